This design comes from an exercise in tuning for small area on the open sky130 flow, not from production work.
Function was checked by simulation only, so behaviour that the tests miss may differ from the original.
Runs are listed by start time; runs that overlapped did not see each other's results, and the first one shown may already differ from the original design.
Some runs may be left out. An edit can pass the tests and still lose a function that they never use.
Power and IR drop assume default switching activity.

### flow/constraint.sdc
create_clock -name core_clock -period 8.0 [get_ports {clk}]
set_input_delay 1.6000 -clock core_clock [delete_from_list [all_inputs] [get_ports {clk}]]
set_output_delay 1.6000 -clock core_clock [all_outputs]
set_load 0.01 [all_outputs]
### flow/run.sh
#!/bin/bash
# synth_recipe.tcl (not shown) runs the flow's synth.tcl, then flattens the netlist and writes it again
# the make line also repeats each setting of config.mk as NAME=value (left out here)
make -C /OpenROAD-flow-scripts/flow DESIGN_CONFIG=/design/flow/config.mk WORK_HOME=/design/flow/orfs CLKGATE_MAP_FILE= SYNTH_SCRIPT=/design/flow/synth_recipe.tcl finish
### flow/config.mk
export PLATFORM = sky130hd
export DESIGN_NAME = DevelopmentBoard
export DESIGN_NICKNAME = DevelopmentBoard
export VERILOG_FILES = /design/flow/design.v
export SDC_FILE = /design/flow/constraint.sdc
export NUM_CORES = 4
export LEC_CHECK = 0
export CAP_MARGIN = 20
export CORE_MARGIN = 2
export CORE_UTILIZATION = 40
export SLEW_MARGIN = 20
### flow/design.v
module btn_ctrl(	input clk,
				input reset_n,
				input a,
				input b,
				input c,
				output start,
				output reg [WIDTH-1:0] ctrl);
	parameter WIDTH = 6;
	parameter LIMIT = 19;
	parameter DEBOUNCE = 15000;
reg [2:0] btn;
reg [2:0] btn_d1;
reg [2:0] btn_d2;
always@(posedge clk or negedge reset_n) begin
    if(~reset_n) begin
        btn <= 3'b111;
        btn_d1 <= 3'b111;
        btn_d2 <= 3'b111;
    end else begin
        btn <= {c,b,a};
        btn_d1 <= btn;
        btn_d2 <= btn_d1;
    end
end
wire b2_fall = ~btn_d1[0] & btn_d2[0];
wire b3_fall = ~btn_d1[1] & btn_d2[1];
assign start = ~btn_d1[2] & btn_d2[2];
	always @ (posedge clk or negedge reset_n)
	begin : encoder_logic
		if (!reset_n)
		begin
			ctrl <= 9;
		end
		else if (b3_fall) 
		begin
			if (ctrl < LIMIT) 
				ctrl <= ctrl + 1'b1; 
			else
				ctrl <= ctrl; 
		end
		else if (b2_fall) 
		begin
			if (ctrl > 1) 
				ctrl <= ctrl - 1'b1; 
			else
				ctrl <= ctrl;
		end
	end
endmodule
module vga( input pxl_clk,
            input reset_n,
            output reg [9:0] hcount,
            output reg [9:0] vcount,
            output reg vsync,
            output reg hsync );
    always @ (posedge pxl_clk or negedge reset_n)
    begin : hcounter
        if (!reset_n) hcount <= 0;
        else if (hcount <= 799) hcount <= hcount + 1'b1;
        else hcount <= 0;
    end
    always @ (posedge pxl_clk or negedge reset_n)
    begin : vcounter
        if (!reset_n) vcount <= 0;
        else if (hcount == 799 && vcount <= 524) vcount <= vcount + 1'b1;
        else if(vcount <= 524) vcount <= vcount;
        else vcount <= 0;
    end
    always @ (posedge pxl_clk)
    begin : hsync_decoder
        if (hcount >= 656 && hcount <= 752) hsync <= 1;
        else hsync <= 0;
    end
    always @ (posedge pxl_clk)
    begin : vsync_decoder
        if (vcount >= 490 && vcount <= 492) vsync <= 1;
        else vsync <= 0;
    end
endmodule
module ball_logic(  input pxl_clk,
                    input reset_n,
                    input vsync,
                    input h_collision,
                    input v_collision,
                    input start,
                    output reg [9:0] ball_x,
                    output reg [9:0] ball_y   );
    parameter down_right = 3'b000;
    parameter down_left = 3'b001;
    parameter up_right = 3'b010;
    parameter up_left = 3'b011;
    parameter stop = 3'b100;
    parameter speed = 10;
    reg drawn;
    reg [2:0] ball_state;
    reg [2:0] next_ball_state;
    always @ (posedge pxl_clk or negedge reset_n)
    begin : ball_logic
        if (!reset_n)  
        begin
            drawn <= 1;
            ball_y <= 400;
            ball_x <= 320;
        end
        else if (vsync && !drawn) 
        begin
            drawn <= 1;
            case(ball_state)
                stop:
                begin
                    ball_x <= ball_x;
                    ball_y <= ball_y;
                end
                down_right:
                begin
                    ball_x <= ball_x + 'd1 * speed;
                    ball_y <= ball_y + 'd2 * speed;
                end
                down_left:
                begin
                    ball_x <= ball_x - 'd1 * speed;
                    ball_y <= ball_y + 'd2 * speed;
                end
                up_right:
                begin
                    ball_x <= ball_x + 'd1 * speed;
                    ball_y <= ball_y - 'd2 * speed;
                end
                up_left:
                begin
                    ball_x <= ball_x - 'd1 * speed;
                    ball_y <= ball_y - 'd2 * speed;
                end
                default:
                begin
                    ball_x <= ball_x + 'd1 * speed;
                    ball_y <= ball_y + 'd2 * speed;
                end
            endcase
        end
        else if (~vsync && drawn)
        begin
            drawn <= 0;
        end
    end
    always @ (posedge pxl_clk or negedge reset_n)
    begin : register_generation
        if (!reset_n) ball_state <= stop;
        else ball_state <= next_ball_state;
    end
    always @ (ball_state or ball_x or ball_y or h_collision or v_collision or start)
    begin
        case (ball_state)
            stop:
            begin
                if (start == 1) next_ball_state = up_left;
                else next_ball_state = stop;
            end
            down_right:
            begin
                if (ball_y+8 >= 472) next_ball_state = up_right;
                else if (ball_x+8 >= 632) next_ball_state = down_left;
                else if (v_collision) next_ball_state = up_right;
                else if (h_collision) next_ball_state = down_left;
                else next_ball_state = down_right;
            end
            down_left:
            begin
                if (ball_y+8 >= 472) next_ball_state = up_left;
                else if (ball_x-8 <= 8) next_ball_state = down_right;
                else if (v_collision) next_ball_state = up_left;
                else if (h_collision) next_ball_state = down_right;
                else next_ball_state = down_left;
            end
            up_right:
            begin
                if (ball_y-2*speed <= 8) next_ball_state = down_right;
                else if (ball_x+8 >= 632) next_ball_state = up_left;
                else if (v_collision) next_ball_state = down_right;
                else if (h_collision) next_ball_state = up_left;
                else next_ball_state = up_right;
            end
            up_left:
            begin
                if (ball_y-2*speed <= 8) next_ball_state = down_left;
                else if (ball_x-8 <= 8) next_ball_state = up_right;
                else if (v_collision) next_ball_state = down_left;
                else if (h_collision) next_ball_state = up_right;
                else next_ball_state = up_left;
            end 
            default: next_ball_state = stop;
        endcase
    end
endmodule
module collision_logic( input pxl_clk,
                        input reset_n,
                        input [9:0] vcount,
                        input [9:0] hcount,
                        input [9:0] ball_x,
                        input [9:0] ball_y,
                        input vsync,
                        input start,
                        input [1:0] mode,
                        input drawing_player,
                        input [2:0] drawing_block,
                        output reg win,
                        output reg lose,
                        output wire [3:0] block_num,
                        output reg [7:0] block_status1,
                        output reg [7:0] block_status2,
                        output reg [7:0] block_status3,
                        output reg h_collision,
                        output reg v_collision );
    reg block_clr;
    wire [9:0] block_addr_r;
    reg [9:0] block_addr_wr;
    reg [3:0] block_to_delete;
    reg [4:0] num_blocks;
    reg [9:0] block_addr;
    reg checked;
    reg [1:0] hold;
    wire [9:0] block_hcount = hcount - 64;
    assign block_num = 4'd0;
    always @ (posedge pxl_clk or negedge reset_n)
    begin : delete_objects
        if (!reset_n)
        begin
            block_addr_wr <= 0;
            checked <= 1;
            block_clr <= 0;
            block_to_delete <= 0;
            v_collision <= 0;
            h_collision <= 0;
            hold <= 0;
            win <= 0;
            lose <= 0;
            num_blocks <= 0;
            block_status1 <= 0;
            block_status2 <= 0;
            block_status3 <= 0;
        end
        else if(start)
        begin
            if(mode[0]) begin
                num_blocks <= 16;
                block_status1 <= 8'hFF;
                block_status2 <= 0;
                block_status3 <= 8'hFF;
            end else if(mode[1])begin
                num_blocks <= 1;
                block_status1 <= 8'h01;
                block_status2 <= 8'h00;
                block_status3 <= 8'h00;
            end else begin
                num_blocks <= 24;
                block_status1 <= 8'hff;
                block_status2 <= 8'hff;
                block_status3 <= 8'hff;
            end
        end
        else if (~vsync)
        begin
            block_clr <= 0;
            if (drawing_player) 
            begin
                if (ball_x == hcount && ball_y-3 <= vcount && ball_y + 3 >= vcount) v_collision <= 1;
                else v_collision <= 0;
            end 
            else if (drawing_block[0])
            begin
                if (ball_x == hcount && ball_y - 10 <= vcount && ball_y + 10 >= vcount & block_status1[block_hcount[8:6]])
                begin
                    v_collision <= 1;
                    block_status1[block_hcount[8:6]] <= 0;
                    num_blocks <= num_blocks - 1;
                    if (num_blocks == 1) win <= 1;
                end
                else if (ball_y == vcount && ball_x - 5 <= hcount && ball_x + 5 >= hcount & block_status1[block_hcount[8:6]]) 
                begin
                    h_collision <= 1;
                    block_status1[block_hcount[8:6]] <= 0;
                    num_blocks <= num_blocks - 1;
                    if (num_blocks == 1) win <= 1;
                end
                else
                begin
                    v_collision <= 0;
                    h_collision <= 0;
                end
            end
            else if (drawing_block[1])
            begin
                if (ball_x == hcount && ball_y - 1 <= vcount && ball_y + 10 >= vcount & block_status2[block_hcount[8:6]])
                begin
                    v_collision <= 1;
                    block_status2[block_hcount[8:6]]  <= 0;
                    num_blocks <= num_blocks - 1;
                    if (num_blocks == 1) win <= 1;
                end
                else if (ball_y == vcount && ball_x - 5 <= hcount && ball_x + 5 >= hcount & block_status2[block_hcount[8:6]]) 
                begin
                    h_collision <= 1;
                    block_status2[block_hcount[8:6]]  <= 0;
                    num_blocks <= num_blocks - 1;
                    if (num_blocks == 1) win <= 1;
                end
                else
                begin
                    v_collision <= 0;
                    h_collision <= 0;
                end
            end
            else if (drawing_block[2])
            begin
                if (ball_x == hcount && ball_y - 1 <= vcount && ball_y + 10 >= vcount & block_status3[block_hcount[8:6]])
                begin
                    v_collision <= 1;
                    block_status3[block_hcount[8:6]]  <= 0;
                    num_blocks <= num_blocks - 1;
                    if (num_blocks == 1) win <= 1;
                end
                else if (ball_y == vcount && ball_x - 5 <= hcount && ball_x + 5 >= hcount & block_status3[block_hcount[8:6]]) 
                begin
                    h_collision <= 1;
                    block_status3[block_hcount[8:6]]  <= 0;
                    num_blocks <= num_blocks - 1;
                    if (num_blocks == 1) win <= 1;
                end
                else
                begin
                    v_collision <= 0;
                    h_collision <= 0;
                end
            end
            else if (ball_y >= 472) lose <= 1;
        end
        else if (vsync && checked)  
        begin
            block_addr_wr <= 0;
            checked <= 0;
            block_clr <= 0;
            hold <= 0;
        end
        else if (vsync && !checked)
        begin
            if (block_num != 0 && block_num == block_to_delete) 
            begin
                block_clr <= 1;
            end
            else 
            begin
                block_clr <= 0;
            end
            if (hold != 2 ) block_addr_wr <= block_addr_wr;
            else block_addr_wr <= block_addr_wr + 1;
            hold <= hold + 1;
            if (block_addr_wr >= 256) 
            begin
                block_addr_wr <= 0;
                checked <= 1;
            end
        end
    end
endmodule
module display_logic(   input pxl_clk,
                        input reset_n,
                        input [9:0] hcount,
                        input [9:0] vcount,
                        input [9:0] ball_y,
                        input [9:0] ball_x,
                        input [5:0] paddle_position,
                        input [3:0] block_num,
                        input vsync,
                        input lose,
                        input win,
                        input [7:0] block_status1,
                        input [7:0] block_status2,
                        input [7:0] block_status3,
                        output reg drawing_player,
                        output reg [2:0] drawing_block,
                        output reg [2:0] rgb    );
    reg [2:0] flash;
    reg [3:0] flash_time;
    reg flash_hold;
    reg [9:0] block_vcount;
    reg [9:0] block_hcount;
    reg [2:0] rgb_block;
    always@(*) begin
        block_vcount[9:0] = vcount - 64;
        block_hcount[9:0] = hcount - 64;
        rgb_block = 0;
        if (vcount > 64 && vcount <= 96 && hcount > 64 && hcount <= 576)
        begin
            rgb_block = block_status1[block_hcount[8:6]] ? block_hcount[8:6] : 0;
        end                    
        else if (vcount > 128 && vcount <= 160 && hcount > 64 && hcount <= 576)
        begin
            rgb_block = block_status2[block_hcount[8:6]] ? block_hcount[8:6] : 0;
        end                    
        else if (vcount > 192 && vcount <= 224 && hcount > 64 && hcount <= 576)
        begin
            rgb_block = block_status3[block_hcount[8:6]] ? block_hcount[8:6] : 0;
        end
    end
    always@(posedge pxl_clk or negedge reset_n) begin
        if(~reset_n)
            drawing_player <= 0;
        else if(   vcount > 460 && vcount < (460 + 8 ) && 
                    hcount > (paddle_position << 5) - 32 + 8 && 
                    hcount < ((paddle_position << 5) + 32 + 8) )
            drawing_player <= 1;
        else
            drawing_player <= 0;
    end
    always@(posedge pxl_clk or negedge reset_n) begin
        if(~reset_n)
            drawing_block <= 0;
        else if(vcount > 64 && vcount <= 96 && hcount > 64 && hcount <= 576)
            drawing_block <= 3'd1;
        else if(vcount > 128 && vcount <= 160 && hcount > 64 && hcount <= 576)
            drawing_block <= 3'd2;
        else if(vcount > 192 && vcount <= 224 && hcount > 64 && hcount <= 576)
            drawing_block <= 3'd4;
        else
            drawing_block <= 0;
    end
    always@(posedge pxl_clk or negedge reset_n)
    begin
        if(~reset_n)
            rgb <= 3'd0;
        else if (hcount > 639 || vcount > 479) rgb <= 3'b000;
        else if (win) rgb <= flash;
        else if (lose) rgb <= 3'b100;
        else if (vcount < 472 && hcount < 8) rgb <= 3'b010;
        else if (vcount < 472 && hcount > 632) rgb <= 3'b010;
        else if (vcount < 8 ) rgb <= 3'b010;
        else if (vcount > 472) rgb <= 3'b100;
        else if (vcount < ball_y + 3 && vcount > ball_y - 3 && 
                    hcount < ball_x + 3 && hcount > ball_x - 3) rgb <= 3'b111;
        else if (   vcount > 460 && vcount < (460 + 8 ) && 
                    hcount > (paddle_position << 5) - 32 + 8 && 
                    hcount < ((paddle_position << 5) + 32 + 8) ) 
        begin
            rgb <= 3'b111;
        end 
        else if (vcount > 64 && vcount <= 96 && hcount > 64 && hcount <= 576)
        begin
            rgb <= block_status1[block_hcount[8:6]] ? (|rgb_block ? rgb_block : rgb_block + 3) : 0;
        end                    
        else if (vcount > 128 && vcount <= 160 && hcount > 64 && hcount <= 576)
        begin
            rgb <= block_status2[block_hcount[8:6]] ? (|rgb_block ? rgb_block : rgb_block + 3) : 0;
        end
        else if (vcount > 192 && vcount <= 224 && hcount > 64 && hcount <= 576)
        begin
            rgb <= block_status3[block_hcount[8:6]] ? (|rgb_block ? rgb_block : rgb_block + 3) : 0;
        end
        else rgb <= 3'b000;
    end
    always @ (posedge pxl_clk or negedge reset_n)
    begin
        if (!reset_n)
        begin
            flash <= 3'b000;
            flash_time <= 0;
            flash_hold <= 0;
        end
        else begin
        if (vsync)
        begin
            if (!flash_hold) flash_time <= flash_time + 1;
            flash_hold <= 1;
        end
        else
        begin
            flash_hold <= 0;
        end
        if (flash_time == 0)
        begin
            flash <= 3'b000;
        end
        else if (flash_time == 3)
        begin
            if (win) flash <=  3'b111;
            else if (lose) flash <= 3'b100;
        end
        else if (flash_time >= 6)
        begin
            flash_time <= 0;
        end
        end
    end
endmodule
module start_end(
    input   clk,
    input   rst,
    input  video_hs	,     
    input  video_vs	, 
    input  [1:0] mode,    
    input  	[9:0]  pixel_xpos	,
    input  	[9:0]  pixel_ypos  ,
    output reg [15:0] rgb565
);
reg [127:0] char_0 [0:31];
reg [127:0] char_1 [0:10];
integer i;
always@(posedge clk) begin
    if(rst) begin
        for(i=0; i<=31;i=i+1)
            char_0[i] <= 0;
    end else begin
        char_0[ 0] <= 128'h00000000000000000000000000000000;
        char_0[ 1] <= 128'h00000000000000000000000000000000;
        char_0[ 2] <= 128'h00000000000000000000000000000000;
        char_0[ 3] <= 128'h00000000000000000000000000000000;
        char_0[ 4] <= 128'h00000000000000000000000000000000;
        char_0[ 5] <= 128'h00000000000000000000000000000000;
        char_0[ 6] <= 128'h7FE07FE07FFC03807E7C03C0FC3E3FFC;
        char_0[ 7] <= 128'h18381838180C038018300C3030083184;
        char_0[ 8] <= 128'h18181818180403801820181830082186;
        char_0[ 9] <= 128'h180C180C180203801860100830084182;
        char_0[10] <= 128'h180C180C180204C01840300C30084182;
        char_0[11] <= 128'h180C180C180004C01880300C30080180;
        char_0[12] <= 128'h180C180C180004C01880600430080180;
        char_0[13] <= 128'h180C180C181004C01900600630080180;
        char_0[14] <= 128'h1818181818100C401900600630080180;
        char_0[15] <= 128'h18301830183008601B00600630080180;
        char_0[16] <= 128'h1FE01FE01FF008601D80600630080180;
        char_0[17] <= 128'h181818C0183008601D80600630080180;
        char_0[18] <= 128'h180C18C01810182018C0600630080180;
        char_0[19] <= 128'h1804186018101FF018C0600630080180;
        char_0[20] <= 128'h18061860180010301860600630080180;
        char_0[21] <= 128'h18061860180010301860200630080180;
        char_0[22] <= 128'h18061830180010301830300C30080180;
        char_0[23] <= 128'h18061830180220181830300C30080180;
        char_0[24] <= 128'h18061830180220181830100830080180;
        char_0[25] <= 128'h180C1818180420181818181818100180;
        char_0[26] <= 128'h18181818180C601C18180C301C200180;
        char_0[27] <= 128'h7FF07E1E7FFCF83E7E3E03C007C007E0;
        char_0[28] <= 128'h00000000000000000000000000000000;
        char_0[29] <= 128'h00000000000000000000000000000000;
        char_0[30] <= 128'h00000000000000000000000000000000;
        char_0[31] <= 128'h00000000000000000000000000000000;
    end
end
always@(posedge clk) begin
    if(rst) begin
        for(i=0; i<=10;i=i+1)
            char_1[i] <= 0;
    end else begin
        char_1[ 0] <= 128'h07F80380F00F7FFC00007FFCF01F7FC0;
        char_1[ 1] <= 128'h1C3C0380381C18040000180438041818;
        char_1[ 2] <= 128'h381C04C0381C1802000018022C04180C;
        char_1[ 3] <= 128'h700004C02C2C18000000180026041806;
        char_1[ 4] <= 128'hF0000C402C2C18100000181023041806;
        char_1[ 5] <= 128'hF00008602C4C1FF000001FF021841806;
        char_1[ 6] <= 128'hF0FF1820264C18100000181020C41806;
        char_1[ 7] <= 128'hF01C1030268C18000000180020641806;
        char_1[ 8] <= 128'h781C1030238C1800000018002034180C;
        char_1[ 9] <= 128'h381C2018230C180200001802201C1818;
        char_1[10] <= 128'h1E7C601C210C180C0000180C200C1860;
    end
end
reg video_vs_d;
reg content_sel;
wire vs_fall = ~video_vs & video_vs_d;
always@(posedge clk) begin
    if(rst) video_vs_d <= 0;
    else    video_vs_d <= video_vs;
end
always@(posedge clk) begin
    if(rst) content_sel <= 0;
    else if(vs_fall) begin
        content_sel <= ~content_sel;
    end
end
always@(posedge clk) begin
    if(rst) begin
        rgb565 <= 'h0;
    end else if(mode == 3)begin
        case(content_sel)
            1'b1: begin
                if(pixel_xpos >= 'd256 & pixel_xpos < 'd384 & pixel_ypos >=210 & pixel_ypos < 221) begin
                    rgb565 <= {16{(pixel_xpos != 'd256) & char_1[pixel_ypos-210][384-pixel_xpos]}};
                end else begin
                    rgb565 <= 0;
                end
            end
            default: begin
                if(pixel_xpos >= 'd256 & pixel_xpos < 'd384 & pixel_ypos >=200 & pixel_ypos < 211) begin
                    rgb565 <= {16{(pixel_xpos != 'd256) & char_1[pixel_ypos-200][384-pixel_xpos]}};
                end else begin
                    rgb565 <= 0;
                end
            end
        endcase
    end else begin
        case(content_sel)
            1'b1: begin
                if(pixel_xpos >= 'd256 & pixel_xpos < 'd384 & pixel_ypos >=210 & pixel_ypos < 242) begin
                    rgb565 <= {16{(pixel_xpos != 'd256) & char_0[pixel_ypos-210][384-pixel_xpos]}};
                end else begin
                    rgb565 <= 0;
                end
            end
            default: begin
                if(pixel_xpos >= 'd256 & pixel_xpos < 'd384 & pixel_ypos >=200 & pixel_ypos < 232) begin
                    rgb565 <= {16{(pixel_xpos != 'd256) & char_0[pixel_ypos-200][384-pixel_xpos]}};
                end else begin
                    rgb565 <= 0;
                end
            end
        endcase
    end
end
endmodule
module breakout_top(  input wire clk,
                    input wire reset_n,
                    input wire btn_start,
                    input wire btn_l,
                    input wire btn_r,
                    input wire [1:0] mode,
                    output wire [9:0] hcount,
                    output wire [9:0] vcount,
                    output wire [2:0] rgb,
                    output wire lose,
                    output wire hsync,
                    output wire vsync
                    );
    wire [5:0] paddle_position;
    wire pxl_clk;        
    wire win;
    wire [9:0] ball_x;
    wire [9:0] ball_y;
    wire [3:0] block_num;
    wire v_collision;
    wire h_collision;
    wire drawing_player;
    wire [2:0] drawing_block;  
    wire [7:0] block_status1;
    wire [7:0] block_status2;
    wire [7:0] block_status3;
    wire start;
    assign pxl_clk = clk;
    btn_ctrl btn_ctrl (.clk(pxl_clk),
                            .reset_n(reset_n),
                            .a(btn_l),
                            .b(btn_r),
                            .c(btn_start),
                            .start(start),
                            .ctrl(paddle_position) );
    vga vga_inst(   .pxl_clk(pxl_clk),
                    .reset_n(reset_n),
                    .hcount(hcount),
                    .vcount(vcount),
                    .vsync(vsync),
                    .hsync(hsync)   );
    ball_logic ball_inst(   .pxl_clk(pxl_clk),
                            .reset_n(reset_n),
                            .vsync(vsync),
                            .h_collision(h_collision),
                            .v_collision(v_collision),
                            .start(start),
                            .ball_x(ball_x),
                            .ball_y(ball_y) );
    display_logic display_logic_inst(   .pxl_clk(pxl_clk),
                                        .reset_n(reset_n),
                                        .hcount(hcount),
                                        .vcount(vcount),
                                        .ball_y(ball_y),
                                        .ball_x(ball_x),
                                        .paddle_position(paddle_position),
                                        .block_num(block_num),
                                        .lose(lose),
                                        .win(win),
                                        .vsync(vsync),
                                        .block_status1(block_status1),
                                        .block_status2(block_status2),
                                        .block_status3(block_status3),
                                        .drawing_player(drawing_player),
                                        .drawing_block(drawing_block),
                                        .rgb(rgb)    );
    collision_logic collision_inst( .pxl_clk(pxl_clk),
                                    .reset_n(reset_n),
                                    .start(start),
                                    .mode(mode),
                                    .vcount(vcount),
                                    .hcount(hcount),
                                    .ball_x(ball_x),
                                    .ball_y(ball_y),
                                    .vsync(vsync),
                                    .drawing_player(drawing_player),
                                    .drawing_block(drawing_block),
                                    .win(win),
                                    .lose(lose),
                                    .block_num(block_num),
                                    .block_status1(block_status1),
                                    .block_status2(block_status2),
                                    .block_status3(block_status3),
                                    .h_collision(h_collision),
                                    .v_collision(v_collision)    );
endmodule
module DevelopmentBoard(
    input wire clk,  
    input wire reset, B2, B3, B4, B5,
    output wire h_sync, v_sync,
    output wire [15:0] rgb
);
reg [3:0] btn;
reg [3:0] btn_d1;
reg [3:0] btn_d2;
always@(posedge clk or negedge reset) begin
    if(~reset) begin
        btn <= 4'b1111;
        btn_d1 <= 4'b1111;
        btn_d2 <= 4'b1111;
    end else begin
        btn <= {B5,B4,B3,B2};
        btn_d1 <= btn;
        btn_d2 <= btn_d1;
    end
end
wire b2_fall = ~btn_d1[0] & btn_d2[0];
wire b3_fall = ~btn_d1[1] & btn_d2[1];
wire b4_fall = ~btn_d1[2] & btn_d2[2];
wire b5_fall = ~btn_d1[3] & btn_d2[3];
wire [2:0] vgaRgb;
wire [9:0] pix_x;
wire [9:0] pix_y;
wire [15:0] start_rgb;
wire lose;
reg [2:0] mode;
assign rgb = (mode == 0 || mode == 3) ? start_rgb : {{5{vgaRgb[2]}},{6{vgaRgb[1]}},{5{vgaRgb[0]}}};
always@(posedge clk or negedge reset) begin
    if(~reset) begin
        mode <= 0;
    end else if(b2_fall & (mode==0)) begin
        mode <= 2'd1;
    end else if(b5_fall & (mode==0)) begin
        mode <= 2'd2;
    end else if(b3_fall & (mode==0)) begin
        mode <= 3'd4;
	end else if(lose & (mode==1 | mode==2)) begin
        mode <= 2'd3;
	end else if(b2_fall & (mode==3)) begin
        mode <= 2'd0;		
    end
end
start_end start_end(
    .clk(clk),
    .rst(~reset),
    .video_hs	(h_sync),     
    .video_vs	(v_sync),    
	.mode(mode) ,
    .pixel_xpos	(pix_x),
    .pixel_ypos (pix_y) ,
    .rgb565(start_rgb)
);
breakout_top breakout_top(  
	.clk(clk),
    .reset_n(reset),
	.btn_start(B2|B5),
    .btn_l(B3),
    .btn_r(B4),
    .mode(mode[2:1]),
	.hcount(pix_x),
    .vcount(pix_y),
    .rgb(vgaRgb),
	.lose(lose),
    .hsync(h_sync),
    .vsync(v_sync)
);
endmodule
==> impl_metrics.csv, run 1 <==
group,metric,value,unit
status,status,"complete, no violations",
synthesis,synthArstFlopShare,94.9,%
timing,tns,0,ps
floorplanning,initial_core_util,40.8,%
timing,clock_skew,16.8,ps
power,leakagePower,6.81,nW
worst_setup_path,crit_path_end_kind,"flop",
timing,hold_viol,0,
synthesis,synth_area_leaders,"dfrtp_1, ha_1, nand2_1",
timing,finalSetupViolCount,0,
drt,detail_route.wl_per_cell,27.3,um
clock_network,cts_resized,0,
layout,area_growth_syn_to_layout,7.48,%
layout,mostFrequentLayoutCell,"nand2_1",
floorplanning,ioPinCount,24,
synthesis,synth.yosys.seq_area_share,18.1,%
synthesis,synth_fp_nets,2339,
placed_design,io_buffers,23,
timing,fin_crit_sh,65.0,%
clock_network,path_clk_slew,70,ps
synthesis,yosys.cell_types.count,113,
global_route,grt_pass1_wl,109000,um
min_path,min-delay-start,"breakout_top.btn_ctrl.btn[0]$_DFF_PN1_",
clock_network,clock-sinks,118,
global_route,grt-ovfl-total,0,
global_route,antenna_found_initial,3,
synthesis,yosys_most_used_dff,"dfrtp_1",
clock_network,post_cts_buffers,0,
layout,final_cell_mix,"nand2_1, nor2_1, a21oi_1",
floorplanning,die_width,206,um
synthesis,synth_top_area_share,13.5,%
synthesis,ys_seq_elements,118,
min_path,min_path_type,"reg -> reg",
synthesis,synth_edf_count,0,
clock_network,cts-root-buf,"clkbuf_16",
synthesis,avgSynthCellArea,7.43,sq um
global_route,grtUsageTotal,33.8,%
placed_design,hpwl,52800,um
global_route,grt_pass1_vias,17200,
timing,rsz0062_at_grt,"no",
power,cellPowerDensity,111,mW/mm^2
drt,first_iter_violations,2575,
placed_design,dp_slack,2990,ps
timing,slew_viol_final,0,
clock_network,htreeDepth,4,
clock_network,cts_max_path_buffers,2,
min_path,whs_path_depth,0,
drt,drtAntennaViolNets,0,
clock_network,cts_tree,"built",
drt,num_vias,18400,
layout,nets,2265,
drt,postRouteWirelength,72400,um
synthesis,syn_area,0.0163,sq mm
timing,slew_headroom,21.0,%
floorplanning,dieHeight,206,um
clock_network,postCtsHoldBufs,0,
drt,drc,0,
power,ir_worst_vdd,0.000135,V
timing,fin_crit,5200,ps
run,max_cap_viol_count,0,
drt,drt_first_pass_iters,9,
layout,drive_gt1_share,9.77,%
worst_setup_path,r2r_cells,13,
worst_setup_path,rr_startpoint,"breakout_top.vga_inst.vcount[1]$_DFFE_PN0P_",
worst_setup_path,critPathMaxFanout,23,
floorplanning,dieArea,0.0423,sq mm
floorplanning,core_area,0.0399,sq mm
min_path,min_to,"breakout_top.btn_ctrl.btn_d1[0]$_DFF_PN1_",
worst_setup_path,crit_type,"reg -> reg",
worst_setup_path,startpoint_type,"flop",
worst_setup_path,worstPathArrival,5570,ps
synthesis,yosys.area.top_type,"dfrtp_1",
synthesis,syn_inst,2189,
timing,fmax,192,MHz
synthesis,yosysWarnings,10,
timing,worstMarginPinSlew,1170,ps
worst_setup_path,worst-r2r-setup-slack,2800,ps
floorplanning,row_count,73,
worst_setup_path,worst_ep_required_time,8370,ps
clock_network,numCtsBuffers,17,
timing,worst_slack,2800,ps
clock_network,clock_latency,450,ps
drt,vias_per_cell,6.92,
global_route,grt_max_degree,69,
worst_setup_path,reg2reg_to,"start_end.rgb565[14]$_SDFF_PN0_",
placed_design,place_congestion,1.01,
[critical path, stage by stage, from the launching register on]
cell	delay (ps)
dfrtp_1	810
inv_1	250
ha_1	410
xnor2_2	470
buf_4	380
a21oi_1	160
a211oi_2	810
nand2_1	350
o31ai_1	320
a211oi_1	110
o31ai_1	360
a21oi_1	130
o311a_1	390
a32oi_1	160
[cell usage after synthesis (all sizes together) (10+ instances only)]
cell       n
mux2i     15
or3       20
o21ai    148
a2111oi   19
nor3      68
o2111ai   10
nand2b    25
a21oi    150
a311oi    19
clkbuf   103
and2      13
and3      14
xor2      31
a31oi     57
buf       73
a21o      18
o31ai     29
nand3     80
ha       143
a221oi    14
xnor2     81
o211ai    59
o311ai    14
o21a      24
nand4     35
dfrtp     88
or2       16
nor2b     31
a211oi    36
dfstp     24
inv       63
nor2     200
nor4      34
o32ai     13
o22ai     25
nand2    204
[flip-flops by register name, summed over array words and instances (netlist names), 2 cells and up]
signal and cells:
breakout_top.vga_inst.hcount 10, breakout_top.vga_inst.vcount 10, breakout_top.ball_inst.ball_x 9, breakout_top.ball_inst.ball_y 8, breakout_top.collision_inst.block_status1 8, breakout_top.collision_inst.block_status2 8
breakout_top.collision_inst.block_status3 8, breakout_top.btn_ctrl.ctrl 6, breakout_top.collision_inst.num_blocks 5, breakout_top.display_logic_inst.flash_time 4, breakout_top.ball_inst.ball_state 3, breakout_top.btn_ctrl.btn 3
breakout_top.btn_ctrl.btn_d1 3, breakout_top.btn_ctrl.btn_d2 3, breakout_top.display_logic_inst.drawing_block 3, breakout_top.display_logic_inst.rgb 3, mode 3, breakout_top.display_logic_inst.flash 2
btn 2, btn_d1 2, btn_d2 2
[logic make-up after synthesis]
logic type      Yosys count  synth area share, %
fa+ha+maj               145                 11.2
other cells               1               0.0230
compound gates          746                 31.5
flops                   118                 18.1
mux                      28                 2.24
xor+xnor                112                 6.07
simple gates            793                 24.3
buf+inv                 246                 6.45
[report_power, final]
group | total (mW) | internal (mW) | leakage (nW) | switching, mW
clock network | 0.787 | 0.469 | 0.287 | 0.318
registers | 0.763 | 0.680 | 1.44 | 0.0828
logic | 0.394 | 0.175 | 5.08 | 0.218
total | 1.94 | 1.32 | 6.81 | 0.619
[area by class of cell]
cell class / count / area, sq um
fill: 4015 / 22400
multi-input combinational: 1825 / 12300
sequential: 118 / 2960
timing repair buffer: 83 / 678
tap: 525 / 657
clock buffer: 18 / 439
inverter: 70 / 263
clock inverter: 14 / 151
antenna: 1 / 2.50
[per-stage QoR]
stage	hold slack [ps]	power (mW)	area, sq um	util (%)	instances
floorplan	345	1.04	16300	-	2189
global placement	346	1.15	16900	42.3	2621
detailed placement	348	1.16	16900	42.3	2621
CTS	356	1.95	17500	43.8	2653
global route	358	2.03	17500	43.8	2653
finish	354	1.94	17500	43.8	2654
[per-layer routing]
| layer | track usage (%) | share of wire, % |
|---|---|---|
| met5 | 0 | 0.064 |
| met4 | 19.4 | 6.6 |
| met3 | 6.60 | 9.9 |
| met2 | 51.0 | 43 |
| met1 | 45.0 | 41 |
[worst max-delay path by stage]
stage / slack [ps] / end / start
5_1_grt: 2540 / start_end.rgb565[14]$_SDFF_PN0_ / breakout_top.vga_inst.vcount[1]$_DFFE_PN0P_
3_3_place_gp: 2840 / start_end.rgb565[14]$_SDFF_PN0_ / breakout_top.vga_inst.vcount[1]$_DFFE_PN0P_
4_1_cts: 2980 / start_end.rgb565[14]$_SDFF_PN0_ / breakout_top.vga_inst.vcount[1]$_DFFE_PN0P_
2_1_floorplan: 3930 / start_end.rgb565[14]$_SDFF_PN0_ / breakout_top.vga_inst.hcount[0]$_DFF_PN0_
6_report: 2800 / start_end.rgb565[14]$_SDFF_PN0_ / breakout_top.vga_inst.vcount[1]$_DFFE_PN0P_
3_5_place_dp: 2990 / start_end.rgb565[14]$_SDFF_PN0_ / breakout_top.vga_inst.vcount[1]$_DFFE_PN0P_
==> inputs of run 2 (changes only) <==
==> flow/design.v (replaced) <==
module start_end(input g, input [4:0] r, input [6:0] c, output reg bit_o);
always @(*) begin
    case ({g, r, c})
        13'h0302, 13'h0303, 13'h0304, 13'h0305, 13'h0306, 13'h0307, 13'h0308, 13'h0309,
        13'h030a, 13'h030b, 13'h0312, 13'h0313, 13'h0314, 13'h0315, 13'h0316, 13'h0317,
        13'h0318, 13'h0319, 13'h031a, 13'h031b, 13'h0322, 13'h0323, 13'h0324, 13'h0325,
        13'h0326, 13'h0327, 13'h0328, 13'h0329, 13'h032a, 13'h032b, 13'h032c, 13'h032d,
        13'h032e, 13'h0337, 13'h0338, 13'h0339, 13'h0342, 13'h0343, 13'h0344, 13'h0345,
        13'h0346, 13'h0347, 13'h034a, 13'h034b, 13'h034c, 13'h034d, 13'h034e, 13'h0357,
        13'h0358, 13'h0359, 13'h035a, 13'h0361, 13'h0362, 13'h0363, 13'h0364, 13'h0365,
        13'h0366, 13'h036b, 13'h036c, 13'h036d, 13'h036e, 13'h036f, 13'h0373, 13'h0374,
        13'h0375, 13'h0376, 13'h0377, 13'h0378, 13'h0379, 13'h037a, 13'h037b, 13'h037c,
        13'h037d, 13'h037e, 13'h0384, 13'h0385, 13'h038b, 13'h038c, 13'h038d, 13'h0394,
        13'h0395, 13'h039b, 13'h039c, 13'h039d, 13'h03a4, 13'h03a5, 13'h03ad, 13'h03ae,
        13'h03b7, 13'h03b8, 13'h03b9, 13'h03c4, 13'h03c5, 13'h03cb, 13'h03cc, 13'h03d5,
        13'h03d6, 13'h03db, 13'h03dc, 13'h03e3, 13'h03e4, 13'h03ed, 13'h03f3, 13'h03f4,
        13'h03f8, 13'h03f9, 13'h03fe, 13'h0404, 13'h0405, 13'h040c, 13'h040d, 13'h0414,
        13'h0415, 13'h041c, 13'h041d, 13'h0424, 13'h0425, 13'h042e, 13'h0437, 13'h0438,
        13'h0439, 13'h0444, 13'h0445, 13'h044b, 13'h0454, 13'h0455, 13'h045c, 13'h045d,
        13'h0463, 13'h0464, 13'h046d, 13'h0473, 13'h0478, 13'h0479, 13'h047e, 13'h047f,
        13'h0484, 13'h0485, 13'h048d, 13'h048e, 13'h0494, 13'h0495, 13'h049d, 13'h049e,
        13'h04a4, 13'h04a5, 13'h04af, 13'h04b7, 13'h04b8, 13'h04b9, 13'h04c4, 13'h04c5,
        13'h04ca, 13'h04cb, 13'h04d4, 13'h04dd, 13'h04e3, 13'h04e4, 13'h04ed, 13'h04f2,
        13'h04f8, 13'h04f9, 13'h04ff, 13'h0504, 13'h0505, 13'h050d, 13'h050e, 13'h0514,
        13'h0515, 13'h051d, 13'h051e, 13'h0524, 13'h0525, 13'h052f, 13'h0536, 13'h0539,
        13'h053a, 13'h0544, 13'h0545, 13'h054a, 13'h0553, 13'h0554, 13'h055d, 13'h055e,
        13'h0563, 13'h0564, 13'h056d, 13'h0572, 13'h0578, 13'h0579, 13'h057f, 13'h0584,
        13'h0585, 13'h058d, 13'h058e, 13'h0594, 13'h0595, 13'h059d, 13'h059e, 13'h05a4,
        13'h05a5, 13'h05b6, 13'h05b9, 13'h05ba, 13'h05c4, 13'h05c5, 13'h05c9, 13'h05d3,
        13'h05d4, 13'h05dd, 13'h05de, 13'h05e3, 13'h05e4, 13'h05ed, 13'h05f8, 13'h05f9,
        13'h0604, 13'h0605, 13'h060d, 13'h060e, 13'h0614, 13'h0615, 13'h061d, 13'h061e,
        13'h0624, 13'h0625, 13'h0636, 13'h0639, 13'h063a, 13'h0644, 13'h0645, 13'h0649,
        13'h0652, 13'h0653, 13'h065e, 13'h0663, 13'h0664, 13'h066d, 13'h0678, 13'h0679,
        13'h0684, 13'h0685, 13'h068d, 13'h068e, 13'h0694, 13'h0695, 13'h069d, 13'h069e,
        13'h06a4, 13'h06a5, 13'h06ac, 13'h06b6, 13'h06b9, 13'h06ba, 13'h06c4, 13'h06c5,
        13'h06c8, 13'h06d2, 13'h06d3, 13'h06de, 13'h06df, 13'h06e3, 13'h06e4, 13'h06ed,
        13'h06f8, 13'h06f9, 13'h0704, 13'h0705, 13'h070c, 13'h070d, 13'h0714, 13'h0715,
        13'h071c, 13'h071d, 13'h0724, 13'h0725, 13'h072c, 13'h0735, 13'h0736, 13'h073a,
        13'h0744, 13'h0745, 13'h0748, 13'h0752, 13'h0753, 13'h075e, 13'h075f, 13'h0763,
        13'h0764, 13'h076d, 13'h0778, 13'h0779, 13'h0784, 13'h0785, 13'h078b, 13'h078c,
        13'h0794, 13'h0795, 13'h079b, 13'h079c, 13'h07a4, 13'h07a5, 13'h07ab, 13'h07ac,
        13'h07b5, 13'h07ba, 13'h07bb, 13'h07c4, 13'h07c5, 13'h07c7, 13'h07c8, 13'h07d2,
        13'h07d3, 13'h07de, 13'h07df, 13'h07e3, 13'h07e4, 13'h07ed, 13'h07f8, 13'h07f9,
        13'h0804, 13'h0805, 13'h0806, 13'h0807, 13'h0808, 13'h0809, 13'h080a, 13'h080b,
        13'h0814, 13'h0815, 13'h0816, 13'h0817, 13'h0818, 13'h0819, 13'h081a, 13'h081b,
        13'h0824, 13'h0825, 13'h0826, 13'h0827, 13'h0828, 13'h0829, 13'h082a, 13'h082b,
        13'h082c, 13'h0835, 13'h083a, 13'h083b, 13'h0844, 13'h0845, 13'h0846, 13'h0848,
        13'h0849, 13'h0852, 13'h0853, 13'h085e, 13'h085f, 13'h0863, 13'h0864, 13'h086d,
        13'h0878, 13'h0879, 13'h0884, 13'h0885, 13'h088c, 13'h088d, 13'h0894, 13'h0895,
        13'h0899, 13'h089a, 13'h08a4, 13'h08a5, 13'h08ab, 13'h08ac, 13'h08b5, 13'h08ba,
        13'h08bb, 13'h08c4, 13'h08c5, 13'h08c6, 13'h08c8, 13'h08c9, 13'h08d2, 13'h08d3,
        13'h08de, 13'h08df, 13'h08e3, 13'h08e4, 13'h08ed, 13'h08f8, 13'h08f9, 13'h0904,
        13'h0905, 13'h090d, 13'h090e, 13'h0914, 13'h0915, 13'h0919, 13'h091a, 13'h0924,
        13'h0925, 13'h092c, 13'h0934, 13'h0935, 13'h093b, 13'h0944, 13'h0945, 13'h0949,
        13'h094a, 13'h0952, 13'h0953, 13'h095e, 13'h095f, 13'h0963, 13'h0964, 13'h096d,
        13'h0978, 13'h0979, 13'h0984, 13'h0985, 13'h098e, 13'h0994, 13'h0995, 13'h099a,
        13'h099b, 13'h09a4, 13'h09a5, 13'h09ac, 13'h09b4, 13'h09b5, 13'h09b6, 13'h09b7,
        13'h09b8, 13'h09b9, 13'h09ba, 13'h09bb, 13'h09bc, 13'h09c4, 13'h09c5, 13'h09c9,
        13'h09ca, 13'h09d2, 13'h09d3, 13'h09de, 13'h09df, 13'h09e3, 13'h09e4, 13'h09ed,
        13'h09f8, 13'h09f9, 13'h0a04, 13'h0a05, 13'h0a0e, 13'h0a0f, 13'h0a14, 13'h0a15,
        13'h0a1a, 13'h0a1b, 13'h0a24, 13'h0a25, 13'h0a34, 13'h0a3b, 13'h0a3c, 13'h0a44,
        13'h0a45, 13'h0a4a, 13'h0a4b, 13'h0a52, 13'h0a53, 13'h0a5e, 13'h0a5f, 13'h0a63,
        13'h0a64, 13'h0a6d, 13'h0a78, 13'h0a79, 13'h0a84, 13'h0a85, 13'h0a8e, 13'h0a8f,
        13'h0a94, 13'h0a95, 13'h0a9a, 13'h0a9b, 13'h0aa4, 13'h0aa5, 13'h0ab4, 13'h0abb,
        13'h0abc, 13'h0ac4, 13'h0ac5, 13'h0aca, 13'h0acb, 13'h0ad3, 13'h0ade, 13'h0adf,
        13'h0ae3, 13'h0ae4, 13'h0aed, 13'h0af8, 13'h0af9, 13'h0b04, 13'h0b05, 13'h0b0e,
        13'h0b0f, 13'h0b14, 13'h0b15, 13'h0b1b, 13'h0b1c, 13'h0b24, 13'h0b25, 13'h0b34,
        13'h0b3b, 13'h0b3c, 13'h0b44, 13'h0b45, 13'h0b4b, 13'h0b4c, 13'h0b53, 13'h0b54,
        13'h0b5d, 13'h0b5e, 13'h0b63, 13'h0b64, 13'h0b6d, 13'h0b78, 13'h0b79, 13'h0b84,
        13'h0b85, 13'h0b8e, 13'h0b8f, 13'h0b94, 13'h0b95, 13'h0b9b, 13'h0b9c, 13'h0ba4,
        13'h0ba5, 13'h0baf, 13'h0bb3, 13'h0bbc, 13'h0bbd, 13'h0bc4, 13'h0bc5, 13'h0bcb,
        13'h0bcc, 13'h0bd3, 13'h0bd4, 13'h0bdd, 13'h0bde, 13'h0be3, 13'h0be4, 13'h0bed,
        13'h0bf8, 13'h0bf9, 13'h0c04, 13'h0c05, 13'h0c0e, 13'h0c0f, 13'h0c14, 13'h0c15,
        13'h0c1b, 13'h0c1c, 13'h0c24, 13'h0c25, 13'h0c2f, 13'h0c33, 13'h0c3c, 13'h0c3d,
        13'h0c44, 13'h0c45, 13'h0c4b, 13'h0c4c, 13'h0c54, 13'h0c5d, 13'h0c63, 13'h0c64,
        13'h0c6d, 13'h0c78, 13'h0c79, 13'h0c84, 13'h0c85, 13'h0c8d, 13'h0c8e, 13'h0c94,
        13'h0c95, 13'h0c9c, 13'h0c9d, 13'h0ca4, 13'h0ca5, 13'h0cae, 13'h0cb3, 13'h0cbc,
        13'h0cbd, 13'h0cc4, 13'h0cc5, 13'h0ccc, 13'h0ccd, 13'h0cd4, 13'h0cd5, 13'h0cdc,
        13'h0cdd, 13'h0ce4, 13'h0ce5, 13'h0cec, 13'h0cf8, 13'h0cf9, 13'h0d04, 13'h0d05,
        13'h0d0c, 13'h0d0d, 13'h0d14, 13'h0d15, 13'h0d1c, 13'h0d1d, 13'h0d24, 13'h0d25,
        13'h0d2d, 13'h0d2e, 13'h0d32, 13'h0d33, 13'h0d3c, 13'h0d3d, 13'h0d3e, 13'h0d44,
        13'h0d45, 13'h0d4c, 13'h0d4d, 13'h0d55, 13'h0d56, 13'h0d5b, 13'h0d5c, 13'h0d64,
        13'h0d65, 13'h0d66, 13'h0d6b, 13'h0d78, 13'h0d79, 13'h0d82, 13'h0d83, 13'h0d84,
        13'h0d85, 13'h0d86, 13'h0d87, 13'h0d88, 13'h0d89, 13'h0d8a, 13'h0d8b, 13'h0d8c,
        13'h0d92, 13'h0d93, 13'h0d94, 13'h0d95, 13'h0d96, 13'h0d97, 13'h0d9c, 13'h0d9d,
        13'h0d9e, 13'h0d9f, 13'h0da2, 13'h0da3, 13'h0da4, 13'h0da5, 13'h0da6, 13'h0da7,
        13'h0da8, 13'h0da9, 13'h0daa, 13'h0dab, 13'h0dac, 13'h0dad, 13'h0dae, 13'h0db1,
        13'h0db2, 13'h0db3, 13'h0db4, 13'h0db5, 13'h0dbb, 13'h0dbc, 13'h0dbd, 13'h0dbe,
        13'h0dbf, 13'h0dc2, 13'h0dc3, 13'h0dc4, 13'h0dc5, 13'h0dc6, 13'h0dc7, 13'h0dcb,
        13'h0dcc, 13'h0dcd, 13'h0dce, 13'h0dcf, 13'h0dd7, 13'h0dd8, 13'h0dd9, 13'h0dda,
        13'h0de6, 13'h0de7, 13'h0de8, 13'h0de9, 13'h0dea, 13'h0df6, 13'h0df7, 13'h0df8,
        13'h0df9, 13'h0dfa, 13'h0dfb, 13'h1006, 13'h1007, 13'h1008, 13'h1009, 13'h100a,
        13'h100b, 13'h100c, 13'h100d, 13'h1017, 13'h1018, 13'h1019, 13'h1021, 13'h1022,
        13'h1023, 13'h1024, 13'h102d, 13'h102e, 13'h102f, 13'h1030, 13'h1032, 13'h1033,
        13'h1034, 13'h1035, 13'h1036, 13'h1037, 13'h1038, 13'h1039, 13'h103a, 13'h103b,
        13'h103c, 13'h103d, 13'h103e, 13'h1052, 13'h1053, 13'h1054, 13'h1055, 13'h1056,
        13'h1057, 13'h1058, 13'h1059, 13'h105a, 13'h105b, 13'h105c, 13'h105d, 13'h105e,
        13'h1061, 13'h1062, 13'h1063, 13'h1064, 13'h106c, 13'h106d, 13'h106e, 13'h106f,
        13'h1070, 13'h1072, 13'h1073, 13'h1074, 13'h1075, 13'h1076, 13'h1077, 13'h1078,
        13'h1079, 13'h107a, 13'h1084, 13'h1085, 13'h1086, 13'h108b, 13'h108c, 13'h108d,
        13'h108e, 13'h1097, 13'h1098, 13'h1099, 13'h10a3, 13'h10a4, 13'h10a5, 13'h10ac,
        13'h10ad, 13'h10ae, 13'h10b4, 13'h10b5, 13'h10be, 13'h10d4, 13'h10d5, 13'h10de,
        13'h10e3, 13'h10e4, 13'h10e5, 13'h10ee, 13'h10f4, 13'h10f5, 13'h10fc, 13'h10fd,
        13'h1103, 13'h1104, 13'h1105, 13'h110c, 13'h110d, 13'h110e, 13'h1116, 13'h1119,
        13'h111a, 13'h1123, 13'h1124, 13'h1125, 13'h112c, 13'h112d, 13'h112e, 13'h1134,
        13'h1135, 13'h113f, 13'h1154, 13'h1155, 13'h115f, 13'h1163, 13'h1165, 13'h1166,
        13'h116e, 13'h1174, 13'h1175, 13'h117d, 13'h117e, 13'h1182, 13'h1183, 13'h1184,
        13'h1196, 13'h1199, 13'h119a, 13'h11a3, 13'h11a5, 13'h11a6, 13'h11ab, 13'h11ad,
        13'h11ae, 13'h11b4, 13'h11b5, 13'h11d4, 13'h11d5, 13'h11e3, 13'h11e6, 13'h11e7,
        13'h11ee, 13'h11f4, 13'h11f5, 13'h11fe, 13'h11ff, 13'h1201, 13'h1202, 13'h1203,
        13'h1204, 13'h1215, 13'h1216, 13'h121a, 13'h1223, 13'h1225, 13'h1226, 13'h122b,
        13'h122d, 13'h122e, 13'h1234, 13'h1235, 13'h123c, 13'h1254, 13'h1255, 13'h125c,
        13'h1263, 13'h1267, 13'h1268, 13'h126e, 13'h1274, 13'h1275, 13'h127e, 13'h127f,
        13'h1281, 13'h1282, 13'h1283, 13'h1284, 13'h1295, 13'h129a, 13'h129b, 13'h12a3,
        13'h12a5, 13'h12a6, 13'h12aa, 13'h12ad, 13'h12ae, 13'h12b4, 13'h12b5, 13'h12b6,
        13'h12b7, 13'h12b8, 13'h12b9, 13'h12ba, 13'h12bb, 13'h12bc, 13'h12d4, 13'h12d5,
        13'h12d6, 13'h12d7, 13'h12d8, 13'h12d9, 13'h12da, 13'h12db, 13'h12dc, 13'h12e3,
        13'h12e8, 13'h12e9, 13'h12ee, 13'h12f4, 13'h12f5, 13'h12fe, 13'h12ff, 13'h1301,
        13'h1302, 13'h1303, 13'h1304, 13'h1309, 13'h130a, 13'h130b, 13'h130c, 13'h130d,
        13'h130e, 13'h130f, 13'h1310, 13'h1314, 13'h1315, 13'h131b, 13'h1323, 13'h1326,
        13'h1327, 13'h132a, 13'h132d, 13'h132e, 13'h1334, 13'h1335, 13'h133c, 13'h1354,
        13'h1355, 13'h135c, 13'h1363, 13'h1369, 13'h136a, 13'h136e, 13'h1374, 13'h1375,
        13'h137e, 13'h137f, 13'h1381, 13'h1382, 13'h1383, 13'h1384, 13'h138c, 13'h138d,
        13'h138e, 13'h1394, 13'h139b, 13'h139c, 13'h13a3, 13'h13a6, 13'h13a7, 13'h13a9,
        13'h13ad, 13'h13ae, 13'h13b4, 13'h13b5, 13'h13d4, 13'h13d5, 13'h13e3, 13'h13ea,
        13'h13eb, 13'h13ee, 13'h13f4, 13'h13f5, 13'h13fe, 13'h13ff, 13'h1402, 13'h1403,
        13'h1404, 13'h1405, 13'h140c, 13'h140d, 13'h140e, 13'h1414, 13'h141b, 13'h141c,
        13'h1423, 13'h1427, 13'h1428, 13'h1429, 13'h142d, 13'h142e, 13'h1434, 13'h1435,
        13'h1454, 13'h1455, 13'h1463, 13'h146b, 13'h146c, 13'h146e, 13'h1474, 13'h1475,
        13'h147d, 13'h147e, 13'h1483, 13'h1484, 13'h1485, 13'h148c, 13'h148d, 13'h148e,
        13'h1493, 13'h149c, 13'h149d, 13'h14a3, 13'h14a7, 13'h14a8, 13'h14ad, 13'h14ae,
        13'h14b4, 13'h14b5, 13'h14bf, 13'h14d4, 13'h14d5, 13'h14df, 13'h14e3, 13'h14ec,
        13'h14ed, 13'h14ee, 13'h14f4, 13'h14f5, 13'h14fc, 13'h14fd, 13'h1504, 13'h1505,
        13'h1506, 13'h1507, 13'h150a, 13'h150b, 13'h150c, 13'h150d, 13'h150e, 13'h1512,
        13'h1513, 13'h151c, 13'h151d, 13'h151e, 13'h1523, 13'h1528, 13'h152d, 13'h152e,
        13'h1534, 13'h1535, 13'h153d, 13'h153e, 13'h1554, 13'h1555, 13'h155d, 13'h155e,
        13'h1563, 13'h156d, 13'h156e, 13'h1574, 13'h1575, 13'h157a, 13'h157b:
            bit_o = 1'b1;
        default: bit_o = 1'b0;
    endcase
end
endmodule
module DevelopmentBoard(
    input wire clk,
    input wire reset, B2, B3, B4, B5,
    output wire h_sync, v_sync,
    output wire [15:0] rgb
);
reg [3:0] q0, q1, q2;    
always @(posedge clk or negedge reset) begin
    if (!reset) begin
        q0 <= 4'b1111;
        q1 <= 4'b1111;
        q2 <= 4'b1111;
    end else begin
        q0 <= {B5, B4, B3, B2};
        q1 <= q0;
        q2 <= q1;
    end
end
wire f2 = ~q1[0] & q2[0];
wire f3 = ~q1[1] & q2[1];
wire f4 = ~q1[2] & q2[2];
wire f5 = ~q1[3] & q2[3];
wire start = ~(q1[0] | q1[3]) & (q2[0] | q2[3]);
reg [9:0] h, v;
wire h800 = h[9] & h[8] & h[5];                  
wire h799 = h[9] & h[8] & (&h[4:0]);             
wire v525 = v[9] & v[3] & v[2] & v[0];           
always @(posedge clk or negedge reset) begin
    if (!reset) begin
        h <= 10'd0;
        v <= 10'd0;
    end else begin
        h <= h800 ? 10'd0 : h + 10'd1;
        if (h799) v <= v + 10'd1;
        else if (v525) v <= 10'd0;
    end
end
wire vs = h800 ? ((v == 10'd491) | (v == 10'd492) | (v == 10'd493))
                : ((v == 10'd490) | (v == 10'd491) | (v == 10'd492));
assign v_sync = vs;
assign h_sync = (h >= 10'd657) & (h <= 10'd753);
wire vrise = (h == 10'd0) & (v == 10'd490);      
wire vfall = (h == 10'd0) & (v == 10'd493);      
reg mt, mg, mo;
wire lose;
reg mt_n, mg_n, mo_n;
always @(*) begin
    mt_n = mt; mg_n = mg; mo_n = mo;
    if (mt & ~mg) begin
        if (f2)      begin mt_n = 1'b0; mg_n = 1'b0; mo_n = 1'b0; end
        else if (f5) begin mt_n = 1'b0; mg_n = 1'b1; mo_n = 1'b0; end
        else if (f3) begin mt_n = 1'b0; mg_n = 1'b0; mo_n = 1'b1; end
    end else if (~mt & ~mo) begin
        if (lose)    begin mt_n = 1'b1; mg_n = 1'b1; end
    end else if (mt & mg) begin
        if (f2)      begin mg_n = 1'b0; end
    end
end
always @(posedge clk or negedge reset) begin
    if (!reset) begin
        mt <= 1'b1; mg <= 1'b0; mo <= 1'b0;
    end else begin
        mt <= mt_n; mg <= mg_n; mo <= mo_n;
    end
end
reg [4:0] p;     
always @(posedge clk or negedge reset) begin
    if (!reset) p <= 5'd9;
    else if (f4) begin
        if (p != 5'd19) p <= p + 5'd1;
    end else if (f3) begin
        if (p != 5'd1) p <= p - 5'd1;
    end
end
reg [8:0] bx;
reg [7:0] by;
reg [2:0] bs;    
reg hc, vc;      
wire ybot = (by == 8'd120);      
wire ytop = (by == 8'd5);        
wire xr   = (bx == 9'd315);      
wire xl   = (bx == 9'd5);        
reg [2:0] bs_n;
always @(*) begin
    case (bs)
        3'd4: bs_n = start ? 3'd3 : 3'd4;
        3'd0: bs_n = ybot ? 3'd2 : xr ? 3'd1 : vc ? 3'd2 : hc ? 3'd1 : 3'd0;
        3'd1: bs_n = ybot ? 3'd3 : xl ? 3'd0 : vc ? 3'd3 : hc ? 3'd0 : 3'd1;
        3'd2: bs_n = ytop ? 3'd0 : xr ? 3'd3 : vc ? 3'd0 : hc ? 3'd3 : 3'd2;
        3'd3: bs_n = ytop ? 3'd1 : xl ? 3'd2 : vc ? 3'd1 : hc ? 3'd2 : 3'd3;
        default: bs_n = 3'd4;
    endcase
end
always @(posedge clk or negedge reset) begin
    if (!reset) begin
        bs <= 3'd4;
        bx <= 9'd160;
        by <= 8'd100;
    end else begin
        bs <= bs_n;
        if (vrise & ~bs[2]) begin
            bx <= bs[0] ? bx - 9'd5 : bx + 9'd5;
            by <= bs[1] ? by - 8'd5 : by + 8'd5;
        end
    end
end
wire [8:0] dx = h[9:1] - bx;                     
wire [7:0] dy = v[9:2] - by;                     
wire dx_m3 = (dx == 9'h1fd), dx_m2 = (dx == 9'h1fe), dx_m1 = (dx == 9'h1ff);
wire dx_0 = (dx == 9'd0), dx_1 = (dx == 9'd1), dx_2 = (dx == 9'd2);
wire dy_m3 = (dy == 8'hfd), dy_m2 = (dy == 8'hfe), dy_m1 = (dy == 8'hff);
wire dy_0 = (dy == 8'd0), dy_1 = (dy == 8'd1), dy_2 = (dy == 8'd2);
wire [1:0] vl = v[1:0];
wire x_eq   = dx_0 & ~h[0];                                      
wire x_box  = dx_m1 | dx_0 | dx_1 & ~h[0];                       
wire x_near = dx_m2 | dx_m1 | dx_0 | dx_1 | dx_2 | dx_m3 & h[0];  
wire y_eq   = dy_0 & (vl == 2'd0);                               
wire y_box  = dy_0 & (vl != 2'd3) | dy_m1 & vl[1];               
wire y_pad  = dy_0 | dy_m1 & (vl != 2'd0);                       
wire y_row1 = dy_m2 | dy_m1 | dy_0 | dy_1 | dy_m3 & vl[1] | dy_2 & (vl != 2'd3);  
wire y_row23 = dy_0 | dy_1 | dy_m1 & (vl == 2'd3) | dy_2 & (vl != 2'd3);          
wire row1 = (v > 10'd64) & (v <= 10'd96);
wire row2 = (v > 10'd128) & (v <= 10'd160);
wire row3 = (v > 10'd192) & (v <= 10'd224);
wire hblk = (h > 10'd64) & (h <= 10'd576);       
wire hdb  = (h > 10'd65) & (h <= 10'd577);       
wire [2:0] k = h[8:6] - 3'd1;                    
reg [7:0] s1, s2, s3;
wire [7:0] srow = (row1 ? s1 : 8'd0) | (row2 ? s2 : 8'd0) | (row3 ? s3 : 8'd0);
wire sbit = srow[k];
wire db = hdb & (row1 | row2 | row3);
reg win, lose_r;
assign lose = lose_r;
reg dp;          
wire vhit = x_eq & (row1 ? y_row1 : y_row23) & sbit;
wire hhit = y_eq & x_near & sbit;
wire del = ~start & db & (vhit | hhit);
wire [7:0] kmask = 8'd1 << k;
reg [7:0] s1_n, s2_n, s3_n;
always @(*) begin
    s1_n = s1; s2_n = s2; s3_n = s3;
    if (start) begin
        if (mg) begin
            s1_n = 8'hff; s2_n = 8'h00; s3_n = 8'hff;
        end else if (mo) begin
            s1_n = 8'h01; s2_n = 8'h00; s3_n = 8'h00;
        end else begin
            s1_n = 8'hff; s2_n = 8'hff; s3_n = 8'hff;
        end
    end else if (del) begin
        if (row1) s1_n = s1 & ~kmask;
        if (row2) s2_n = s2 & ~kmask;
        if (row3) s3_n = s3 & ~kmask;
    end
end
always @(posedge clk or negedge reset) begin
    if (!reset) begin
        s1 <= 8'd0; s2 <= 8'd0; s3 <= 8'd0;
        win <= 1'b0; lose_r <= 1'b0;
        hc <= 1'b0; vc <= 1'b0;
    end else begin
        s1 <= s1_n; s2 <= s2_n; s3 <= s3_n;
        if (del & ~|{s1_n, s2_n, s3_n}) win <= 1'b1;
        if (~start) begin
            if (dp) vc <= x_eq & y_pad;
            else if (db) begin
                if (vhit) vc <= 1'b1;
                else if (hhit) hc <= 1'b1;
                else begin vc <= 1'b0; hc <= 1'b0; end
            end else if (ybot & ~vs) lose_r <= 1'b1;
        end
    end
end
wire [4:0] dpx = h[9:5] - p;
wire pbox = (v >= 10'd461) & (v <= 10'd467) &
            ((dpx == 5'd0) | (dpx == 5'h1f) & (h[4:0] >= 5'd9) | (dpx == 5'd1) & (h[4:0] <= 5'd7));
always @(posedge clk or negedge reset) begin
    if (!reset) dp <= 1'b0;
    else dp <= pbox;
end
reg [2:0] ft;        
reg fw, fr;          
always @(posedge clk or negedge reset) begin
    if (!reset) begin
        ft <= 3'd0; fw <= 1'b0; fr <= 1'b0;
    end else begin
        if (ft == 3'd6) ft <= 3'd0;
        else if (vrise) ft <= ft + 3'd1;
        if (ft == 3'd0) begin
            fw <= 1'b0; fr <= 1'b0;
        end else if (ft == 3'd3) begin
            if (win) begin fw <= 1'b1; fr <= 1'b0; end
            else if (lose_r) begin fw <= 1'b0; fr <= 1'b1; end
        end
    end
end
reg [2:0] g_n;
always @(*) begin
    if (h >= 10'd640 || v >= 10'd480) g_n = 3'b000;
    else if (win) g_n = {fw | fr, fw, fw};
    else if (lose_r) g_n = 3'b100;
    else if (v < 10'd472 && (h < 10'd8 || h > 10'd632) || v < 10'd8) g_n = 3'b010;
    else if (v > 10'd472) g_n = 3'b100;
    else if (x_box & y_box) g_n = 3'b111;
    else if (pbox) g_n = 3'b111;
    else if (hblk & (row1 | row2 | row3)) g_n = sbit ? ((k == 3'd0) ? 3'd3 : k) : 3'd0;
    else g_n = 3'b000;
end
reg cs;      
always @(posedge clk or negedge reset) begin
    if (!reset) cs <= 1'b0;
    else if (vfall) cs <= ~cs;
end
wire [9:0] ty = v - (cs ? 10'd210 : 10'd200);
wire tgo = mt & mg;                              
wire twin = (h[9:7] == 3'b010) & (h[6:0] != 7'd0) & (ty[9:5] == 5'd0) &
            (~tgo | (ty[4:0] <= 5'd10));
wire tbit;
start_end rom (.g(tgo), .r(ty[4:0]), .c(h[6:0]), .bit_o(tbit));
wire t_n = twin & tbit;
reg [2:0] o;
always @(posedge clk or negedge reset) begin
    if (!reset) o <= 3'b000;
    else o <= mt_n ? {3{t_n}} : g_n;
end
assign rgb = {{5{o[2]}}, {6{o[1]}}, {5{o[0]}}};
endmodule
==> run 2 against run 1 <==
Effect of this change: routed wire length shrank 39%; still clean; non-clock buffer count shrank 39; sequential share of layout area grew 6.2 points; global-route usage shrank 0.13 points; first-iteration DRC count shrank 30%; critical path type unchanged; fmax grew 0.46%; largest power group is now sequential cells; critical path depth grew 1; design area shrank 39%; count of clock-buffer cells in the layout shrank 7.
==> impl_metrics.csv, run 2 <==
group,metric,value,unit
worst_setup_path,worstPathArrival,5430,ps
clock_network,clock-sinks,98,
placed_design,hpwl,32100,um
clock_network,cts_tree,"built",
drt,postRouteWirelength,44500,um
timing,slew_headroom,26.7,%
worst_setup_path,startpoint_type,"flop",
power,ir_worst_vdd,0.000134,V
synthesis,synth-compound-area-share,30.0,%
power,leakagePower,3.94,nW
drt,drtAntennaViolNets,0,
timing,rsz0062_at_grt,"no",
global_route,grt_pass1_vias,10800,
power,power,1.20,mW
status,status,"complete, no violations",
timing,clock_skew,13.0,ps
timing,finalSetupViolCount,0,
layout,n_antenna_cell,0,
timing,fin_crit_sh,64.7,%
min_path,min-delay-start,"q0[2]$_DFF_PN1_",
drt,num_vias,11500,
synthesis,synthTopCellsByCount,"nand2_1, nor2_1, o21ai_0",
global_route,grt_max_degree,71,
global_route,grt_pass1_wl,67700,um
layout,fin_util,43.9,%
timing,slew_viol_final,0,
synthesis,synth.yosys.seq_area_share,24.7,%
timing,fin_crit,5180,ps
timing,worstMarginPinSlew,1090,ps
placed_design,place_inst,1636,
floorplanning,initial_core_util,41.0,%
min_path,min_to,"q1[2]$_DFF_PN1_",
timing,whs,357,ps
worst_setup_path,worst_ep_required_time,8250,ps
synthesis,synthMuxAreaShare,1.05,%
clock_network,cts-root-buf,"clkbuf_16",
run,max_cap_viol_count,0,
layout,drive_gt1_share,5.87,%
min_path,min_path_type,"reg -> reg",
worst_setup_path,crit_chain,"buf_4, inv_1, ha_1, nor4b_1, a2bb2oi_1, nor3_1, a311oi_1, o41ai_1, nor3_1, a211o_1, or2_1, o31ai_1, a41o_1, a31o_1",
synthesis,synth_xor_area_share,4.28,%
synthesis,synthAdderAreaFrac,6.96,%
floorplanning,dieHeight,162,um
worst_setup_path,critPathMaxFanout,29,
worst_setup_path,r2r_cells,14,
drt,drt_first_pass_iters,6,
placed_design,io_buffers,23,
placed_design,place_congestion,1.08,
worst_setup_path,rr_startpoint,"v[0]$_DFFE_PN0P_",
worst_setup_path,reg2reg_to,"win$_DFFE_PN0P_",
floorplanning,ioPinCount,24,
synthesis,yosysWarnings,2,
layout,instances_no_fill,1652,
clock_network,cts_resized,0,
min_path,whs_path_depth,0,
floorplanning,row_count,57,
clock_network,clock_latency,360,ps
synthesis,ys_seq_elements,98,
synthesis,synthArstFlopShare,100,%
floorplanning,dieArea,0.0263,sq mm
worst_setup_path,cp-startpoint,"v[0]$_DFFE_PN0P_",
synthesis,yosysMostFrequentCell,"nand2_1",
layout,reg.largest.list,"h x10, v x10, bx x9",
placed_design,placed_cell_area,0.0104,sq mm
global_route,grt-ovfl-total,0,
synthesis,syn_area,0.0100,sq mm
synthesis,yosys.cell_types.count,77,
synthesis,syn_inst,1367,
synthesis,synth_edf_count,0,
layout,final_cell_mix,"nand2_1, nor2_1, o21ai_0",
layout,nets,1383,
synthesis,yosys_most_used_dff,"dfrtp_1",
layout,area_growth_syn_to_layout,7.03,%
clock_network,htreeDepth,3,
layout,fill_cells,2539,
synthesis,synth_area_leaders,"dfrtp_1, nand2_1, ha_1",
worst_setup_path,crit_type,"reg -> reg",
floorplanning,die_width,162,um
timing,fmax,193,MHz
timing,hold_viol,0,
clock_network,path_clk_slew,70,ps
worst_setup_path,worst-r2r-setup-slack,2820,ps
synthesis,avgSynthCellArea,7.33,sq um
synthesis,synthSimpleGateAreaFrac,26.6,%
drt,vias_per_cell,6.94,
worst_setup_path,cpPeakStageDelay,780,ps
drt,detail_route.wl_per_cell,26.9,um
timing,worst_slack,2820,ps
worst_setup_path,cpMostUsedCell,"nor3_1",
global_route,antenna_found_initial,0,
worst_setup_path,crit_path_end_kind,"flop",
floorplanning,core_area,0.0245,sq mm
worst_setup_path,crit_slowest_cell,"nor3_1",
global_route,grtUsageTotal,33.7,%
drt,drc,0,
clock_network,numCtsBuffers,9,
timing,tns,0,ps
power,cellPowerDensity,112,mW/mm^2
clock_network,cts_max_path_buffers,2,
synthesis,synth_fp_nets,1427,
synthesis,synth_top_area_share,19.2,%
clock_network,post_cts_buffers,0,
synthesis,synth_top_family_by_area,"compound AO/OA/AOI/OAI gates",
layout,mostFrequentLayoutCell,"nand2_1",
layout,fin_area,0.0107,sq mm
clock_network,postCtsHoldBufs,0,
placed_design,dp_slack,3020,ps
drt,first_iter_violations,1796,
synthesis,yosys.area.top_type,"dfrtp_1",
-- run 2: cell types whose count changed in the layout (fill, tap and decap cells not counted), moves of 36 or more --
cell | previous run | this run
ha_1 | 142 | 51
nor2_1 | 196 | 114
nand3_1 | 80 | 34
a21oi_1 | 145 | 105
o211ai_1 | 59 | 19
buf_4 | 61 | 22
xnor2_1 | 77 | 40
a31oi_1 | 57 | 21
-- run 2: how the worst max path moves through the flow --
stage	end	slack, ps	depth (start not counted)
floorplan	win$_DFFE_PN0P_	3560	16
global placement	win$_DFFE_PN0P_	3040	14
detailed placement	win$_DFFE_PN0P_	3020	14
CTS	v_sync	2880	4
global route	v_sync	2550	4
finish	win$_DFFE_PN0P_	2820	14
-- run 2: power breakdown --
part / internal, mW / switching [mW] / total, mW / leakage, nW
clock: 0.264 / 0.211 / 0.475 / 0.155
combinational: 0.0659 / 0.0883 / 0.154 / 2.58
sequential: 0.535 / 0.0362 / 0.572 / 1.21
-- run 2: cell type report --
class                   count  area, sq um  share of cell area, %
multi-input cells        1112         6930                   64.6
clock inverters             5         61.3                  0.571
well taps                 324          405                   3.78
clock buffers              11          254                   2.37
repair buffers             44          385                   3.59
flip-flops and latches     98         2480                   23.1
inverters                  58          218                   2.03
-- run 2: cells by family (layout without fill, tap and decap cells) --
| group | count (synthesis) | count (layout) |
|---|---|---|
| AO/OA/AOI/OAI | 458 | 458 |
| XOR/XNOR | 49 | 49 |
| adder cells (fa/ha/maj) | 54 | 54 |
| buffers and inverters | 157 | 118 |
| flip-flops | 98 | 98 |
| multiplexers | 10 | 10 |
| AND/OR/NAND/NOR | 541 | 541 |
-- run 2: layer usage --
layer	track usage, %	vias up	share of wire (%)
li1	-	5025	-
met1	45.0	5493	41
met2	49.4	741	42
met3	9.65	207	11
met4	17.6	0	5.9
met5	0	-	0
-- run 2: worst max-delay path: cells and delay by family (launching register included) --
family                     cells  cell delay [ps]
and+or+nand+nor                4             1610
DFF                            1              360
adders and majority gates      1              300
AOI/OAI and AO/OA              7             2120
buffers and inverters          2              650
==> inputs of run 3 (changes only) <==
==> flow/design.v (replaced) <==
module start_end(input g, input [4:0] r, input [6:0] c, output bit_o);
wire [5:0] a = {g, r};
wire [127:0] row;
wire [63:0] k0 = 64'h0000000000000000; assign row[0] = k0[a];
wire [63:0] k1 = 64'h000000f000000000; assign row[1] = k1[a];
wire [63:0] k2 = 64'h000001f808000040; assign row[2] = k2[a];
wire [63:0] k3 = 64'h000003fc08000040; assign row[3] = k3[a];
wire [63:0] k4 = 64'h000007fe0fffffc0; assign row[4] = k4[a];
wire [63:0] k5 = 64'h000007060fffffc0; assign row[5] = k5[a];
wire [63:0] k6 = 64'h0000040308010040; assign row[6] = k6[a];
wire [63:0] k7 = 64'h0000040108010040; assign row[7] = k7[a];
wire [63:0] k8 = 64'h0000000108010040; assign row[8] = k8[a];
wire [63:0] k9 = 64'h0000004108010040; assign row[9] = k9[a];
wire [63:0] k10 = 64'h0000044108010040; assign row[10] = k10[a];
wire [63:0] k11 = 64'h00000443080180c0; assign row[11] = k11[a];
wire [63:0] k12 = 64'h000007c70c02c180; assign row[12] = k12[a];
wire [63:0] k13 = 64'h000007c706067f80; assign row[13] = k13[a];
wire [63:0] k14 = 64'h000007c603fc3e00; assign row[14] = k14[a];
wire [63:0] k15 = 64'h0000004001f00000; assign row[15] = k15[a];
wire [63:0] k16 = 64'h0000004000000000; assign row[16] = k16[a];
wire [63:0] k17 = 64'h0000000000000000; assign row[17] = k17[a];
wire [63:0] k18 = 64'h0000040008000040; assign row[18] = k18[a];
wire [63:0] k19 = 64'h0000060008000040; assign row[19] = k19[a];
wire [63:0] k20 = 64'h000001c00fffffc0; assign row[20] = k20[a];
wire [63:0] k21 = 64'h000000700fffffc0; assign row[21] = k21[a];
wire [63:0] k22 = 64'h0000001c08010040; assign row[22] = k22[a];
wire [63:0] k23 = 64'h0000000308010040; assign row[23] = k23[a];
wire [63:0] k24 = 64'h0000000300010040; assign row[24] = k24[a];
wire [63:0] k25 = 64'h0000000f00070040; assign row[25] = k25[a];
wire [63:0] k26 = 64'h0000003c003f0040; assign row[26] = k26[a];
wire [63:0] k27 = 64'h000001e001f980c0; assign row[27] = k27[a];
wire [63:0] k28 = 64'h000007800fc0c180; assign row[28] = k28[a];
wire [63:0] k29 = 64'h000006000e007f80; assign row[29] = k29[a];
wire [63:0] k30 = 64'h0000040008003e00; assign row[30] = k30[a];
wire [63:0] k31 = 64'h0000000008000000; assign row[31] = k31[a];
wire [63:0] k32 = 64'h0000000000000000; assign row[32] = k32[a];
wire [63:0] k33 = 64'h0000000100000000; assign row[33] = k33[a];
wire [63:0] k34 = 64'h0000000108000040; assign row[34] = k34[a];
wire [63:0] k35 = 64'h000007ff08000040; assign row[35] = k35[a];
wire [63:0] k36 = 64'h000000070fffffc0; assign row[36] = k36[a];
wire [63:0] k37 = 64'h0000003e0fffffc0; assign row[37] = k37[a];
wire [63:0] k38 = 64'h000000f808010040; assign row[38] = k38[a];
wire [63:0] k39 = 64'h000003c008010040; assign row[39] = k39[a];
wire [63:0] k40 = 64'h0000070008010040; assign row[40] = k40[a];
wire [63:0] k41 = 64'h0000018008010040; assign row[41] = k41[a];
wire [63:0] k42 = 64'h0000006008010040; assign row[42] = k42[a];
wire [63:0] k43 = 64'h0000001808038040; assign row[43] = k43[a];
wire [63:0] k44 = 64'h00000006080fe040; assign row[44] = k44[a];
wire [63:0] k45 = 64'h000007ff0c0000c0; assign row[45] = k45[a];
wire [63:0] k46 = 64'h000007ff0e0001c0; assign row[46] = k46[a];
wire [63:0] k47 = 64'h0000000101800600; assign row[47] = k47[a];
wire [63:0] k48 = 64'h0000000100000000; assign row[48] = k48[a];
wire [63:0] k49 = 64'h0000000008000000; assign row[49] = k49[a];
wire [63:0] k50 = 64'h000000010c000000; assign row[50] = k50[a];
wire [63:0] k51 = 64'h000000010f800000; assign row[51] = k51[a];
wire [63:0] k52 = 64'h000007ff087c0000; assign row[52] = k52[a];
wire [63:0] k53 = 64'h000007ff080fc000; assign row[53] = k53[a];
wire [63:0] k54 = 64'h0000002100087c00; assign row[54] = k54[a];
wire [63:0] k55 = 64'h00000021000803c0; assign row[55] = k55[a];
wire [63:0] k56 = 64'h00000021000803c0; assign row[56] = k56[a];
wire [63:0] k57 = 64'h0000002100083fc0; assign row[57] = k57[a];
wire [63:0] k58 = 64'h00000021000bfc00; assign row[58] = k58[a];
wire [63:0] k59 = 64'h00000021087f8000; assign row[59] = k59[a];
wire [63:0] k60 = 64'h000000710ff80000; assign row[60] = k60[a];
wire [63:0] k61 = 64'h000004010f800000; assign row[61] = k61[a];
wire [63:0] k62 = 64'h000004030c000000; assign row[62] = k62[a];
wire [63:0] k63 = 64'h0000020408000000; assign row[63] = k63[a];
wire [63:0] k64 = 64'h0000000000000000; assign row[64] = k64[a];
wire [63:0] k65 = 64'h0000000000000000; assign row[65] = k65[a];
wire [63:0] k66 = 64'h0000000008000040; assign row[66] = k66[a];
wire [63:0] k67 = 64'h0000000008000040; assign row[67] = k67[a];
wire [63:0] k68 = 64'h000000000fffffc0; assign row[68] = k68[a];
wire [63:0] k69 = 64'h000000000fffffc0; assign row[69] = k69[a];
wire [63:0] k70 = 64'h0000000008030040; assign row[70] = k70[a];
wire [63:0] k71 = 64'h0000000008008040; assign row[71] = k71[a];
wire [63:0] k72 = 64'h000000000003e000; assign row[72] = k72[a];
wire [63:0] k73 = 64'h00000000000f1800; assign row[73] = k73[a];
wire [63:0] k74 = 64'h00000000003c0640; assign row[74] = k74[a];
wire [63:0] k75 = 64'h0000000009f003c0; assign row[75] = k75[a];
wire [63:0] k76 = 64'h000000000fc000c0; assign row[76] = k76[a];
wire [63:0] k77 = 64'h000000000e000040; assign row[77] = k77[a];
wire [63:0] k78 = 64'h0000000008000040; assign row[78] = k78[a];
wire [63:0] k79 = 64'h0000000008000000; assign row[79] = k79[a];
wire [63:0] k80 = 64'h0000000000000000; assign row[80] = k80[a];
wire [63:0] k81 = 64'h0000000000000000; assign row[81] = k81[a];
wire [63:0] k82 = 64'h00000001001ff000; assign row[82] = k82[a];
wire [63:0] k83 = 64'h0000000100fffc00; assign row[83] = k83[a];
wire [63:0] k84 = 64'h000007ff03c00f00; assign row[84] = k84[a];
wire [63:0] k85 = 64'h000007ff06000180; assign row[85] = k85[a];
wire [63:0] k86 = 64'h0000002104000080; assign row[86] = k86[a];
wire [63:0] k87 = 64'h0000002108000040; assign row[87] = k87[a];
wire [63:0] k88 = 64'h0000002108000040; assign row[88] = k88[a];
wire [63:0] k89 = 64'h0000002108000040; assign row[89] = k89[a];
wire [63:0] k90 = 64'h0000002108000040; assign row[90] = k90[a];
wire [63:0] k91 = 64'h0000002104000080; assign row[91] = k91[a];
wire [63:0] k92 = 64'h0000007106000180; assign row[92] = k92[a];
wire [63:0] k93 = 64'h0000040103c00f00; assign row[93] = k93[a];
wire [63:0] k94 = 64'h0000040300fffc00; assign row[94] = k94[a];
wire [63:0] k95 = 64'h00000204003fe000; assign row[95] = k95[a];
wire [63:0] k96 = 64'h0000000000000000; assign row[96] = k96[a];
wire [63:0] k97 = 64'h0000000100000040; assign row[97] = k97[a];
wire [63:0] k98 = 64'h0000000100000040; assign row[98] = k98[a];
wire [63:0] k99 = 64'h000007ff01ffffc0; assign row[99] = k99[a];
wire [63:0] k100 = 64'h0000000307ffffc0; assign row[100] = k100[a];
wire [63:0] k101 = 64'h0000000606000040; assign row[101] = k101[a];
wire [63:0] k102 = 64'h0000000c0c000040; assign row[102] = k102[a];
wire [63:0] k103 = 64'h0000001808000000; assign row[103] = k103[a];
wire [63:0] k104 = 64'h0000003008000000; assign row[104] = k104[a];
wire [63:0] k105 = 64'h0000006008000000; assign row[105] = k105[a];
wire [63:0] k106 = 64'h000000c008000000; assign row[106] = k106[a];
wire [63:0] k107 = 64'h0000018004000040; assign row[107] = k107[a];
wire [63:0] k108 = 64'h0000030102000040; assign row[108] = k108[a];
wire [63:0] k109 = 64'h0000060101ffffc0; assign row[109] = k109[a];
wire [63:0] k110 = 64'h000007ff00000040; assign row[110] = k110[a];
wire [63:0] k111 = 64'h0000000100000040; assign row[111] = k111[a];
wire [63:0] k112 = 64'h0000000100000000; assign row[112] = k112[a];
wire [63:0] k113 = 64'h0000000000000000; assign row[113] = k113[a];
wire [63:0] k114 = 64'h0000000100000600; assign row[114] = k114[a];
wire [63:0] k115 = 64'h00000001000001c0; assign row[115] = k115[a];
wire [63:0] k116 = 64'h000007ff000000c0; assign row[116] = k116[a];
wire [63:0] k117 = 64'h000007ff00000040; assign row[117] = k117[a];
wire [63:0] k118 = 64'h0000000108000040; assign row[118] = k118[a];
wire [63:0] k119 = 64'h0000000108000040; assign row[119] = k119[a];
wire [63:0] k120 = 64'h000000010fffffc0; assign row[120] = k120[a];
wire [63:0] k121 = 64'h000000010fffffc0; assign row[121] = k121[a];
wire [63:0] k122 = 64'h0000040108000040; assign row[122] = k122[a];
wire [63:0] k123 = 64'h0000040008000040; assign row[123] = k123[a];
wire [63:0] k124 = 64'h0000020200000040; assign row[124] = k124[a];
wire [63:0] k125 = 64'h0000030600000040; assign row[125] = k125[a];
wire [63:0] k126 = 64'h000001fc000001c0; assign row[126] = k126[a];
wire [63:0] k127 = 64'h000000f800000700; assign row[127] = k127[a];
assign bit_o = row[c];
endmodule
module DevelopmentBoard(
    input wire clk,
    input wire reset, B2, B3, B4, B5,
    output wire h_sync, v_sync,
    output wire [15:0] rgb
);
reg [3:0] q0, q1, q2;    
always @(posedge clk or negedge reset) begin
    if (!reset) begin
        q0 <= 4'b1111;
        q1 <= 4'b1111;
        q2 <= 4'b1111;
    end else begin
        q0 <= {B5, B4, B3, B2};
        q1 <= q0;
        q2 <= q1;
    end
end
wire f2 = ~q1[0] & q2[0];
wire f3 = ~q1[1] & q2[1];
wire f4 = ~q1[2] & q2[2];
wire f5 = ~q1[3] & q2[3];
wire start = ~(q1[0] | q1[3]) & (q2[0] | q2[3]);
reg [9:0] h, v;
wire h800 = h[9] & h[8] & h[5];                  
wire h799 = h[9] & h[8] & (&h[4:0]);             
wire v525 = v[9] & v[3] & v[2] & v[0];           
always @(posedge clk or negedge reset) begin
    if (!reset) begin
        h <= 10'd0;
        v <= 10'd0;
    end else begin
        h <= h800 ? 10'd0 : h + 10'd1;
        if (h799) v <= v + 10'd1;
        else if (v525) v <= 10'd0;
    end
end
wire vs = h800 ? ((v == 10'd491) | (v == 10'd492) | (v == 10'd493))
                : ((v == 10'd490) | (v == 10'd491) | (v == 10'd492));
assign v_sync = vs;
assign h_sync = (h >= 10'd657) & (h <= 10'd753);
wire vrise = (h == 10'd0) & (v == 10'd490);      
wire vfall = (h == 10'd0) & (v == 10'd493);      
reg mt, mg, mo;
wire lose;
reg mt_n, mg_n, mo_n;
always @(*) begin
    mt_n = mt; mg_n = mg; mo_n = mo;
    if (mt & ~mg) begin
        if (f2)      begin mt_n = 1'b0; mg_n = 1'b0; mo_n = 1'b0; end
        else if (f5) begin mt_n = 1'b0; mg_n = 1'b1; mo_n = 1'b0; end
        else if (f3) begin mt_n = 1'b0; mg_n = 1'b0; mo_n = 1'b1; end
    end else if (~mt & ~mo) begin
        if (lose)    begin mt_n = 1'b1; mg_n = 1'b1; end
    end else if (mt & mg) begin
        if (f2)      begin mg_n = 1'b0; end
    end
end
always @(posedge clk or negedge reset) begin
    if (!reset) begin
        mt <= 1'b1; mg <= 1'b0; mo <= 1'b0;
    end else begin
        mt <= mt_n; mg <= mg_n; mo <= mo_n;
    end
end
reg [4:0] p;     
always @(posedge clk or negedge reset) begin
    if (!reset) p <= 5'd9;
    else if (f4) begin
        if (p != 5'd19) p <= p + 5'd1;
    end else if (f3) begin
        if (p != 5'd1) p <= p - 5'd1;
    end
end
reg [8:0] bx;
reg [7:0] by;
reg [2:0] bs;    
reg hc, vc;      
wire ybot = (by == 8'd120);      
wire ytop = (by == 8'd5);        
wire xr   = (bx == 9'd315);      
wire xl   = (bx == 9'd5);        
reg [2:0] bs_n;
always @(*) begin
    case (bs)
        3'd4: bs_n = start ? 3'd3 : 3'd4;
        3'd0: bs_n = ybot ? 3'd2 : xr ? 3'd1 : vc ? 3'd2 : hc ? 3'd1 : 3'd0;
        3'd1: bs_n = ybot ? 3'd3 : xl ? 3'd0 : vc ? 3'd3 : hc ? 3'd0 : 3'd1;
        3'd2: bs_n = ytop ? 3'd0 : xr ? 3'd3 : vc ? 3'd0 : hc ? 3'd3 : 3'd2;
        3'd3: bs_n = ytop ? 3'd1 : xl ? 3'd2 : vc ? 3'd1 : hc ? 3'd2 : 3'd3;
        default: bs_n = 3'd4;
    endcase
end
always @(posedge clk or negedge reset) begin
    if (!reset) begin
        bs <= 3'd4;
        bx <= 9'd160;
        by <= 8'd100;
    end else begin
        bs <= bs_n;
        if (vrise & ~bs[2]) begin
            bx <= bs[0] ? bx - 9'd5 : bx + 9'd5;
            by <= bs[1] ? by - 8'd5 : by + 8'd5;
        end
    end
end
wire [8:0] dx = h[9:1] - bx;                     
wire [7:0] dy = v[9:2] - by;                     
wire dx_m3 = (dx == 9'h1fd), dx_m2 = (dx == 9'h1fe), dx_m1 = (dx == 9'h1ff);
wire dx_0 = (dx == 9'd0), dx_1 = (dx == 9'd1), dx_2 = (dx == 9'd2);
wire dy_m3 = (dy == 8'hfd), dy_m2 = (dy == 8'hfe), dy_m1 = (dy == 8'hff);
wire dy_0 = (dy == 8'd0), dy_1 = (dy == 8'd1), dy_2 = (dy == 8'd2);
wire [1:0] vl = v[1:0];
wire x_eq   = dx_0 & ~h[0];                                      
wire x_box  = dx_m1 | dx_0 | dx_1 & ~h[0];                       
wire x_near = dx_m2 | dx_m1 | dx_0 | dx_1 | dx_2 | dx_m3 & h[0];  
wire y_eq   = dy_0 & (vl == 2'd0);                               
wire y_box  = dy_0 & (vl != 2'd3) | dy_m1 & vl[1];               
wire y_pad  = dy_0 | dy_m1 & (vl != 2'd0);                       
wire y_row1 = dy_m2 | dy_m1 | dy_0 | dy_1 | dy_m3 & vl[1] | dy_2 & (vl != 2'd3);  
wire y_row23 = dy_0 | dy_1 | dy_m1 & (vl == 2'd3) | dy_2 & (vl != 2'd3);          
wire row1 = (v > 10'd64) & (v <= 10'd96);
wire row2 = (v > 10'd128) & (v <= 10'd160);
wire row3 = (v > 10'd192) & (v <= 10'd224);
wire hblk = (h > 10'd64) & (h <= 10'd576);       
wire hdb  = (h > 10'd65) & (h <= 10'd577);       
wire [2:0] k = h[8:6] - 3'd1;                    
reg [7:0] s1, s2, s3;
wire [7:0] srow = (row1 ? s1 : 8'd0) | (row2 ? s2 : 8'd0) | (row3 ? s3 : 8'd0);
wire sbit = srow[k];
wire db = hdb & (row1 | row2 | row3);
reg win, lose_r;
assign lose = lose_r;
reg dp;          
wire vhit = x_eq & (row1 ? y_row1 : y_row23) & sbit;
wire hhit = y_eq & x_near & sbit;
wire del = ~start & db & (vhit | hhit);
wire [7:0] kmask = 8'd1 << k;
reg [7:0] s1_n, s2_n, s3_n;
always @(*) begin
    s1_n = s1; s2_n = s2; s3_n = s3;
    if (start) begin
        if (mg) begin
            s1_n = 8'hff; s2_n = 8'h00; s3_n = 8'hff;
        end else if (mo) begin
            s1_n = 8'h01; s2_n = 8'h00; s3_n = 8'h00;
        end else begin
            s1_n = 8'hff; s2_n = 8'hff; s3_n = 8'hff;
        end
    end else if (del) begin
        if (row1) s1_n = s1 & ~kmask;
        if (row2) s2_n = s2 & ~kmask;
        if (row3) s3_n = s3 & ~kmask;
    end
end
always @(posedge clk or negedge reset) begin
    if (!reset) begin
        s1 <= 8'd0; s2 <= 8'd0; s3 <= 8'd0;
        win <= 1'b0; lose_r <= 1'b0;
        hc <= 1'b0; vc <= 1'b0;
    end else begin
        s1 <= s1_n; s2 <= s2_n; s3 <= s3_n;
        if (del & ~|{s1_n, s2_n, s3_n}) win <= 1'b1;
        if (~start) begin
            if (dp) vc <= x_eq & y_pad;
            else if (db) begin
                if (vhit) vc <= 1'b1;
                else if (hhit) hc <= 1'b1;
                else begin vc <= 1'b0; hc <= 1'b0; end
            end else if (ybot & ~vs) lose_r <= 1'b1;
        end
    end
end
wire [4:0] dpx = h[9:5] - p;
wire pbox = (v >= 10'd461) & (v <= 10'd467) &
            ((dpx == 5'd0) | (dpx == 5'h1f) & (h[4:0] >= 5'd9) | (dpx == 5'd1) & (h[4:0] <= 5'd7));
always @(posedge clk or negedge reset) begin
    if (!reset) dp <= 1'b0;
    else dp <= pbox;
end
reg [2:0] ft;        
reg fw, fr;          
always @(posedge clk or negedge reset) begin
    if (!reset) begin
        ft <= 3'd0; fw <= 1'b0; fr <= 1'b0;
    end else begin
        if (ft == 3'd6) ft <= 3'd0;
        else if (vrise) ft <= ft + 3'd1;
        if (ft == 3'd0) begin
            fw <= 1'b0; fr <= 1'b0;
        end else if (ft == 3'd3) begin
            if (win) begin fw <= 1'b1; fr <= 1'b0; end
            else if (lose_r) begin fw <= 1'b0; fr <= 1'b1; end
        end
    end
end
reg [2:0] g_n;
always @(*) begin
    if (h >= 10'd640 || v >= 10'd480) g_n = 3'b000;
    else if (win) g_n = {fw | fr, fw, fw};
    else if (lose_r) g_n = 3'b100;
    else if (v < 10'd472 && (h < 10'd8 || h > 10'd632) || v < 10'd8) g_n = 3'b010;
    else if (v > 10'd472) g_n = 3'b100;
    else if (x_box & y_box) g_n = 3'b111;
    else if (pbox) g_n = 3'b111;
    else if (hblk & (row1 | row2 | row3)) g_n = sbit ? ((k == 3'd0) ? 3'd3 : k) : 3'd0;
    else g_n = 3'b000;
end
reg cs;      
always @(posedge clk or negedge reset) begin
    if (!reset) cs <= 1'b0;
    else if (vfall) cs <= ~cs;
end
wire [9:0] ty = v - (cs ? 10'd210 : 10'd200);
wire tgo = mt & mg;                              
wire twin = (h[9:7] == 3'b010) & (h[6:0] != 7'd0) & (ty[9:5] == 5'd0) &
            (~tgo | (ty[4:0] <= 5'd10));
wire tbit;
start_end rom (.g(tgo), .r(ty[4:0]), .c(h[6:0]), .bit_o(tbit));
wire t_n = twin & tbit;
reg [2:0] o;
always @(posedge clk or negedge reset) begin
    if (!reset) o <= 3'b000;
    else o <= mt_n ? {3{t_n}} : g_n;
end
assign rgb = {{5{o[2]}}, {6{o[1]}}, {5{o[0]}}};
endmodule
==> flow/flow/run.sh (new file) <==
#!/bin/bash
# Own layout flow: the standard synthesis, then its combinational logic re-mapped for
# area (flip-flops untouched, same cells and names), then the standard layout steps.
set -euo pipefail
W=$(pwd)
F=$W/flow
R=$W/orfs/results/$FLOW_PLATFORM/DevelopmentBoard/base
LIB=$FLOW_HOME/platforms/$FLOW_PLATFORM/lib/sky130_fd_sc_hd__tt_025C_1v80.lib

bash standard.sh synth > $W/log_1_standard_synth.txt 2>&1
cp $R/1_2_yosys.v $W/std_1_2_yosys.v

python3 $F/comb2gen.py $LIB $W/std_1_2_yosys.v $W/reopt_in.v > $W/log_2_comb2gen.txt 2>&1
REOPT_LIB=$LIB REOPT_IN=$W/reopt_in.v REOPT_OUT=$W/reopt_out.v REOPT_ABC=$F/area.abc \
    yosys -c $F/reopt.tcl > $W/log_3_reopt.txt 2>&1

cp $W/reopt_out.v $R/1_2_yosys.v
rm -f $R/1_synth.odb $R/1_synth.sdc
bash standard.sh finish > $W/log_4_standard_finish.txt 2>&1
==> flow/flow/area.abc (new file) <==
strash
&get -n
&deepsyn -T 600
&put
dch
amap
topo
==> flow/flow/comb2gen.py (new file) <==
# Rewrite a mapped sky130 netlist (Yosys write_verilog output) so that every
# combinational cell becomes an assign with the cell's liberty function.
# Flip-flop instances (and anything without a function) are kept as they are.
# usage: python3 comb2gen.py LIB IN.v OUT.v
import re
import sys


def block(text, start):
    """Return the index just past the brace block that opens at or after start."""
    i = text.index('{', start)
    depth = 0
    while True:
        ch = text[i]
        if ch == '{':
            depth += 1
        elif ch == '}':
            depth -= 1
            if depth == 0:
                return i + 1
        i += 1


def lib_functions(path):
    text = open(path).read()
    funcs = {}
    for m in re.finditer(r'\bcell\s*\(\s*"?(\w+)"?\s*\)\s*\{', text):
        name = m.group(1)
        end = block(text, m.start())
        body = text[m.end():end - 1]
        outs = {}
        is_seq = re.search(r'\b(ff|latch|statetable)\s*\(', body) is not None
        for pm in re.finditer(r'\bpin\s*\(\s*"?(\w+)"?\s*\)\s*\{', body):
            pend = block(body, pm.start())
            pbody = body[pm.end():pend - 1]
            # only the pin's own attributes, not nested groups
            flat = re.sub(r'\{[^{}]*\}', '', pbody)
            while re.search(r'\{[^{}]*\}', flat):
                flat = re.sub(r'\{[^{}]*\}', '', flat)
            d = re.search(r'(?<![\w])direction\s*:\s*"?(\w+)"?', flat)
            f = re.search(r'(?<![\w])function\s*:\s*"([^"]*)"', flat)
            if d and d.group(1) == 'output' and f:
                outs[pm.group(1)] = f.group(1)
        if outs and not is_seq:
            funcs[name] = outs
    return funcs


def expr(func, pins):
    def sub(m):
        tok = m.group(0)
        if tok in pins:
            return '(' + pins[tok] + ')'
        if tok in ('0', '1'):
            return "1'b" + tok
        raise KeyError(tok)
    e = re.sub(r'[A-Za-z_]\w*|\b[01]\b', sub, func)
    e = e.replace('!', '~')
    return e


def main():
    lib, inp, outp = sys.argv[1:4]
    funcs = lib_functions(lib)
    src = open(inp).read()
    out = []
    pos = 0
    inst_re = re.compile(r'^(\s*)(sky130_fd_sc_hd__\w+)\s+(\\\S+\s|\w+)\s*\((.*?)\);\s*$',
                         re.S | re.M)
    n_conv = 0
    for m in inst_re.finditer(src):
        cell = m.group(2)
        if cell not in funcs:
            continue
        out.append(src[pos:m.start()])
        pins = {}
        for pm in re.finditer(r'\.(\w+)\s*\(\s*((?:\\\S+\s)|[^()]*?)\s*\)', m.group(4)):
            net = pm.group(2)
            if net.startswith('\\') and not net.endswith(' '):
                net += ' '
            pins[pm.group(1)] = net
        lines = []
        for opin, f in funcs[cell].items():
            if opin in pins and pins[opin].strip():
                lines.append('  assign %s = %s;' % (pins[opin], expr(f, pins)))
        out.append('\n'.join(lines) + '\n')
        pos = m.end()
        n_conv += 1
    out.append(src[pos:])
    open(outp, 'w').write(''.join(out))
    print('converted', n_conv, 'cells')


main()
==> flow/flow/reopt.tcl (new file) <==
# Re-map the combinational logic of the standard synthesis for area.
# The flip-flops of the standard synthesis stay as they are (same cells and names).
# env: REOPT_LIB, REOPT_IN, REOPT_OUT, REOPT_ABC (abc script)
set lib $::env(REOPT_LIB)
set dont_use {probe_p_8 probec_p_8 lpflow_bleeder_1 lpflow_clkbufkapwr_1 lpflow_clkbufkapwr_16
  lpflow_clkbufkapwr_2 lpflow_clkbufkapwr_4 lpflow_clkbufkapwr_8 lpflow_clkinvkapwr_1
  lpflow_clkinvkapwr_16 lpflow_clkinvkapwr_2 lpflow_clkinvkapwr_4 lpflow_clkinvkapwr_8
  lpflow_decapkapwr_12 lpflow_decapkapwr_3 lpflow_decapkapwr_4 lpflow_decapkapwr_6
  lpflow_decapkapwr_8 lpflow_inputiso0n_1 lpflow_inputiso0p_1 lpflow_inputiso1n_1
  lpflow_inputiso1p_1 lpflow_inputisolatch_1 lpflow_isobufsrc_1 lpflow_isobufsrc_16
  lpflow_isobufsrc_2 lpflow_isobufsrc_4 lpflow_isobufsrc_8 lpflow_isobufsrckapwr_16
  lpflow_lsbuf_lh_hl_isowell_tap_1 lpflow_lsbuf_lh_hl_isowell_tap_2
  lpflow_lsbuf_lh_hl_isowell_tap_4 lpflow_lsbuf_lh_isowell_4 lpflow_lsbuf_lh_isowell_tap_1
  lpflow_lsbuf_lh_isowell_tap_2 lpflow_lsbuf_lh_isowell_tap_4}
set du_args {}
foreach c $dont_use { lappend du_args -dont_use sky130_fd_sc_hd__$c }

yosys read_liberty -lib $lib
yosys read_verilog -defer $::env(REOPT_IN)
yosys hierarchy -check -top DevelopmentBoard
yosys proc
yosys opt_clean
yosys techmap
yosys opt -fast
yosys tee -o reopt_stat_in.txt stat -liberty $lib
yosys abc -liberty $lib {*}$du_args -script $::env(REOPT_ABC)
yosys opt_clean -purge
yosys splitnets
yosys opt_clean -purge
yosys hilomap -singleton -hicell sky130_fd_sc_hd__conb_1 HI -locell sky130_fd_sc_hd__conb_1 LO
yosys insbuf -buf sky130_fd_sc_hd__buf_4 A X
yosys check -assert
yosys tee -o reopt_stat_out.txt stat -liberty $lib
yosys write_verilog -noattr -nohex -nodec $::env(REOPT_OUT)
==> flow/standard.sh (new file) <==
#!/bin/bash
# synth_recipe.tcl (not shown) runs the flow's synth.tcl, then flattens the netlist and writes it again
# the make line also repeats each setting of config.mk as NAME=value (left out here)
make -C /OpenROAD-flow-scripts/flow DESIGN_CONFIG=/design/flow/config.mk WORK_HOME=/design/flow/orfs CLKGATE_MAP_FILE= SYNTH_SCRIPT=/design/flow/synth_recipe.tcl "${@:-finish}"
--- a/flow/config.mk
+++ b/flow/config.mk
@@ -9,3 +9,3 @@
 export CORE_MARGIN = 2
-export CORE_UTILIZATION = 40
+export CORE_UTILIZATION = 65
 export SLEW_MARGIN = 20
removed: flow/run.sh
==> run 3 against run 2 <==
Effect of this change: largest cell class unchanged; count of clock-buffer cells in the layout shrank 2; utilization grew 28 points; fmax shrank 22%; global-route usage grew 11 points; sequential cell count is the same; design area shrank 24%; combinational power shrank 32%; first-iteration DRC count grew 3.2%; critical path type unchanged; routed wire length shrank 37%; register-to-register slack lost 1500 ps.
==> impl_metrics.csv, run 3 <==
group,metric,value,unit
status,status,"complete, no violations",
power,p_sw_share,28.8,%
synthesis,synth_fp_nets,1077,
timing,fin_crit_sh,83.1,%
worst_setup_path,crit_chain,"clkinv_1, o22ai_1, nor2_1, nor2_1, nor2_1, o21ai_0, clkinv_1, nor2_1, clkinv_1, o21ai_0, clkinv_1, o221a_1, o311a_1, or3_1, nor3_1, nor2_1, nor2_1, nor2_1, nor4b_1, a31oi_1, o21ai_0",
floorplanning,dieHeight,111,um
layout,nets,1108,
floorplanning,ioPinCount,24,
worst_setup_path,crit_path_end_kind,"flop",
global_route,grt_max_degree,67,
clock_network,cts_max_path_buffers,2,
worst_setup_path,path_buf_inv,4,
drt,detail_route.wl_per_cell,22.5,um
worst_setup_path,critPathMaxFanout,8,
timing,fmax,150,MHz
global_route,grt_pass1_wl,44300,um
global_route,grtUsageTotal,45.1,%
global_route,grt_pass1_vias,8370,
floorplanning,dieArea,0.0123,sq mm
synthesis,syn_area,0.00744,sq mm
clock_network,cts_tree,"built",
clock_network,clock-sinks,98,
power,intPower,776,uW
run,max_cap_viol_count,0,
placed_design,io_buffers,23,
timing,clock_skew,13.3,ps
clock_network,post_cts_buffers,0,
placed_design,place_congestion,1.17,
worst_setup_path,startpoint_type,"flop",
layout,area_growth_syn_to_layout,9.36,%
power,leakagePower,2.88,nW
global_route,grt-ovfl-total,0,
drt,drt_first_pass_iters,12,
drt,drtAntennaViolNets,0,
power,cellPowerDensity,134,mW/mm^2
clock_network,path_clk_slew,80,ps
power,combPwrFrac,9.6,%
timing,worstMarginPinSlew,978,ps
synthesis,syn_inst,1071,
clock_network,postCtsHoldBufs,0,
placed_design,hpwl,20400,um
worst_setup_path,crit_type,"reg -> reg",
clock_network,cts-root-buf,"clkbuf_16",
timing,tns,0,ps
layout,n_antenna_cell,0,
layout,drive_gt1_share,4.43,%
layout,fill_cells,855,
power,ir_worst_vdd,0.000174,V
clock_network,numCtsBuffers,9,
clock_network,cts_resized,0,
timing,whs,360,ps
worst_setup_path,cpPeakStageDelay,700,ps
floorplanning,initial_core_util,66.0,%
power,seqPwrFrac,49.4,%
synthesis,avgSynthCellArea,6.94,sq um
layout,reg.largest.list,"h x10, v x10, bx x9",
layout,final_cell_mix,"nor2_1, clkinv_1, o21ai_0",
worst_setup_path,worstPathArrival,6930,ps
drt,drc,0,
timing,finalSetupViolCount,0,
clock_network,clock_latency,360,ps
power,power_switching,314,uW
floorplanning,die_width,111,um
synthesis,yosysWarnings,1,
drt,first_iter_violations,1853,
drt,postRouteWirelength,28100,um
drt,num_vias,9239,
worst_setup_path,worst_ep_required_time,8280,ps
worst_setup_path,critPathTopFamily,"compound AO/OA/AOI/OAI gates",
timing,fin_crit,6640,ps
timing,hold_viol,0,
clock_network,htreeDepth,3,
timing,slew_headroom,34.2,%
timing,rsz0062_at_grt,"no",
global_route,antenna_found_initial,1,
worst_setup_path,cpMostUsedCell,"nor2_1",
min_path,min_path_type,"reg -> reg",
worst_setup_path,crit_slowest_cell,"o21ai_0",
drt,vias_per_cell,7.39,
layout,mostFrequentLayoutCell,"nor2_1",
timing,slew_viol_final,0,
power,clock_power_share,41.0,%
floorplanning,row_count,39,
floorplanning,core_area,0.0113,sq mm
-- run 3: cell types whose count changed in the layout (fill, tap and decap cells not counted), sizes merged, moves of 14 or more --
cell | previous run | this run
o21ai | 115 | 91
nand2 | 172 | 74
a21oi | 106 | 55
nor2b | 19 | 5
ha | 51 | 0
inv | 55 | 3
nor2 | 115 | 256
xnor2 | 40 | 0
nand4 | 24 | 6
nor4 | 28 | 11
clkinv | 7 | 150
o21a | 4 | 20
-- run 3: power by group through the flow --
stage	registers, mW	logic, mW	clock network (mW)
after floorplan	0.541	0.0720	0
after CTS	0.537	0.102	0.440
after detailed placement	0.546	0.101	0
after global routing	0.541	0.117	0.461
after global placement	0.546	0.0965	0
final	0.538	0.105	0.447
-- run 3: final cells by class --
| class | count | area [sq um] | area share (%) |
|---|---|---|---|
| multi-input cells | 814 | 4320 | 53.1 |
| flip-flops and latches | 98 | 2480 | 30.5 |
| inverters | 146 | 548 | 6.74 |
| repair buffers | 33 | 303 | 3.72 |
| clock buffers | 9 | 225 | 2.77 |
| well taps | 143 | 179 | 2.20 |
| clock inverters | 7 | 81.3 | 1.00 |
-- run 3: per-stage QoR --
| step | util, % | instance area, sq um | total power [mW] | cells | worst slack [ps] |
|---|---|---|---|---|---|
| after floorplan | - | 7440 | 0.613 | 1071 | 3300 |
| after global placement | 69.4 | 7830 | 0.642 | 1234 | 1670 |
| after detailed placement | 69.4 | 7830 | 0.647 | 1234 | 1770 |
| after CTS | 72.1 | 8130 | 1.08 | 1250 | 1710 |
| after global routing | 72.1 | 8130 | 1.12 | 1250 | 1040 |
| final | 72.1 | 8130 | 1.09 | 1250 | 1360 |
-- run 3: path summary, 6_finish.rpt --
path,startpoint,end,slack [ps],depth (start not counted)
max in group asynchronous,reset,bs[0]$_DFF_PN0_,5640,2
worst min-delay path,q0[2]$_DFF_PN1_,q1[2]$_DFF_PN1_,360,0
min in group asynchronous,reset,mo$_DFFE_PN0P_,1160,1
worst min register to register,q0[2]$_DFF_PN1_,q1[2]$_DFF_PN1_,360,0
worst max register to register,v[1]$_DFFE_PN0P_,o[1]$_DFF_PN0_,1360,21
worst max-delay path,v[1]$_DFFE_PN0P_,o[1]$_DFF_PN0_,1360,21
-- run 3: routing by layer --
metal / vias to the layer above / global-route usage [%] / wire length [um] / share of wire (%)
li1: 3941 / - / - / -
met1: 4063 / 59.4 / 10100 / 36
met2: 969 / 66.0 / 11500 / 41
met3: 264 / 16.9 / 4610 / 16
met4: 2 / 20.8 / 1920 / 6.8
met5: - / 0 / 7 / 0.025
==> inputs of run 4 (changes only) <==
--- a/flow/design.v
+++ b/flow/design.v
@@ -208,7 +208,7 @@
 reg [8:0] bx;
-reg [7:0] by;
+reg [6:0] by;
 reg [2:0] bs;    
 reg hc, vc;      
-wire ybot = (by == 8'd120);      
-wire ytop = (by == 8'd5);        
+wire ybot = (by == 7'd120);      
+wire ytop = (by == 7'd5);        
 wire xr   = (bx == 9'd315);      
@@ -230,3 +230,3 @@
         bx <= 9'd160;
-        by <= 8'd100;
+        by <= 7'd100;
     end else begin
@@ -235,3 +235,3 @@
             bx <= bs[0] ? bx - 9'd5 : bx + 9'd5;
-            by <= bs[1] ? by - 8'd5 : by + 8'd5;
+            by <= bs[1] ? by - 7'd5 : by + 7'd5;
         end
@@ -240,3 +240,3 @@
 wire [8:0] dx = h[9:1] - bx;                     
-wire [7:0] dy = v[9:2] - by;                     
+wire [7:0] dy = v[9:2] - {1'b0, by};                    
 wire dx_m3 = (dx == 9'h1fd), dx_m2 = (dx == 9'h1fe), dx_m1 = (dx == 9'h1ff);
@@ -282,3 +282,3 @@
         end
-    end else if (del) begin
+    end else if (db & (x_eq & (row1 ? y_row1 : y_row23) | y_eq & x_near)) begin
         if (row1) s1_n = s1 & ~kmask;
@@ -309,6 +309,3 @@
             ((dpx == 5'd0) | (dpx == 5'h1f) & (h[4:0] >= 5'd9) | (dpx == 5'd1) & (h[4:0] <= 5'd7));
-always @(posedge clk or negedge reset) begin
-    if (!reset) dp <= 1'b0;
-    else dp <= pbox;
-end
+always @(posedge clk) dp <= pbox;
 reg [2:0] ft;        
@@ -354,6 +351,3 @@
 reg [2:0] o;
-always @(posedge clk or negedge reset) begin
-    if (!reset) o <= 3'b000;
-    else o <= mt_n ? {3{t_n}} : g_n;
-end
+always @(posedge clk) o <= mt_n ? {3{t_n}} : g_n;
 assign rgb = {{5{o[2]}}, {6{o[1]}}, {5{o[0]}}};
--- a/flow/flow/run.sh
+++ b/flow/flow/run.sh
@@ -8,2 +8,3 @@
 LIB=$FLOW_HOME/platforms/$FLOW_PLATFORM/lib/sky130_fd_sc_hd__tt_025C_1v80.lib
+DS_TIME=${DS_TIME:-300}
 
@@ -13,7 +14,21 @@
 python3 $F/comb2gen.py $LIB $W/std_1_2_yosys.v $W/reopt_in.v > $W/log_2_comb2gen.txt 2>&1
-REOPT_LIB=$LIB REOPT_IN=$W/reopt_in.v REOPT_OUT=$W/reopt_out.v REOPT_ABC=$F/area.abc \
-    yosys -c $F/reopt.tcl > $W/log_3_reopt.txt 2>&1
 
-cp $W/reopt_out.v $R/1_2_yosys.v
+# several area re-mappings in parallel (deepsyn with different seeds); keep the smallest
+for s in 1 2 3; do
+  printf 'strash\n&get -n\n&deepsyn -T %s -S %s\n&put\ndch\namap -A 10 -F 4 -C 1000\ntopo\n' $DS_TIME $s > $W/reopt_$s.abc
+  REOPT_LIB=$LIB REOPT_IN=$W/reopt_in.v REOPT_OUT=$W/reopt_out_$s.v REOPT_ABC=$W/reopt_$s.abc REOPT_TAG=$s \
+      yosys -c $F/reopt.tcl > $W/log_3_reopt_$s.txt 2>&1 &
+done
+wait
+best=""
+best_area=""
+for s in 1 2 3; do
+  a=$(grep "Chip area" $W/reopt_stat_out_$s.txt | awk '{print $NF}')
+  echo "seed $s area $a" >> $W/log_3_reopt_summary.txt
+  if [[ -z "$best" ]] || awk "BEGIN{exit !($a < $best_area)}"; then best=$s; best_area=$a; fi
+done
+echo "chosen seed $best" >> $W/log_3_reopt_summary.txt
+
+cp $W/reopt_out_$best.v $R/1_2_yosys.v
 rm -f $R/1_synth.odb $R/1_synth.sdc
-bash standard.sh finish > $W/log_4_standard_finish.txt 2>&1
+bash standard.sh finish BUFFER_PORTS_ARGS="-buffer_cell sky130_fd_sc_hd__buf_1" > $W/log_4_standard_finish.txt 2>&1
--- a/flow/flow/reopt.tcl
+++ b/flow/flow/reopt.tcl
@@ -2,4 +2,5 @@
 # The flip-flops of the standard synthesis stay as they are (same cells and names).
-# env: REOPT_LIB, REOPT_IN, REOPT_OUT, REOPT_ABC (abc script)
+# env: REOPT_LIB, REOPT_IN, REOPT_OUT, REOPT_ABC (abc script), REOPT_TAG (stat file names)
 set lib $::env(REOPT_LIB)
+set tag $::env(REOPT_TAG)
 set dont_use {probe_p_8 probec_p_8 lpflow_bleeder_1 lpflow_clkbufkapwr_1 lpflow_clkbufkapwr_16
@@ -24,3 +25,3 @@
 yosys opt -fast
-yosys tee -o reopt_stat_in.txt stat -liberty $lib
+yosys tee -o reopt_stat_in_$tag.txt stat -liberty $lib
 yosys abc -liberty $lib {*}$du_args -script $::env(REOPT_ABC)
@@ -32,3 +33,3 @@
 yosys check -assert
-yosys tee -o reopt_stat_out.txt stat -liberty $lib
+yosys tee -o reopt_stat_out_$tag.txt stat -liberty $lib
 yosys write_verilog -noattr -nohex -nodec $::env(REOPT_OUT)
removed: flow/flow/area.abc
==> run 4 against run 3 <==
Effect of this change: global-route usage shrank 0.091 points; utilization shrank 0.59 points; routed wire length grew 1.0%; register-to-register slack gained 480 ps; clock skew shrank 5.0 ps; setup slack gained 480 ps; highest routed layer is now met4; count of clock-buffer cells in the layout grew 2; power grew 7.3%.
==> impl_metrics.csv, run 4 <==
group,metric,value,unit
synthesis,syn_inst,1092,
drt,first_iter_violations,1668,
clock_network,path_clk_slew,70,ps
worst_setup_path,critPathCapture,"o[1]$_DFF_P_",
worst_setup_path,startpoint_type,"flop",
clock_network,cts_resized,0,
layout,nets,1125,
worst_setup_path,crit_slowest_cell,"dfrtp_1",
drt,detail_route.wl_per_cell,22.4,um
timing,fmax,162,MHz
layout,fin_area,0.00814,sq mm
drt,met1Wirelength,10100,um
worst_setup_path,worst_ep_required_time,8300,ps
clock_network,clock-sinks,97,
global_route,grt_max_degree,79,
timing,worstMarginPinSlew,973,ps
floorplanning,dieArea,0.0125,sq mm
synthesis,avgSynthCellArea,6.92,sq um
status,status,"complete, no violations",
drt,highest_layer,"met4",
placed_design,place_congestion,1.22,
floorplanning,ioPinCount,24,
placed_design,hpwl,20100,um
worst_setup_path,cp-startpoint,"v[3]$_DFFE_PN0P_",
drt,wl_met3,4250,um
clock_network,clock_latency,360,ps
clock_network,cts_max_path_buffers,2,
power,ir_worst_vdd,0.000215,V
power,leakagePower,2.84,nW
timing,fin_crit,6160,ps
timing,slew_headroom,33.4,%
timing,finalSetupViolCount,0,
layout,n_antenna_cell,0,
timing,slew_viol_final,0,
min_path,whs_path_depth,0,
power,cellPowerDensity,144,mW/mm^2
timing,tns,0,ps
layout,area_growth_syn_to_layout,7.68,%
worst_setup_path,reg2reg_to,"o[1]$_DFF_P_",
global_route,grt-ovfl-total,0,
floorplanning,core_area,0.0114,sq mm
global_route,grt_pass1_vias,8685,
global_route,grtUsageTotal,45.0,%
layout,final_cell_mix,"nor2_1, clkinv_1, o21ai_0",
worst_setup_path,crit_type,"reg -> reg",
drt,drtAntennaViolNets,0,
global_route,antenna_found_initial,0,
clock_network,htreeDepth,3,
worst_setup_path,crit_path_end_kind,"flop",
synthesis,synth_fp_nets,1098,
synthesis,syn_area,0.00755,sq mm
clock_network,cts_tree,"built",
worst_setup_path,rr_startpoint,"v[3]$_DFFE_PN0P_",
worst_setup_path,worst-r2r-setup-slack,1840,ps
clock_network,cts-root-buf,"clkbuf_16",
worst_setup_path,cpPeakStageDelay,640,ps
worst_setup_path,critPathMaxFanout,17,
worst_setup_path,cpMostUsedCell,"nor2_1",
floorplanning,die_width,112,um
floorplanning,dieHeight,112,um
timing,fin_crit_sh,77.0,%
drt,vias_per_cell,7.47,
drt,met2WireLength,11800,um
clock_network,numCtsBuffers,9,
timing,clock_skew,8.32,ps
clock_network,post_cts_buffers,0,
timing,hold_viol,0,
layout,fill_cells,882,
worst_setup_path,worstPathArrival,6460,ps
layout,reg.largest.list,"h x10, v x10, bx x9",
timing,worst_slack,1840,ps
min_path,min_path_type,"reg -> reg",
placed_design,dp_slack,2180,ps
layout,mostFrequentLayoutCell,"nor2_1",
drt,drt_first_pass_iters,10,
global_route,grt_pass1_wl,45300,um
drt,num_vias,9465,
synthesis,yosysWarnings,1,
placed_design,io_buffers,23,
clock_network,postCtsHoldBufs,0,
worst_setup_path,r2r_cells,29,
run,max_cap_viol_count,0,
layout,drive_gt1_share,4.00,%
drt,drc,0,
floorplanning,row_count,39,
timing,rsz0062_at_grt,"no",
floorplanning,initial_core_util,66.4,%
placed_design,placed_cell_area,0.00777,sq mm
drt,postRouteWirelength,28400,um
==> run 4: cell count changes in the layout (fill, tap and decap cells not counted), moves of 8 or more <==
| cell | delta |
|---|---|
| buf_1 | +22 |
| o221a_1 | -9 |
| clkinv_1 | +12 |
| nor2_1 | -23 |
| o21a_1 | +10 |
| a21oi_1 | +16 |
| clkdlybuf4s50_1 | -22 |
| o21ai_0 | +10 |
| o22ai_1 | +11 |
| a2111oi_0 | -8 |
| a22oi_1 | +8 |
| nand2_1 | -11 |
==> run 4: layout make-up <==
cell class / count / area [sq um] / share of cell area (%)
Sequential cell: 97 / 2430 / 29.9
Clock buffer: 11 / 253 / 3.11
Multi-Input combinational cell: 824 / 4440 / 54.5
Inverter: 158 / 593 / 7.29
Timing Repair Buffer: 29 / 155 / 1.91
Tap cell: 143 / 179 / 2.20
Clock inverter: 5 / 86.3 / 1.06
==> run 4: power breakdown <==
part / switching (mW) / internal, mW / total [mW]
clock: 0.197 / 0.293 / 0.490
combinational: 0.0869 / 0.0462 / 0.133
sequential: 0.0267 / 0.520 / 0.546
==> run 4: worst min path at each step <==
| stage | start | endpoint | slack [ps] |
|---|---|---|---|
| global placement | q0[2]$_DFF_PN1_ | q1[2]$_DFF_PN1_ | 350 |
| floorplan | q0[0]$_DFF_PN1_ | q1[0]$_DFF_PN1_ | 350 |
| CTS | q0[2]$_DFF_PN1_ | q1[2]$_DFF_PN1_ | 360 |
| global route | q0[2]$_DFF_PN1_ | q1[2]$_DFF_PN1_ | 360 |
| finish | q0[2]$_DFF_PN1_ | q1[2]$_DFF_PN1_ | 360 |
| detailed placement | q0[3]$_DFF_PN1_ | q1[3]$_DFF_PN1_ | 350 |
==> run 4: critical path: cells and delay by family, from the launching register on <==
| family | cells | cell delay, ps |
|---|---|---|
| AO/OA/AOI/OAI | 10 | 1700 |
| flip-flops | 1 | 640 |
| buffers and inverters | 4 | 700 |
| AND/OR/NAND/NOR | 15 | 3070 |
==> run 4: through the flow <==
step	std cells	total power [mW]	util, %	hold slack [ps]
4_1_cts	1266	1.16	71.3	359
3_3_place_gp	1250	0.669	68.3	349
2_1_floorplan	1092	0.639	-	345
3_5_place_dp	1250	0.673	68.3	347
6_report	1267	1.17	71.6	358
5_1_grt	1267	1.20	71.6	360
==> run 4: routing by layer <==
metal  vias to the layer above  global-route usage [%]
li1                       4039                       -
met1                      4176                    59.6
met2                       973                    66.8
met3                       277                    11.4
met4                         0                    26.5
met5                         -                       0
==> inputs of run 5 (changes only) <==
--- a/flow/design.v
+++ b/flow/design.v
@@ -313,13 +313,12 @@
 always @(posedge clk or negedge reset) begin
-    if (!reset) begin
-        ft <= 3'd0; fw <= 1'b0; fr <= 1'b0;
-    end else begin
-        if (ft == 3'd6) ft <= 3'd0;
-        else if (vrise) ft <= ft + 3'd1;
-        if (ft == 3'd0) begin
-            fw <= 1'b0; fr <= 1'b0;
-        end else if (ft == 3'd3) begin
-            if (win) begin fw <= 1'b1; fr <= 1'b0; end
-            else if (lose_r) begin fw <= 1'b0; fr <= 1'b1; end
-        end
+    if (!reset) ft <= 3'd0;
+    else if (ft == 3'd6) ft <= 3'd0;
+    else if (vrise) ft <= ft + 3'd1;
+end
+always @(posedge clk) begin
+    if (ft == 3'd0) begin
+        fw <= 1'b0; fr <= 1'b0;
+    end else if (ft == 3'd3) begin
+        if (win) begin fw <= 1'b1; fr <= 1'b0; end
+        else if (lose_r) begin fw <= 1'b0; fr <= 1'b1; end
     end
@@ -345,4 +344,3 @@
 wire tgo = mt & mg;                              
-wire twin = (h[9:7] == 3'b010) & (h[6:0] != 7'd0) & (ty[9:5] == 5'd0) &
-            (~tgo | (ty[4:0] <= 5'd10));
+wire twin = (h[9:7] == 3'b010) & (ty[9:5] == 5'd0);
 wire tbit;
--- a/flow/config.mk
+++ b/flow/config.mk
@@ -10,2 +10,3 @@
 export CORE_UTILIZATION = 65
+export CTS_BUF_LIST = sky130_fd_sc_hd__clkbuf_8
 export SLEW_MARGIN = 20
==> run 5 against run 4 <==
Effect of this change: count of clock-buffer cells in the layout is 2 lower; sequential cell count stayed put; die area is 2.5% lower; register-to-register slack worse by 340 ps; highest routed layer unchanged; largest cell class unchanged.
==> impl_metrics.csv, run 5 <==
group,metric,value,unit
worst_setup_path,worst_ep_required_time,8320,ps
clock_network,numCtsBuffers,9,
synthesis,syn_inst,1060,
placed_design,place_congestion,1.25,
drt,drc,0,
min_path,whs_path_depth,0,
worst_setup_path,crit_type,"reg -> reg",
power,leakagePower,2.80,nW
clock_network,cts_resized,0,
min_path,min-delay-start,"q0[2]$_DFF_PN1_",
layout,area_growth_syn_to_layout,5.97,%
status,status,"complete, no violations",
layout,reg.largest.list,"h x10, v x10, bx x9",
clock_network,path_clk_slew,110,ps
synthesis,avgSynthCellArea,6.94,sq um
global_route,grtUsageTotal,45.0,%
layout,nets,1095,
worst_setup_path,crit_path_end_kind,"flop",
worst_setup_path,critPathMaxFanout,10,
power,ir_worst_vdd,0.000180,V
timing,finalSetupViolCount,0,
floorplanning,initial_core_util,67.3,%
worst_setup_path,r2r_cells,26,
synthesis,yosysWarnings,1,
clock_network,clock-sinks,97,
min_path,min_path_type,"reg -> reg",
timing,fin_crit,6500,ps
clock_network,cts_tree,"built",
clock_network,cts_max_path_buffers,2,
floorplanning,row_count,38,
clock_network,htreeDepth,3,
worst_setup_path,rr_startpoint,"v[1]$_DFFE_PN0P_",
drt,first_iter_violations,1336,
drt,detail_route.wl_per_cell,21.3,um
timing,clock_skew,29.7,ps
timing,fmax,154,MHz
clock_network,post_cts_buffers,0,
drt,vias_per_cell,7.19,
clock_network,clock_latency,390,ps
placed_design,placed_cell_area,0.00759,sq mm
floorplanning,dieArea,0.0122,sq mm
floorplanning,die_width,110,um
worst_setup_path,worstPathArrival,6820,ps
synthesis,syn_area,0.00736,sq mm
run,max_cap_viol_count,0,
layout,mostFrequentLayoutCell,"nor2_1",
timing,worstMarginPinSlew,963,ps
clock_network,postCtsHoldBufs,0,
timing,rsz0062_at_grt,"no",
global_route,grt-ovfl-total,0,
timing,slew_headroom,35.2,%
layout,final_cell_mix,"nor2_1, clkinv_1, o21ai_0",
layout,n_antenna_cell,0,
drt,drtAntennaViolNets,0,
global_route,grt_pass1_wl,41600,um
global_route,grt_pass1_vias,7936,
placed_design,io_buffers,23,
global_route,antenna_found_initial,0,
clock_network,cts-root-buf,"clkbuf_8",
timing,slew_viol_final,0,
power,cellPowerDensity,131,mW/mm^2
placed_design,hpwl,19500,um
drt,postRouteWirelength,26200,um
drt,num_vias,8876,
worst_setup_path,startpoint_type,"flop",
floorplanning,core_area,0.0109,sq mm
floorplanning,dieHeight,110,um
synthesis,synth_fp_nets,1066,
timing,hold_viol,0,
worst_setup_path,cp-startpoint,"v[1]$_DFFE_PN0P_",
timing,fin_crit_sh,81.2,%
floorplanning,ioPinCount,24,
layout,drive_gt1_share,3.93,%
timing,tns,0,ps
layout,fin_area,0.00780,sq mm
drt,drt_first_pass_iters,19,
global_route,grt_max_degree,61,
-- run 5: cell count changes in the layout (fill, tap and decap cells not counted), moves of 6 or more --
| cell | delta |
|---|---|
| a21oi_1 | -8 |
| a221oi_1 | +7 |
| clkbuf_16 | -9 |
| clkbuf_8 | +7 |
| nor4_1 | -6 |
| o21a_1 | -9 |
-- run 5: stage by stage --
stage | setup WS, ps | std cells | utilization (%) | hold WS [ps] | power (mW)
floorplan | 3200 | 1060 | - | 345 | 0.636
global placement | 2020 | 1218 | 69.4 | 345 | 0.667
detailed placement | 1940 | 1218 | 69.4 | 349 | 0.672
CTS | 1900 | 1234 | 71.3 | 361 | 1.01
global route | 1170 | 1234 | 71.3 | 362 | 1.05
finish | 1500 | 1234 | 71.3 | 362 | 1.02
-- run 5: cell type report --
type | instances | area, sq um
sequential | 97 | 2420
multi-input combinational | 795 | 4260
timing repair buffer | 31 | 150
clock inverter | 7 | 82.6
tap | 140 | 175
clock buffer | 9 | 124
fill | 886 | 3140
inverter | 155 | 582
-- run 5: per-layer routing --
| metal | global-route usage [%] | routed length, um | vias to the layer above |
|---|---|---|---|
| li1 | - | - | 3928 |
| met1 | 60.3 | 9710 | 3901 |
| met2 | 65.7 | 10800 | 855 |
| met3 | 15.0 | 4150 | 192 |
| met4 | 21.5 | 1610 | 0 |
| met5 | 0 | 0 | - |
-- run 5: critical path, stage by stage, from the launching register on --
cell and delay (ps):
dfrtp_1 520, clkinv_1 240, o21ai_0 430, clkinv_1 160
o22ai_1 550, clkinv_1 250, nor2_1 310, clkinv_1 170
nor2_1 280, clkinv_1 220, nor2_1 260, o21ai_0 220
nor2_1 320, nand2_1 170, clkinv_1 140, nor2_1 170
o21ai_0 230, a21oi_1 150, nor3_1 180, o221a_1 210
o22ai_1 120, o311a_1 160, nor2_1 80, o21ai_0 80
nor2b_1 170, or4_1 480, o21ai_0 110
-- run 5: power breakdown --
| group | switching (mW) | internal (mW) | leakage (nW) |
|---|---|---|---|
| Clock | 0.175 | 0.172 | 0.114 |
| Sequential | 0.0299 | 0.520 | 1.12 |
| Combinational | 0.0797 | 0.0419 | 1.57 |
| Total | 0.285 | 0.734 | 2.80 |
-- run 5: final timing paths --
kind	to	slack [ps]
max reg2reg	o[1]$_DFF_P_	1500
min in group asynchronous	ft[1]$_DFFE_PN0P_	1170
min	q1[2]$_DFF_PN1_	360
max	o[1]$_DFF_P_	1500
min reg2reg	q1[2]$_DFF_PN1_	360
max in group asynchronous	h[1]$_DFF_PN0_	5730
==> inputs of run 6 (changes only) <==
==> flow/flow/run.sh (replaced) <==
#!/bin/bash
# Own layout flow: the standard synthesis, then its combinational logic re-mapped for
# area (flip-flops untouched, same cells and names), then the standard layout steps.
set -euo pipefail
W=$(pwd)
F=$W/flow
R=$W/orfs/results/$FLOW_PLATFORM/DevelopmentBoard/base
LIB=$FLOW_HOME/platforms/$FLOW_PLATFORM/lib/sky130_fd_sc_hd__tt_025C_1v80.lib
DS_TIME=${DS_TIME:-120}
MAP='&put\ndch\namap -A 10 -F 4 -C 1000\ntopo\n'
PRE_A='strash\n'
PRE_B='strash\ndc2\nbalance\nrewrite -z\nrefactor -z\ndc2\n'
PRE_D='strash\n&get -n\n&synch2\n&put\nstrash\n'
PRE_E='strash\nif -K 6\nstrash\ndc2\n'

bash standard.sh synth > $W/log_1_standard_synth.txt 2>&1
cp $R/1_2_yosys.v $W/std_1_2_yosys.v

# one area re-mapping: reopt TAG INPUT PRESCRIPT SEED
reopt() {
  printf "$3&get -n\n&deepsyn -T $DS_TIME -S $4\n$MAP" > $W/reopt_$1.abc
  REOPT_LIB=$LIB REOPT_IN=$2 REOPT_OUT=$W/reopt_out_$1.v REOPT_ABC=$W/reopt_$1.abc REOPT_TAG=$1 \
      yosys -c $F/reopt.tcl > $W/log_3_reopt_$1.txt 2>&1 || true
}
best=""
best_area=""
pick() {
  for t in "$@"; do
    [[ -f $W/reopt_stat_out_$t.txt && -f $W/reopt_out_$t.v ]] || continue
    a=$(grep "Chip area" $W/reopt_stat_out_$t.txt | awk '{print $NF}')
    echo "run $t area $a" >> $W/log_3_reopt_summary.txt
    if [[ -z "$best" ]] || awk "BEGIN{exit !($a < $best_area)}"; then best=$t; best_area=$a; fi
  done
}

# stage 1: from the standard synthesis, four starting structures and seeds in parallel
python3 $F/comb2gen.py $LIB $W/std_1_2_yosys.v $W/reopt_in.v > $W/log_2_comb2gen.txt 2>&1
reopt s1b $W/reopt_in.v "$PRE_B" 1 &
reopt s1e $W/reopt_in.v "$PRE_E" 1 &
reopt s1f $W/reopt_in.v "$PRE_B" 2 &
reopt s1g $W/reopt_in.v "$PRE_E" 2 &
wait
pick s1b s1e s1f s1g

for st in 2 3; do
  python3 $F/comb2gen.py $LIB $W/reopt_out_$best.v $W/reopt_in$st.v > $W/log_2_comb2gen_$st.txt 2>&1
  reopt s${st}a $W/reopt_in$st.v "$PRE_A" $((st + 1)) &
  reopt s${st}b $W/reopt_in$st.v "$PRE_B" $((st + 1)) &
  reopt s${st}d $W/reopt_in$st.v "$PRE_D" $((st + 1)) &
  reopt s${st}e $W/reopt_in$st.v "$PRE_E" $((st + 1)) &
  wait
  pick s${st}a s${st}b s${st}d s${st}e
done
echo "chosen $best" >> $W/log_3_reopt_summary.txt

cp $W/reopt_out_$best.v $R/1_2_yosys.v
rm -f $R/1_synth.odb $R/1_synth.sdc
bash standard.sh finish BUFFER_PORTS_ARGS="-buffer_cell sky130_fd_sc_hd__buf_1" > $W/log_4_standard_finish.txt 2>&1
==> run 6 against run 5 <==
Effect of this change: clock power is 3% lower; power increased by 2.3%; count of clock-buffer cells in the layout rose by 1; sequential power increased by 3%; area after synthesis shrank 1.1%; largest power group unchanged; global-route usage rose by 1.2 points; combinational power up 12%; synthesized cell count decreased by 1.1%; fmax fell by 5.4%; critical path depth rose by 8; cell count down 0.57%.
==> impl_metrics.csv, run 6 <==
group,metric,value,unit
status,status,"complete, no violations",
layout,fill_cells,853,
layout,fin_util,71.2,%
global_route,grt_pass1_vias,8100,
layout,nets,1088,
timing,slew_headroom,33.6,%
min_path,min_path_type,"reg -> reg",
timing,worst_slack,1130,ps
floorplanning,dieArea,0.0121,sq mm
global_route,grtUsageTotal,46.3,%
clock_network,htreeDepth,3,
global_route,antenna_found_initial,0,
power,power_switching,330,uW
worst_setup_path,startpoint_type,"flop",
worst_setup_path,worstPathArrival,7170,ps
timing,whs,363,ps
power,combPwrFrac,13.2,%
drt,drtAntennaViolNets,0,
floorplanning,core_area,0.0109,sq mm
worst_setup_path,worst_ep_required_time,8310,ps
drt,drc,0,
global_route,grt_pass1_wl,42400,um
power,ir_worst_vdd,0.000197,V
timing,fin_crit,6870,ps
clock_network,post_cts_buffers,0,
worst_setup_path,path_buf_inv,10,
synthesis,synth_fp_nets,1054,
power,cellPowerDensity,134,mW/mm^2
clock_network,postCtsHoldBufs,0,
floorplanning,initial_core_util,66.8,%
timing,fmax,146,MHz
layout,final_cell_mix,"nor2_1, o21ai_0, clkinv_1",
drt,postRouteWirelength,27000,um
layout,area_growth_syn_to_layout,6.58,%
worst_setup_path,crit_path_end_kind,"flop",
timing,finalSetupViolCount,0,
global_route,grt_max_degree,48,
floorplanning,ioPinCount,24,
timing,slew_viol_final,0,
placed_design,io_buffers,23,
drt,num_vias,9041,
layout,reg.largest.list,"h x10, v x10, bx x9",
worst_setup_path,cpPeakStageDelay,580,ps
clock_network,cts_max_path_buffers,2,
floorplanning,dieHeight,110,um
power,p_sw_share,31.7,%
synthesis,yosysWarnings,1,
clock_network,path_clk_slew,100,ps
timing,tns,0,ps
clock_network,numCtsBuffers,9,
timing,fin_crit_sh,85.8,%
drt,first_iter_violations,1521,
power,leakagePower,2.75,nW
floorplanning,die_width,110,um
placed_design,placed_cell_area,0.00755,sq mm
worst_setup_path,crit_slowest_cell,"dfrtp_1",
synthesis,syn_inst,1048,
worst_setup_path,crit_type,"reg -> reg",
power,clock_power_share,32.3,%
placed_design,place_congestion,1.21,
timing,rsz0062_at_grt,"no",
clock_network,cts_resized,0,
worst_setup_path,worst-r2r-setup-slack,1130,ps
power,intPower,711,uW
worst_setup_path,critPathMaxFanout,13,
layout,drive_gt1_share,4.78,%
timing,hold_viol,0,
timing,worstMarginPinSlew,992,ps
layout,fin_area,0.00776,sq mm
drt,drt_first_pass_iters,17,
drt,detail_route.wl_per_cell,22.0,um
placed_design,dp_slack,1470,ps
worst_setup_path,cpMostUsedCell,"nor2_1",
layout,n_antenna_cell,0,
placed_design,hpwl,19600,um
clock_network,clock-sinks,97,
synthesis,syn_area,0.00728,sq mm
timing,clock_skew,17.2,ps
run,max_cap_viol_count,0,
global_route,grt-ovfl-total,0,
layout,mostFrequentLayoutCell,"nor2_1",
worst_setup_path,critPathTopFamily,"simple AND/OR/NAND/NOR gates",
clock_network,cts_tree,"built",
power,seqPwrFrac,54.5,%
drt,vias_per_cell,7.37,
clock_network,clock_latency,400,ps
floorplanning,row_count,38,
clock_network,cts-root-buf,"clkbuf_8",
synthesis,avgSynthCellArea,6.94,sq um
==> run 6: final timing paths <==
kind | from | to | depth (start not counted)
min in group asynchronous | reset | s1[1]$_DFF_PN0_ | 1
max in group asynchronous | reset | h[0]$_DFF_PN0_ | 2
worst max-delay path | v[2]$_DFFE_PN0P_ | o[1]$_DFF_P_ | 34
worst min-delay path | q0[2]$_DFF_PN1_ | q1[2]$_DFF_PN1_ | 0
worst min register to register | q0[2]$_DFF_PN1_ | q1[2]$_DFF_PN1_ | 0
worst max register to register | v[2]$_DFFE_PN0P_ | o[1]$_DFF_P_ | 34
==> run 6: final cells by class <==
cell class                 instances  area, sq um  share of cell area, %
inverter                         137          514                   6.63
tap                              140          175                   2.26
timing repair buffer              36          188                   2.42
clock inverter                     6         71.3                  0.919
multi-input combinational        801         4250                   54.8
sequential                        97         2420                   31.2
clock buffer                      10          138                   1.77
==> run 6: layer usage <==
layer  global-route usage, %  vias up  part of all wire (%)
met5                    2.23        -                  0.12
met4                    26.6        2                   8.0
met3                    12.8      241                    15
met2                    69.0      902                    42
met1                    60.0     3990                    35
li1                        -     3906                     -
==> run 6: stage by stage <==
stage / power [mW] / cells
floorplan: 0.660 / 1048
global placement: 0.697 / 1211
detailed placement: 0.708 / 1211
CTS: 1.03 / 1227
global route: 1.08 / 1227
finish: 1.04 / 1227
==> run 6: power by group through the flow <==
stage                     Combinational (mW)  Clock [mW]  Sequential (mW)
after floorplan                       0.0949           0            0.565
after global placement                 0.125           0            0.573
after detailed placement               0.133           0            0.576
after CTS                              0.134       0.333            0.566
after global routing                   0.152       0.351            0.573
final                                  0.137       0.337            0.568
==> inputs of run 7 (changes only) <==
--- a/flow/design.v
+++ b/flow/design.v
@@ -302,4 +302,5 @@
                 else begin vc <= 1'b0; hc <= 1'b0; end
-            end else if (ybot & ~vs) lose_r <= 1'b1;
+            end
         end
+        if (~start & ybot & ~vs) lose_r <= 1'b1;
     end
--- a/flow/flow/run.sh
+++ b/flow/flow/run.sh
@@ -8,3 +8,3 @@
 LIB=$FLOW_HOME/platforms/$FLOW_PLATFORM/lib/sky130_fd_sc_hd__tt_025C_1v80.lib
-DS_TIME=${DS_TIME:-120}
+DS_TIME=${DS_TIME:-150}
 MAP='&put\ndch\namap -A 10 -F 4 -C 1000\ntopo\n'
@@ -44,3 +44,3 @@
 
-for st in 2 3; do
+for st in 2 3 4; do
   python3 $F/comb2gen.py $LIB $W/reopt_out_$best.v $W/reopt_in$st.v > $W/log_2_comb2gen_$st.txt 2>&1
==> run 7 against run 6 <==
Effect of this change: synthesized cell count up 1.0%; count of clock-buffer cells in the layout down 1; setup slack better by 260 ps; clock power down 7.1%; via count up 0.28%; largest cell class unchanged; utilization down 0.32 points; critical endpoint is now o[2]$_DFF_P_; design area down 0.45%; largest power group unchanged; clock skew down 0.62 ps; register-to-register slack better by 260 ps; critical path depth down 6; hold slack worse by 4.7 ps.
==> impl_metrics.csv, run 7 <==
group,metric,value,unit
clock_network,numCtsBuffers,9,
timing,rsz0062_at_grt,"no",
power,ir_worst_vdd,0.000215,V
global_route,grt_pass1_wl,44100,um
global_route,grt_pass1_vias,8309,
floorplanning,row_count,38,
clock_network,cts-root-buf,"clkbuf_8",
worst_setup_path,cpMostUsedCell,"nor2_1",
synthesis,syn_inst,1059,
power,leakagePower,2.79,nW
timing,fin_crit,6600,ps
worst_setup_path,cp.depth,28,
drt,num_vias,9066,
layout,fill_cells,885,
timing,finalSetupViolCount,0,
power,power,1.03,mW
global_route,antenna_found_initial,0,
worst_setup_path,worst-r2r-setup-slack,1400,ps
layout,nets,1093,
placed_design,place_congestion,1.21,
timing,clock_skew,16.5,ps
drt,detail_route.wl_per_cell,22.7,um
timing,hold_viol,0,
layout,area_growth_syn_to_layout,5.56,%
layout,drive_gt1_share,4.12,%
synthesis,syn_area,0.00732,sq mm
clock_network,path_clk_slew,110,ps
floorplanning,dieArea,0.0121,sq mm
worst_setup_path,reg2reg_to,"o[2]$_DFF_P_",
placed_design,hpwl,20400,um
placed_design,io_buffers,23,
layout,final_cell_mix,"nor2_1, clkinv_1, o21ai_0",
clock_network,cts_resized,0,
power,clock_power_share,30.2,%
min_path,min_path_type,"reg -> reg",
status,status,"complete, no violations",
drt,postRouteWirelength,27900,um
worst_setup_path,rr_startpoint,"cs$_DFFE_PN0P_",
timing,fmax,151,MHz
drt,drt_first_pass_iters,9,
timing,fin_crit_sh,82.5,%
power,seqPwrFrac,55.0,%
clock_network,cts_max_path_buffers,2,
drt,drc,0,
floorplanning,dieHeight,110,um
power,p_sw_share,32.1,%
clock_network,clock_latency,400,ps
global_route,grt-ovfl-total,0,
worst_setup_path,critPathCapture,"o[2]$_DFF_P_",
clock_network,htreeDepth,3,
worst_setup_path,crit_path_end_kind,"flop",
layout,reg.largest.list,"h x10, v x10, bx x9",
clock_network,cts_tree,"built",
worst_setup_path,worst_ep_required_time,8300,ps
worst_setup_path,crit_slowest_cell,"nor2_1",
layout,mostFrequentLayoutCell,"nor2_1",
placed_design,dp_slack,1720,ps
worst_setup_path,r2r_cells,28,
global_route,grtUsageTotal,48.2,%
layout,fin_util,70.9,%
worst_setup_path,crit_type,"reg -> reg",
timing,worst_slack,1400,ps
timing,whs,358,ps
power,intPower,703,uW
worst_setup_path,critPathTopFamily,"simple AND/OR/NAND/NOR gates",
synthesis,yosysWarnings,1,
layout,n_antenna_cell,0,
drt,vias_per_cell,7.36,
timing,slew_headroom,24.2,%
drt,drtAntennaViolNets,0,
run,max_cap_viol_count,0,
floorplanning,core_area,0.0109,sq mm
synthesis,avgSynthCellArea,6.91,sq um
power,cellPowerDensity,134,mW/mm^2
timing,worstMarginPinSlew,1130,ps
floorplanning,die_width,110,um
worst_setup_path,startpoint_type,"flop",
power,combPwrFrac,14.7,%
worst_setup_path,cp-startpoint,"cs$_DFFE_PN0P_",
timing,slew_viol_final,0,
min_path,whs_path_depth,0,
clock_network,postCtsHoldBufs,0,
timing,tns,0,ps
clock_network,post_cts_buffers,0,
worst_setup_path,worstPathArrival,6900,ps
worst_setup_path,cpPeakStageDelay,530,ps
worst_setup_path,path_buf_inv,6,
power,power_switching,332,uW
drt,first_iter_violations,1717,
clock_network,clock-sinks,97,
synthesis,synth_fp_nets,1065,
floorplanning,ioPinCount,24,
worst_setup_path,critPathMaxFanout,12,
floorplanning,initial_core_util,67.2,%
global_route,grt_max_degree,55,
-- run 7: worst min-delay path by stage --
stage / slack (ps) / end / start
after floorplan: 350 / q1[0]$_DFF_PN1_ / q0[0]$_DFF_PN1_
after global placement: 350 / q1[2]$_DFF_PN1_ / q0[2]$_DFF_PN1_
after detailed placement: 350 / q1[3]$_DFF_PN1_ / q0[3]$_DFF_PN1_
after CTS: 360 / q1[3]$_DFF_PN1_ / q0[3]$_DFF_PN1_
after global routing: 360 / q1[3]$_DFF_PN1_ / q0[3]$_DFF_PN1_
final: 360 / q1[3]$_DFF_PN1_ / q0[3]$_DFF_PN1_
-- run 7: area by class of cell --
| cell class | count | area (sq um) | share of cell area [%] |
|---|---|---|---|
| timing repair buffer | 30 | 143 | 1.85 |
| clock buffer | 9 | 124 | 1.60 |
| inverter | 135 | 507 | 6.56 |
| clock inverter | 7 | 56.3 | 0.729 |
| sequential | 97 | 2420 | 31.4 |
| multi-input combinational | 814 | 4290 | 55.6 |
| tap | 140 | 175 | 2.27 |
-- run 7: stage by stage --
step / std cells / area [sq um]
floorplan: 1059 / 7320
global placement: 1215 / 7530
detailed placement: 1216 / 7540
CTS: 1232 / 7720
global route: 1232 / 7720
finish: 1232 / 7720
-- run 7: per-layer routing --
layer	track usage (%)	part of all wire, %
met2	70.3	41
met4	30.6	8.6
met3	18.6	16
met1	59.8	35
met5	0	0
-- run 7: power groups by stage --
stage	logic, mW	registers, mW	clock network (mW)
5_1_grt	0.167	0.573	0.325
4_1_cts	0.147	0.566	0.308
6_report	0.153	0.569	0.313
2_1_floorplan	0.106	0.564	0
3_3_place_gp	0.134	0.572	0
3_5_place_dp	0.143	0.574	0

## separate check: timing with driven ports
The flow's constraints put no driver on any port. The routed layouts listed below were extracted and timed again, unchanged, in two steps. Step 1: set_driving_cell puts a clkbuf_16 on clk and a buf_2 on each other input, an assumption about the parent block. Step 2 adds t to the input delays and takes it off the output delays; t is the mean of the earliest and latest rising clock arrival at the registers after step 1. Input paths then give back, and output paths get back, about the clock's delay inside the block. Slacks: no drivers / after step 1 / after step 2; pairs: no drivers / after step 1.
run | t (ns) | setup slack, ns | clock arrival spread, ns | worst data-port slew with drivers (ns)
run 1 | 0.494 | 2.798 / 2.798 / 2.798 | 0.021 / 0.021 | 0.06
run 2 | 0.407 | 2.822 / 2.814 / 2.822 | 0.013 / 0.013 | 0.03
run 3 | 0.394 | 1.355 / 1.355 / 1.355 | 0.013 / 0.013 | 0.10
run 4 | 0.394 | 1.837 / 1.837 / 1.837 | 0.009 / 0.008 | 0.04
run 5 | 0.414 | 1.500 / 1.500 / 1.500 | 0.029 / 0.029 | 0.04
run 6 | 0.421 | 1.132 / 1.132 / 1.132 | 0.017 / 0.017 | 0.05
run 7 | 0.428 | 1.397 / 1.397 / 1.397 | 0.016 / 0.017 | 0.03
After both steps every run listed still meets setup and hold.
